What follows belongs to an exercise in optimizing a design on an open flow for small area; a production flow would make more cautious choices. In this exercise RTL edits were held to simulation tests only and were not proved equivalent to the original. Order is by start time. A run may have started before the one above it ended, and the first run may already hold edits. Not every run is shown, and edits may drop behaviour that the tests do not exercise. Power is estimated from default activity; no workload was simulated.

==> flow/design.v <==
module top_robotic_arm (
    input clk,
    input reset,
    input rst,
    input load_rom_data,
    input select_source,
    input [9:0] x_accel,
    input [9:0] y_accel,
    input [9:0] z_accel,
    output [0:6] HEX_0, HEX_1, HEX_2, HEX_3, HEX_4, HEX_5,
    output [9:0] leds,
    output reg pwm_servo1,
    output reg pwm_servo2,
    output reg pwm_servo3,
    output hsync_out,
    output vsync_out,
    output [3:0] VGA_R,
    output [3:0] VGA_G,
    output [3:0] VGA_B
);
reg [12:0] deb_cnt;
wire deb_match = deb_cnt[12] & deb_cnt[9] & deb_cnt[8] & deb_cnt[7] & deb_cnt[3];  
wire deb_two = (deb_cnt == 13'd2);  
always @(posedge clk)
    if (reset | deb_match)
        deb_cnt <= {12'd0, ~reset};
    else
        deb_cnt <= deb_cnt + 13'd1;
reg rst_lvl, rst_rise, load_lvl, load_rise;
always @(posedge clk)
    if (reset) begin
        rst_lvl <= 1'b0;
        rst_rise <= 1'b0;
        load_lvl <= 1'b0;
        load_rise <= 1'b0;
    end else if (deb_match) begin
        rst_lvl <= ~rst;
        rst_rise <= ~rst & ~rst_lvl;
        load_lvl <= ~load_rom_data;
        load_rise <= ~load_rom_data & ~load_lvl;
    end
wire rst_pulse = rst_rise & deb_two;
wire load_pulse = load_rise & deb_two;
wire rstp = reset | rst_pulse;
reg [29:0] rom [0:15];
initial $readmemb("arm_commands.mem", rom);
reg [3:0] idx;
reg valid, active;
reg [14:0] pos;
wire pos_hi = pos[14] & pos[13] & pos[8] & pos[7] & pos[5] & pos[3];
wire pos_tx = pos_hi & pos[0];    
wire pos_end = pos_hi & ~pos[0];  
always @(posedge clk)
    if (rstp) begin
        idx <= 4'd15;
        valid <= 1'b0;
        active <= 1'b0;
        pos <= 15'd25001;
    end else if (!active) begin
        if (load_pulse & (valid | ~select_source))
            active <= 1'b1;
    end else begin
        if (pos_tx) begin
            pos <= 15'd0;
            idx <= idx + 4'd1;
            valid <= 1'b1;
        end else begin
            pos <= pos + 15'd1;
            if (pos_end & (idx == 4'd15))
                active <= 1'b0;
        end
    end
reg [29:0] rom_word;
integer ri;
always @* begin
    rom_word = 30'd0;
    for (ri = 0; ri < 16; ri = ri + 1)
        if (valid && idx == ri)
            rom_word = rom[ri];
end
wire [9:0] xs = select_source ? x_accel : rom_word[29:20];
wire [9:0] ys = select_source ? y_accel : rom_word[19:10];
wire [9:0] zs = select_source ? z_accel : rom_word[9:0];
assign leds = {{5{zs[9]}}, {5{~zs[9]}}};
reg [13:0] q;
reg [12:0] r;
wire q_wrap = q[13] & q[12] & q[10] & q[8] & q[5] & q[2] & q[1] & q[0];  
wire r_carry = (r >= 13'd4973);
wire [12:0] r_next = r_carry ? r - 13'd4973 : r + 13'd27;
wire p2_start = r_carry & (q == 14'd511);
always @(posedge clk)
    if (rstp | q_wrap) begin
        q <= 14'd107;
        r <= 13'd0;
    end else begin
        q <= q + {13'd0, r_carry};
        r <= p2_start ? 13'd26 : r_next;
    end
wire ph0 = (q < 14'd242);
wire ph1 = ~ph0 & (q[13:9] == 5'd0);
wire ph2 = (q[13:9] == 5'd1) & (q[8:0] < 9'd270);
function pwm_level(input [9:0] v, input [8:0] t, input p0, input p1, input p2);
    reg gt;
    begin
        gt = v[8:0] > t;
        pwm_level = p0 | (p1 & (~v[9] | gt)) | (p2 & ~v[9] & gt);
    end
endfunction
always @(posedge clk)
    if (rstp) begin
        pwm_servo1 <= 1'b0;
        pwm_servo2 <= 1'b0;
        pwm_servo3 <= 1'b0;
    end else begin
        pwm_servo1 <= pwm_level(xs, q[8:0], ph0, ph1, ph2);
        pwm_servo2 <= pwm_level(ys, q[8:0], ph0, ph1, ph2);
        pwm_servo3 <= pwm_level(zs, q[8:0], ph0, ph1, ph2);
    end
function [11:0] bcd(input [9:0] v);
    reg [9:0] a;
    reg [21:0] s;
    integer i;
    begin
        a = v[9] ? -v : v;
        s = {12'd0, a};
        for (i = 0; i < 10; i = i + 1) begin
            if (s[13:10] >= 4'd5) s[13:10] = s[13:10] + 4'd3;
            if (s[17:14] >= 4'd5) s[17:14] = s[17:14] + 4'd3;
            if (s[21:18] >= 4'd5) s[21:18] = s[21:18] + 4'd3;
            s = s << 1;
        end
        bcd = s[21:10];
    end
endfunction
function [6:0] seg7(input [3:0] d);
    case (d)
        4'd0: seg7 = 7'b0000001;
        4'd1: seg7 = 7'b1001111;
        4'd2: seg7 = 7'b0010010;
        4'd3: seg7 = 7'b0000110;
        4'd4: seg7 = 7'b1001100;
        4'd5: seg7 = 7'b0100100;
        4'd6: seg7 = 7'b0100000;
        4'd7: seg7 = 7'b0001111;
        4'd8: seg7 = 7'b0000000;
        4'd9: seg7 = 7'b0000100;
        default: seg7 = 7'b1111111;
    endcase
endfunction
wire [11:0] xd = bcd(xs);
wire x_neg = xs[9];
wire h_nz = (xd[11:8] != 4'd0);
wire t_nz = (xd[7:4] != 4'd0);
assign HEX_0 = seg7(xd[3:0]);
assign HEX_1 = (t_nz | h_nz) ? seg7(xd[7:4]) : (x_neg ? 7'b1111110 : 7'b1111111);
assign HEX_2 = h_nz ? seg7(xd[11:8]) : ((x_neg & t_nz) ? 7'b1111110 : 7'b1111111);
assign HEX_3 = {6'b111111, ~(x_neg & h_nz)};
assign HEX_4 = 7'b1111111;
assign HEX_5 = 7'b1111111;
reg half;
reg [9:0] cx, cy;
wire cx_end = cx[9] & cx[8] & cx[5];           
wire cy_end = cy[9] & cy[3] & cy[2] & cy[0];   
always @(posedge clk)
    if (reset) begin
        half <= 1'b0;
        cx <= 10'd0;
        cy <= 10'd0;
    end else begin
        half <= ~half;
        if (~half) begin
            cx <= cx_end ? 10'd0 : cx + 10'd1;
            if (cx_end)
                cy <= cy_end ? 10'd0 : cy + 10'd1;
        end
    end
assign hsync_out = ~((cx >= 10'd658) & (cx <= 10'd752));
assign vsync_out = ~((cx != 10'd0) ? (cy == 10'd491) : (cy == 10'd492));
function [7:0] digit_row(input [3:0] d, input [3:0] row);
    case ({d, row})
        {4'd0, 4'd0}: digit_row = 8'b00111100;
        {4'd0, 4'd1}: digit_row = 8'b01111110;
        {4'd0, 4'd2}: digit_row = 8'b11000011;
        {4'd0, 4'd3}: digit_row = 8'b11000011;
        {4'd0, 4'd4}: digit_row = 8'b11000011;
        {4'd0, 4'd5}: digit_row = 8'b11000011;
        {4'd0, 4'd6}: digit_row = 8'b11000011;
        {4'd0, 4'd7}: digit_row = 8'b11000011;
        {4'd0, 4'd8}: digit_row = 8'b11000011;
        {4'd0, 4'd9}: digit_row = 8'b11000011;
        {4'd0, 4'd10}: digit_row = 8'b01111110;
        {4'd0, 4'd11}: digit_row = 8'b00111100;
        {4'd1, 4'd0}: digit_row = 8'b00011000;
        {4'd1, 4'd1}: digit_row = 8'b00111000;
        {4'd1, 4'd2}: digit_row = 8'b01111000;
        {4'd1, 4'd3}: digit_row = 8'b11011000;
        {4'd1, 4'd4}: digit_row = 8'b10011000;
        {4'd1, 4'd5}: digit_row = 8'b00011000;
        {4'd1, 4'd6}: digit_row = 8'b00011000;
        {4'd1, 4'd7}: digit_row = 8'b00011000;
        {4'd1, 4'd8}: digit_row = 8'b00011000;
        {4'd1, 4'd9}: digit_row = 8'b00011000;
        {4'd1, 4'd10}: digit_row = 8'b01111110;
        {4'd1, 4'd11}: digit_row = 8'b01111110;
        {4'd2, 4'd0}: digit_row = 8'b00111100;
        {4'd2, 4'd1}: digit_row = 8'b01111110;
        {4'd2, 4'd2}: digit_row = 8'b11000011;
        {4'd2, 4'd3}: digit_row = 8'b10000011;
        {4'd2, 4'd4}: digit_row = 8'b00000110;
        {4'd2, 4'd5}: digit_row = 8'b00001100;
        {4'd2, 4'd6}: digit_row = 8'b00011000;
        {4'd2, 4'd7}: digit_row = 8'b00110000;
        {4'd2, 4'd8}: digit_row = 8'b01100000;
        {4'd2, 4'd9}: digit_row = 8'b11000000;
        {4'd2, 4'd10}: digit_row = 8'b11111111;
        {4'd2, 4'd11}: digit_row = 8'b11111111;
        {4'd3, 4'd0}: digit_row = 8'b00111100;
        {4'd3, 4'd1}: digit_row = 8'b01111110;
        {4'd3, 4'd2}: digit_row = 8'b11000011;
        {4'd3, 4'd3}: digit_row = 8'b00000011;
        {4'd3, 4'd4}: digit_row = 8'b00000011;
        {4'd3, 4'd5}: digit_row = 8'b00111110;
        {4'd3, 4'd6}: digit_row = 8'b00111110;
        {4'd3, 4'd7}: digit_row = 8'b00000011;
        {4'd3, 4'd8}: digit_row = 8'b00000011;
        {4'd3, 4'd9}: digit_row = 8'b11000011;
        {4'd3, 4'd10}: digit_row = 8'b01111110;
        {4'd3, 4'd11}: digit_row = 8'b00111100;
        {4'd4, 4'd0}: digit_row = 8'b00000110;
        {4'd4, 4'd1}: digit_row = 8'b00001110;
        {4'd4, 4'd2}: digit_row = 8'b00011110;
        {4'd4, 4'd3}: digit_row = 8'b00110110;
        {4'd4, 4'd4}: digit_row = 8'b01100110;
        {4'd4, 4'd5}: digit_row = 8'b11000110;
        {4'd4, 4'd6}: digit_row = 8'b11111111;
        {4'd4, 4'd7}: digit_row = 8'b11111111;
        {4'd4, 4'd8}: digit_row = 8'b00000110;
        {4'd4, 4'd9}: digit_row = 8'b00000110;
        {4'd4, 4'd10}: digit_row = 8'b00000110;
        {4'd4, 4'd11}: digit_row = 8'b00000110;
        {4'd5, 4'd0}: digit_row = 8'b11111111;
        {4'd5, 4'd1}: digit_row = 8'b11111111;
        {4'd5, 4'd2}: digit_row = 8'b11000000;
        {4'd5, 4'd3}: digit_row = 8'b11000000;
        {4'd5, 4'd4}: digit_row = 8'b11000000;
        {4'd5, 4'd5}: digit_row = 8'b11111100;
        {4'd5, 4'd6}: digit_row = 8'b11111110;
        {4'd5, 4'd7}: digit_row = 8'b00000011;
        {4'd5, 4'd8}: digit_row = 8'b00000011;
        {4'd5, 4'd9}: digit_row = 8'b11000011;
        {4'd5, 4'd10}: digit_row = 8'b01111110;
        {4'd5, 4'd11}: digit_row = 8'b00111100;
        {4'd6, 4'd0}: digit_row = 8'b00111100;
        {4'd6, 4'd1}: digit_row = 8'b01111110;
        {4'd6, 4'd2}: digit_row = 8'b11000011;
        {4'd6, 4'd3}: digit_row = 8'b11000000;
        {4'd6, 4'd4}: digit_row = 8'b11000000;
        {4'd6, 4'd5}: digit_row = 8'b11111100;
        {4'd6, 4'd6}: digit_row = 8'b11111110;
        {4'd6, 4'd7}: digit_row = 8'b11000011;
        {4'd6, 4'd8}: digit_row = 8'b11000011;
        {4'd6, 4'd9}: digit_row = 8'b11000011;
        {4'd6, 4'd10}: digit_row = 8'b01111110;
        {4'd6, 4'd11}: digit_row = 8'b00111100;
        {4'd7, 4'd0}: digit_row = 8'b11111111;
        {4'd7, 4'd1}: digit_row = 8'b11111111;
        {4'd7, 4'd2}: digit_row = 8'b00000011;
        {4'd7, 4'd3}: digit_row = 8'b00000110;
        {4'd7, 4'd4}: digit_row = 8'b00001100;
        {4'd7, 4'd5}: digit_row = 8'b00011000;
        {4'd7, 4'd6}: digit_row = 8'b00110000;
        {4'd7, 4'd7}: digit_row = 8'b01100000;
        {4'd7, 4'd8}: digit_row = 8'b01100000;
        {4'd7, 4'd9}: digit_row = 8'b01100000;
        {4'd7, 4'd10}: digit_row = 8'b01100000;
        {4'd7, 4'd11}: digit_row = 8'b01100000;
        {4'd8, 4'd0}: digit_row = 8'b00111100;
        {4'd8, 4'd1}: digit_row = 8'b01111110;
        {4'd8, 4'd2}: digit_row = 8'b11000011;
        {4'd8, 4'd3}: digit_row = 8'b11000011;
        {4'd8, 4'd4}: digit_row = 8'b11000011;
        {4'd8, 4'd5}: digit_row = 8'b01111110;
        {4'd8, 4'd6}: digit_row = 8'b01111110;
        {4'd8, 4'd7}: digit_row = 8'b11000011;
        {4'd8, 4'd8}: digit_row = 8'b11000011;
        {4'd8, 4'd9}: digit_row = 8'b11000011;
        {4'd8, 4'd10}: digit_row = 8'b01111110;
        {4'd8, 4'd11}: digit_row = 8'b00111100;
        {4'd9, 4'd0}: digit_row = 8'b00111100;
        {4'd9, 4'd1}: digit_row = 8'b01111110;
        {4'd9, 4'd2}: digit_row = 8'b11000011;
        {4'd9, 4'd3}: digit_row = 8'b11000011;
        {4'd9, 4'd4}: digit_row = 8'b11000011;
        {4'd9, 4'd5}: digit_row = 8'b01111111;
        {4'd9, 4'd6}: digit_row = 8'b00111111;
        {4'd9, 4'd7}: digit_row = 8'b00000011;
        {4'd9, 4'd8}: digit_row = 8'b00000011;
        {4'd9, 4'd9}: digit_row = 8'b11000011;
        {4'd9, 4'd10}: digit_row = 8'b01111110;
        {4'd9, 4'd11}: digit_row = 8'b00111100;
        default: digit_row = 8'b00000000;
    endcase
endfunction
function [7:0] letter_row(input [1:0] l, input [3:0] row);
    case ({l, row})
        {2'd0, 4'd0}: letter_row = 8'b11000011;
        {2'd0, 4'd1}: letter_row = 8'b11000011;
        {2'd0, 4'd2}: letter_row = 8'b11000011;
        {2'd0, 4'd3}: letter_row = 8'b01100110;
        {2'd0, 4'd4}: letter_row = 8'b00111100;
        {2'd0, 4'd5}: letter_row = 8'b00111100;
        {2'd0, 4'd6}: letter_row = 8'b00111100;
        {2'd0, 4'd7}: letter_row = 8'b00111100;
        {2'd0, 4'd8}: letter_row = 8'b01100110;
        {2'd0, 4'd9}: letter_row = 8'b11000011;
        {2'd0, 4'd10}: letter_row = 8'b11000011;
        {2'd0, 4'd11}: letter_row = 8'b11000011;
        {2'd1, 4'd0}: letter_row = 8'b11000011;
        {2'd1, 4'd1}: letter_row = 8'b11000011;
        {2'd1, 4'd2}: letter_row = 8'b11000011;
        {2'd1, 4'd3}: letter_row = 8'b11000011;
        {2'd1, 4'd4}: letter_row = 8'b01100110;
        {2'd1, 4'd5}: letter_row = 8'b00111100;
        {2'd1, 4'd6}: letter_row = 8'b00011000;
        {2'd1, 4'd7}: letter_row = 8'b00011000;
        {2'd1, 4'd8}: letter_row = 8'b00011000;
        {2'd1, 4'd9}: letter_row = 8'b00011000;
        {2'd1, 4'd10}: letter_row = 8'b00011000;
        {2'd1, 4'd11}: letter_row = 8'b00011000;
        {2'd2, 4'd0}: letter_row = 8'b11111111;
        {2'd2, 4'd1}: letter_row = 8'b11111111;
        {2'd2, 4'd2}: letter_row = 8'b00000011;
        {2'd2, 4'd3}: letter_row = 8'b00000110;
        {2'd2, 4'd4}: letter_row = 8'b00001100;
        {2'd2, 4'd5}: letter_row = 8'b00011000;
        {2'd2, 4'd6}: letter_row = 8'b00110000;
        {2'd2, 4'd7}: letter_row = 8'b01100000;
        {2'd2, 4'd8}: letter_row = 8'b11000000;
        {2'd2, 4'd9}: letter_row = 8'b11000000;
        {2'd2, 4'd10}: letter_row = 8'b11111111;
        {2'd2, 4'd11}: letter_row = 8'b11111111;
        default: letter_row = 8'b00000000;
    endcase
endfunction
wire band_x = (cy >= 10'd100) & (cy < 10'd116);
wire band_y = (cy >= 10'd150) & (cy < 10'd166);
wire band_z = (cy >= 10'd200) & (cy < 10'd216);
wire [9:0] row_full = cy - (band_x ? 10'd100 : band_y ? 10'd150 : 10'd200);
wire [3:0] row = row_full[3:0];
wire [1:0] letter = band_x ? 2'd0 : band_y ? 2'd1 : 2'd2;
wire [9:0] vs = band_x ? xs : band_y ? ys : zs;
wire v_neg = vs[9];
wire [11:0] vd = bcd(vs);
wire [9:0] colx = cx - (v_neg ? 10'd5 : 10'd0);
reg text_pixel;
reg [3:0] dsel;
reg [2:0] dcol;
reg dshow;
always @* begin
    dsel = 4'd0;
    dcol = 3'd0;
    dshow = 1'b0;
    if (colx >= 10'd115 && colx < 10'd125) begin
        dsel = vd[11:8];
        dcol = colx - 10'd115;
        dshow = (colx < 10'd123);
    end else if (colx >= 10'd125 && colx < 10'd135) begin
        dsel = vd[7:4];
        dcol = colx - 10'd125;
        dshow = (colx < 10'd133);
    end else if (colx >= 10'd135 && colx < 10'd145) begin
        dsel = vd[3:0];
        dcol = colx - 10'd135;
        dshow = (colx < 10'd143);
    end
end
wire [2:0] lcol = cx - 10'd100;
wire [7:0] lrow = letter_row(letter, row);
wire [7:0] drow = digit_row(dsel, row);
always @* begin
    text_pixel = 1'b0;
    if ((band_x | band_y | band_z) && row < 4'd12) begin
        if (cx >= 10'd100 && cx < 10'd108)
            text_pixel = lrow[3'd7 - lcol];
        else if (v_neg && cx >= 10'd115 && cx < 10'd120)
            text_pixel = (row == 4'd5) | (row == 4'd6);
        else if (dshow && cx >= 10'd115)
            text_pixel = drow[3'd7 - dcol];
    end
end
assign VGA_R = {4{text_pixel}};
assign VGA_G = {4{text_pixel}};
assign VGA_B = {4{text_pixel}};
endmodule
==> flow/arm_commands.mem <==
000000110100100001110101101010
000100000001100010110010010111
010010100001011101100111101110
001011100001010000010100111001
011100100000010000100001110110
011100100100010011000101010000
010011011100000010010011100001
001100111001010100110101111000
011011000001000110010010111101
000100001100010111010001101010
010111101100000110010100101111
001010111000010100000110110010
010000111001011100010001000100
011111001001101111010111101000
001101101001100111100000000100
000000100100110100100110001101
==> flow/run.sh <==
#!/bin/bash
# synth_recipe.tcl (not shown) runs the flow's synth.tcl, then flattens the netlist and writes it again
# the make line also repeats each setting of config.mk as NAME=value (left out here)
make -C /OpenROAD-flow-scripts/flow DESIGN_CONFIG=/design/flow/config.mk WORK_HOME=/design/flow/orfs CLKGATE_MAP_FILE= SYNTH_SCRIPT=/design/flow/synth_recipe.tcl finish
==> flow/config.mk <==
export PLATFORM = sky130hd
export DESIGN_NAME = top_robotic_arm
export DESIGN_NICKNAME = top_robotic_arm
export VERILOG_FILES = /design/flow/design.v
export SDC_FILE = /design/flow/constraint.sdc
export NUM_CORES = 4
export LEC_CHECK = 0
export CAP_MARGIN = 20
export CORE_MARGIN = 2
export CORE_UTILIZATION = 40
export SLEW_MARGIN = 20
==> flow/constraint.sdc <==
create_clock -name core_clock -period 50.0 [get_ports {clk}]
set_input_delay 10.0000 -clock core_clock [delete_from_list [all_inputs] [get_ports {clk}]]
set_output_delay 10.0000 -clock core_clock [all_outputs]
set_load 0.01 [all_outputs]
==> impl_metrics.py, run 1 <==
metrics = {
    "floorplanning": {
        "initial_utilization": 0.408,
        "die_x_um": 187,
        "dieArea_um2": 34800,
        "rows": 66,
        "die_h_um": 187,
        "fp.coreArea_um2": 32700,
        "io_pins": 104,
    },
    "clock_network": {
        "cts_made_buffers": 9,
        "post_cts_buffers": 0,
        "postCtsResizedCells": 0,
        "clk_pin_slew_ns": 0.06,
        "htreeDepth": 3,
        "numClockSinks": 89,
        "cts-root-buf": "clkbuf_16",
        "cts_tree": "built",
        "hold_buffers": 0,
        "clk_latency_ns": 0.37,
        "cts_buffer_depth": 2,
    },
    "timing": {
        "clock.fmax_mhz": 28.2,
        "setup_tns_ns": 0,
        "hold_violations": 0,
        "setup_viol": 0,
        "layout_min_cycle_time_ns": 35.41,
        "finClkSkew_ns": 0.00867,
        "setup_ws_ns": 14.59,
        "worstMarginPinSlew_ns": 1.01,
        "final_max_slew_viol_count": 0,
        "grt_setup_unrepaired": "false",
        "holdWs_ns": 0.480,
        "fin_crit_sh": 0.708,
        "relSlewSlack": 0.329,
    },
    "power": {
        "p_per_area_nw_per_um2": 52.2,
        "p_sw_frac": 0.486,
        "leakage_uw": 0.00592,
        "clkPwrFrac": 0.088,
        "seq_power_share": 0.100,
        "internal-power_uw": 389,
        "power.switching_uw": 368,
        "peakVddDrop_mv": 0.158,
        "power_frac_comb": 0.812,
    },
    "synth": {
        "synthTopCellsByCount": "nor2_1, nand2_1, ha_1",
        "ys_ff_latch": 89,
        "yosysMostFrequentCell": "nor2_1",
        "yosysSeqAreaShare": 0.134,
        "yosysWarningCount": 1,
        "netlist-cell-type-count": 104,
        "synthFlopType": "dfxtp_1",
        "async_flop_share": 0,
        "synth.largest_area_cell": "dfxtp_1",
        "synth.area.top_cells": "dfxtp_1, ha_1, nor2_1, a21oi_1, o21ai_0",
        "avgSynthCellArea_um2": 7.17,
        "syn_inst": 1860,
        "mappedNetlistArea_um2": 13300,
        "synth.top_cell.area_share": 0.134,
        "synth_edf_count": 0,
    },
    "placement": {
        "hpwl_mm": 30.0,
        "place_ws_ns": 14.92,
        "port_buffers": 83,
        "gp_congestion": 0.977,
    },
    "setup_path": {
        "cpMostUsedCell": "ha_1",
        "arrival_ns": 25.41,
        "worstPathMaxFanout": 40,
        "slowest_stage": "clkdlybuf4s50_1",
        "critPathKind": "input pin to primary output",
        "start_kind": "input pin",
        "worstPathRequired_ns": 40.00,
        "cp_slowest_stage_delay_ns": 0.62,
        "crit_path_end_kind": "primary output",
    },
    "detailed_routing": {
        "drtAntennaViolNets": 0,
        "dr.first_iter.drc_count": 1356,
        "drcViolationCount": 0,
        "drtPass1Iterations": 7,
        "drt-wirelength-per-cell_um": 16.9,
        "wl_mm": 39.1,
        "dr_total_vias": 13700,
        "via_per_inst": 5.94,
    },
    "layout": {
        "finalNetCount": 2028,
        "area_growth_pct": 8.73,
        "num_antenna_cells": 0,
        "drive_gt1_frac": 0.0606,
        "finish.utilization": 0.443,
    },
    "global_route": {
        "grt_overflow": 0,
        "grt_pass1_vias": 12500,
        "grt_max_degree": 50,
        "grt_first_pass_wirelength_mm": 63.6,
        "grt.total_usage": 0.216,
        "antenna_found_initial": 0,
    },
    "flow_run": {
        "cap_violations": 0,
    },
    "status": {
        "outcome": "complete, no violations",
    },
    "worst_hold_path": {
        "hold_class": "flip-flop to flip-flop",
    },
}
final cells by class:
cell class | count | area, µm²
clock buffer | 9 | 225
clock inverter | 7 | 61.3
fill | 3400 | 18200
inverter | 123 | 462
multi-input combinational | 1538 | 10500
sequential | 89 | 1780
tap | 442 | 553
timing repair buffer | 100 | 958
power by group through the flow:
stage | clock (µW) | sequential (µW) | combinational (µW)
after floorplan | 0 | 75.8 | 403
after global placement | 0 | 77.3 | 601
after detailed placement | 0 | 77.3 | 607
after CTS | 69.0 | 75.7 | 613
after global routing | 71.8 | 76.1 | 687
final | 66.8 | 75.7 | 614
stage by stage:
stage	power [µW]	cells	cell area, µm²
detailed placement	685	2292	14200
floorplan	479	1879	13400
global placement	678	2292	14200
finish	756	2308	14500
global route	835	2308	14500
CTS	758	2308	14500
path summary, 6_finish.rpt:
kind,from,end,slack (ns),cells past startpoint
setup reg to reg,valid$_SDFFE_PP0P_,pwm_servo1$_SDFF_PP0_,45.05,20
hold / removal,r[0]$_SDFF_PP0_,r[0]$_SDFF_PP0_,0.48,1
setup / recovery,select_source,VGA_G[2],14.59,62
hold reg to reg,r[0]$_SDFF_PP0_,r[0]$_SDFF_PP0_,0.48,1
logic make-up (layout without fill, tap and decap cells):
family                   after synthesis  after routing  synth area share
AND/OR/NAND/NOR                      692            692             0.264
XOR/XNOR                              93             93            0.0611
flip-flops                            89             89             0.134
adder cells (fa/ha/maj)              133            133             0.125
buffers and inverters                252            239            0.0881
other                                  1             20          0.000281
AO/OA/AOI/OAI                        536            536             0.278
multiplexers                          64             64            0.0500
critical path: cells and delay by family:
| kind | cells | cell delay (ns) |
|---|---|---|
| AO/OA/AOI/OAI | 20 | 5.83 |
| buffers and inverters | 9 | 2.45 |
| AND/OR/NAND/NOR | 21 | 4.16 |
| XOR/XNOR | 2 | 0.41 |
| adder cells (fa/ha/maj) | 9 | 2.28 |
| multiplexers | 1 | 0.21 |
cell usage in the layout (no fill, tap or decap), drive strengths merged, types with 16 or more instances in the layout:
cell           count
xor2              38
ha               131
xnor2             55
and2              21
a31oi             26
nand3             57
nor3              47
nor2b             30
or3               21
o21ai            125
nand2            148
o211ai            17
mux2i             49
nand2b            39
nand4             30
dfxtp             89
clkdlybuf4s50     83
buf               17
and3              21
a21oi            129
nor4              24
nor2             192
a211oi            23
o21a              16
conb              20
inv              126
state kept, by name (all words and copies together) (netlist names):
name / flops
pos: 15
q: 14
deb_cnt: 13
r: 13
cx: 10
cy: 10
idx: 4
active: 1
half: 1
load_lvl: 1
load_rise: 1
pwm_servo1: 1
pwm_servo2: 1
pwm_servo3: 1
rst_lvl: 1
rst_rise: 1
valid: 1
routing by layer:
metal,part of all wire,GRT usage,vias to the layer above
met4,0.025,0.0714,0
met2,0.45,0.351,496
met5,0,0,-
li1,-,-,6736
met1,0.47,0.295,6405
met3,0.058,0.0276,71
==> run 2: changes to the inputs <==
==> flow/design.v (replaced) <==
module top_robotic_arm (
    input clk,
    input reset,
    input rst,
    input load_rom_data,
    input select_source,
    input [9:0] x_accel,
    input [9:0] y_accel,
    input [9:0] z_accel,
    output [0:6] HEX_0, HEX_1, HEX_2, HEX_3, HEX_4, HEX_5,
    output [9:0] leds,
    output reg pwm_servo1,
    output reg pwm_servo2,
    output reg pwm_servo3,
    output hsync_out,
    output vsync_out,
    output [3:0] VGA_R,
    output [3:0] VGA_G,
    output [3:0] VGA_B
);
function ge_c(input [15:0] x, input [15:0] c);
    integer i;
    reg g;
    begin
        g = 1'b1;
        for (i = 0; i < 16; i = i + 1)
            g = c[i] ? (x[i] & g) : (x[i] | g);
        ge_c = g;
    end
endfunction
function gt9(input [8:0] a, input [8:0] b);
    integer i;
    reg g;
    begin
        g = 1'b0;
        for (i = 0; i < 9; i = i + 1)
            g = (a[i] & ~b[i]) | (~(a[i] ^ b[i]) & g);
        gt9 = g;
    end
endfunction
reg [12:0] deb_cnt;
wire deb_match = deb_cnt[12] & deb_cnt[9] & deb_cnt[8] & deb_cnt[7] & deb_cnt[3];  
wire deb_two = (deb_cnt == 13'd2);  
always @(posedge clk)
    if (reset | deb_match)
        deb_cnt <= {12'd0, ~reset};
    else
        deb_cnt <= deb_cnt + 13'd1;
reg rst_lvl, rst_rise, load_lvl, load_rise;
always @(posedge clk)
    if (reset) begin
        rst_lvl <= 1'b0;
        rst_rise <= 1'b0;
        load_lvl <= 1'b0;
        load_rise <= 1'b0;
    end else if (deb_match) begin
        rst_lvl <= ~rst;
        rst_rise <= ~rst & ~rst_lvl;
        load_lvl <= ~load_rom_data;
        load_rise <= ~load_rom_data & ~load_lvl;
    end
wire rst_pulse = rst_rise & deb_two;
wire load_pulse = load_rise & deb_two;
wire rstp = reset | rst_pulse;
reg [29:0] rom [0:15];
initial $readmemb("arm_commands.mem", rom);
reg [3:0] idx;
reg valid, active;
reg [14:0] pos;
wire pos_hi = pos[14] & pos[13] & pos[8] & pos[7] & pos[5] & pos[3];
wire pos_tx = pos_hi & pos[0];    
wire pos_end = pos_hi & ~pos[0];  
always @(posedge clk)
    if (rstp) begin
        idx <= 4'd15;
        valid <= 1'b0;
        active <= 1'b0;
        pos <= 15'd25001;
    end else if (!active) begin
        if (load_pulse & (valid | ~select_source))
            active <= 1'b1;
    end else begin
        if (pos_tx) begin
            pos <= 15'd0;
            idx <= idx + 4'd1;
            valid <= 1'b1;
        end else begin
            pos <= pos + 15'd1;
            if (pos_end & (idx == 4'd15))
                active <= 1'b0;
        end
    end
reg [29:0] rom_word;
integer ri;
always @* begin
    rom_word = 30'd0;
    for (ri = 0; ri < 16; ri = ri + 1)
        if (valid && idx == ri)
            rom_word = rom[ri];
end
wire [9:0] xs = select_source ? x_accel : rom_word[29:20];
wire [9:0] ys = select_source ? y_accel : rom_word[19:10];
wire [9:0] zs = select_source ? z_accel : rom_word[9:0];
assign leds = {{5{zs[9]}}, {5{~zs[9]}}};
reg [13:0] q;
reg [7:0] s;
reg [4:0] acc;
wire q_wrap = q[13] & q[12] & q[10] & q[8] & q[5] & q[2] & q[1] & q[0];  
wire late = (q[13:9] != 5'd0);                                         
wire long_step = late ? ge_c(acc, 22) : ((acc == 5'd0) | ge_c(acc, 23));
wire step = long_step ? (s == 8'd185) : (s == 8'd184);
reg [4:0] acc_next;
integer ai;
always @* begin
    acc_next = 5'd0;
    for (ai = 0; ai < 27; ai = ai + 1)
        if (acc == ai)
            acc_next = (ai + 5) % 27;
end
always @(posedge clk)
    if (rstp | q_wrap) begin
        q <= 14'd107;
        s <= 8'd0;
        acc <= 5'd0;
    end else if (step) begin
        q <= q + 14'd1;
        s <= 8'd0;
        acc <= acc_next;
    end else begin
        s <= s + 8'd1;
    end
wire ph0 = ~ge_c(q, 242);
wire ph1 = ~ph0 & ~late;
wire ph2 = (q[13:9] == 5'd1) & ~ge_c(q[8:0], 270);
function pwm_level(input [9:0] v, input [8:0] t, input p0, input p1, input p2);
    reg gt;
    begin
        gt = gt9(v[8:0], t);
        pwm_level = p0 | (p1 & (~v[9] | gt)) | (p2 & ~v[9] & gt);
    end
endfunction
always @(posedge clk)
    if (rstp) begin
        pwm_servo1 <= 1'b0;
        pwm_servo2 <= 1'b0;
        pwm_servo3 <= 1'b0;
    end else begin
        pwm_servo1 <= pwm_level(xs, q[8:0], ph0, ph1, ph2);
        pwm_servo2 <= pwm_level(ys, q[8:0], ph0, ph1, ph2);
        pwm_servo3 <= pwm_level(zs, q[8:0], ph0, ph1, ph2);
    end
function [3:0] add3(input [3:0] d);
    case (d)
        4'd5: add3 = 4'd8;
        4'd6: add3 = 4'd9;
        4'd7: add3 = 4'd10;
        4'd8: add3 = 4'd11;
        4'd9: add3 = 4'd12;
        default: add3 = d;
    endcase
endfunction
function [11:0] bcd(input [9:0] v);
    reg [9:0] a;
    reg [21:0] t;
    reg c;
    integer i;
    begin
        c = v[9];
        for (i = 0; i < 10; i = i + 1) begin
            a[i] = (v[i] ^ v[9]) ^ c;
            c = c & (v[i] ^ v[9]);
        end
        t = {12'd0, a};
        for (i = 0; i < 10; i = i + 1) begin
            t[13:10] = add3(t[13:10]);
            t[17:14] = add3(t[17:14]);
            t[21:18] = add3(t[21:18]);
            t = t << 1;
        end
        bcd = t[21:10];
    end
endfunction
function [6:0] seg7(input [3:0] d);
    case (d)
        4'd0: seg7 = 7'b0000001;
        4'd1: seg7 = 7'b1001111;
        4'd2: seg7 = 7'b0010010;
        4'd3: seg7 = 7'b0000110;
        4'd4: seg7 = 7'b1001100;
        4'd5: seg7 = 7'b0100100;
        4'd6: seg7 = 7'b0100000;
        4'd7: seg7 = 7'b0001111;
        4'd8: seg7 = 7'b0000000;
        4'd9: seg7 = 7'b0000100;
        default: seg7 = 7'b1111111;
    endcase
endfunction
wire [11:0] xd = bcd(xs);
wire x_neg = xs[9];
wire h_nz = (xd[11:8] != 4'd0);
wire t_nz = (xd[7:4] != 4'd0);
assign HEX_0 = seg7(xd[3:0]);
assign HEX_1 = (t_nz | h_nz) ? seg7(xd[7:4]) : (x_neg ? 7'b1111110 : 7'b1111111);
assign HEX_2 = h_nz ? seg7(xd[11:8]) : ((x_neg & t_nz) ? 7'b1111110 : 7'b1111111);
assign HEX_3 = {6'b111111, ~(x_neg & h_nz)};
assign HEX_4 = 7'b1111111;
assign HEX_5 = 7'b1111111;
reg half;
reg [7:0] ca;
reg [2:0] cb;
reg [3:0] la;
reg [5:0] lb;
wire cb_end = cb[2];                                   
wire cx_end = ca[7] & ca[5] & (cb == 3'd0);            
wire lb_end = lb[5] & lb[4] & lb[0];                   
wire cy_end = la[3] & la[1] & lb[4] & lb[3] & lb[0];   
always @(posedge clk)
    if (reset) begin
        half <= 1'b0;
        ca <= 8'd0;
        cb <= 3'd0;
        la <= 4'd0;
        lb <= 6'd0;
    end else begin
        half <= ~half;
        if (~half) begin
            if (cx_end) begin
                ca <= 8'd0;
                cb <= 3'd0;
                if (cy_end) begin
                    la <= 4'd0;
                    lb <= 6'd0;
                end else if (lb_end) begin
                    la <= la + 4'd1;
                    lb <= 6'd0;
                end else begin
                    lb <= lb + 6'd1;
                end
            end else if (cb_end) begin
                ca <= ca + 8'd1;
                cb <= 3'd0;
            end else begin
                cb <= cb + 3'd1;
            end
        end
    end
wire hs = ((ca == 8'd131) & (cb[2] | (cb[1] & cb[0]))) |
          (ge_c(ca, 132) & ~ge_c(ca, 150)) |
          ((ca == 8'd150) & ~ge_c(cb, 3));
assign hsync_out = ~hs;
wire cx_zero = (ca == 8'd0) & (cb == 3'd0);
wire vs = (la == 4'd9) & (cx_zero ? (lb == 6'd42) : (lb == 6'd41));
assign vsync_out = ~vs;
function [7:0] glyph_row(input [3:0] code, input [3:0] row);
    case ({code, row})
        {4'd0, 4'd0}: glyph_row = 8'b00111100;
        {4'd0, 4'd1}: glyph_row = 8'b01111110;
        {4'd0, 4'd2}: glyph_row = 8'b11000011;
        {4'd0, 4'd3}: glyph_row = 8'b11000011;
        {4'd0, 4'd4}: glyph_row = 8'b11000011;
        {4'd0, 4'd5}: glyph_row = 8'b11000011;
        {4'd0, 4'd6}: glyph_row = 8'b11000011;
        {4'd0, 4'd7}: glyph_row = 8'b11000011;
        {4'd0, 4'd8}: glyph_row = 8'b11000011;
        {4'd0, 4'd9}: glyph_row = 8'b11000011;
        {4'd0, 4'd10}: glyph_row = 8'b01111110;
        {4'd0, 4'd11}: glyph_row = 8'b00111100;
        {4'd1, 4'd0}: glyph_row = 8'b00011000;
        {4'd1, 4'd1}: glyph_row = 8'b00111000;
        {4'd1, 4'd2}: glyph_row = 8'b01111000;
        {4'd1, 4'd3}: glyph_row = 8'b11011000;
        {4'd1, 4'd4}: glyph_row = 8'b10011000;
        {4'd1, 4'd5}: glyph_row = 8'b00011000;
        {4'd1, 4'd6}: glyph_row = 8'b00011000;
        {4'd1, 4'd7}: glyph_row = 8'b00011000;
        {4'd1, 4'd8}: glyph_row = 8'b00011000;
        {4'd1, 4'd9}: glyph_row = 8'b00011000;
        {4'd1, 4'd10}: glyph_row = 8'b01111110;
        {4'd1, 4'd11}: glyph_row = 8'b01111110;
        {4'd2, 4'd0}: glyph_row = 8'b00111100;
        {4'd2, 4'd1}: glyph_row = 8'b01111110;
        {4'd2, 4'd2}: glyph_row = 8'b11000011;
        {4'd2, 4'd3}: glyph_row = 8'b10000011;
        {4'd2, 4'd4}: glyph_row = 8'b00000110;
        {4'd2, 4'd5}: glyph_row = 8'b00001100;
        {4'd2, 4'd6}: glyph_row = 8'b00011000;
        {4'd2, 4'd7}: glyph_row = 8'b00110000;
        {4'd2, 4'd8}: glyph_row = 8'b01100000;
        {4'd2, 4'd9}: glyph_row = 8'b11000000;
        {4'd2, 4'd10}: glyph_row = 8'b11111111;
        {4'd2, 4'd11}: glyph_row = 8'b11111111;
        {4'd3, 4'd0}: glyph_row = 8'b00111100;
        {4'd3, 4'd1}: glyph_row = 8'b01111110;
        {4'd3, 4'd2}: glyph_row = 8'b11000011;
        {4'd3, 4'd3}: glyph_row = 8'b00000011;
        {4'd3, 4'd4}: glyph_row = 8'b00000011;
        {4'd3, 4'd5}: glyph_row = 8'b00111110;
        {4'd3, 4'd6}: glyph_row = 8'b00111110;
        {4'd3, 4'd7}: glyph_row = 8'b00000011;
        {4'd3, 4'd8}: glyph_row = 8'b00000011;
        {4'd3, 4'd9}: glyph_row = 8'b11000011;
        {4'd3, 4'd10}: glyph_row = 8'b01111110;
        {4'd3, 4'd11}: glyph_row = 8'b00111100;
        {4'd4, 4'd0}: glyph_row = 8'b00000110;
        {4'd4, 4'd1}: glyph_row = 8'b00001110;
        {4'd4, 4'd2}: glyph_row = 8'b00011110;
        {4'd4, 4'd3}: glyph_row = 8'b00110110;
        {4'd4, 4'd4}: glyph_row = 8'b01100110;
        {4'd4, 4'd5}: glyph_row = 8'b11000110;
        {4'd4, 4'd6}: glyph_row = 8'b11111111;
        {4'd4, 4'd7}: glyph_row = 8'b11111111;
        {4'd4, 4'd8}: glyph_row = 8'b00000110;
        {4'd4, 4'd9}: glyph_row = 8'b00000110;
        {4'd4, 4'd10}: glyph_row = 8'b00000110;
        {4'd4, 4'd11}: glyph_row = 8'b00000110;
        {4'd5, 4'd0}: glyph_row = 8'b11111111;
        {4'd5, 4'd1}: glyph_row = 8'b11111111;
        {4'd5, 4'd2}: glyph_row = 8'b11000000;
        {4'd5, 4'd3}: glyph_row = 8'b11000000;
        {4'd5, 4'd4}: glyph_row = 8'b11000000;
        {4'd5, 4'd5}: glyph_row = 8'b11111100;
        {4'd5, 4'd6}: glyph_row = 8'b11111110;
        {4'd5, 4'd7}: glyph_row = 8'b00000011;
        {4'd5, 4'd8}: glyph_row = 8'b00000011;
        {4'd5, 4'd9}: glyph_row = 8'b11000011;
        {4'd5, 4'd10}: glyph_row = 8'b01111110;
        {4'd5, 4'd11}: glyph_row = 8'b00111100;
        {4'd6, 4'd0}: glyph_row = 8'b00111100;
        {4'd6, 4'd1}: glyph_row = 8'b01111110;
        {4'd6, 4'd2}: glyph_row = 8'b11000011;
        {4'd6, 4'd3}: glyph_row = 8'b11000000;
        {4'd6, 4'd4}: glyph_row = 8'b11000000;
        {4'd6, 4'd5}: glyph_row = 8'b11111100;
        {4'd6, 4'd6}: glyph_row = 8'b11111110;
        {4'd6, 4'd7}: glyph_row = 8'b11000011;
        {4'd6, 4'd8}: glyph_row = 8'b11000011;
        {4'd6, 4'd9}: glyph_row = 8'b11000011;
        {4'd6, 4'd10}: glyph_row = 8'b01111110;
        {4'd6, 4'd11}: glyph_row = 8'b00111100;
        {4'd7, 4'd0}: glyph_row = 8'b11111111;
        {4'd7, 4'd1}: glyph_row = 8'b11111111;
        {4'd7, 4'd2}: glyph_row = 8'b00000011;
        {4'd7, 4'd3}: glyph_row = 8'b00000110;
        {4'd7, 4'd4}: glyph_row = 8'b00001100;
        {4'd7, 4'd5}: glyph_row = 8'b00011000;
        {4'd7, 4'd6}: glyph_row = 8'b00110000;
        {4'd7, 4'd7}: glyph_row = 8'b01100000;
        {4'd7, 4'd8}: glyph_row = 8'b01100000;
        {4'd7, 4'd9}: glyph_row = 8'b01100000;
        {4'd7, 4'd10}: glyph_row = 8'b01100000;
        {4'd7, 4'd11}: glyph_row = 8'b01100000;
        {4'd8, 4'd0}: glyph_row = 8'b00111100;
        {4'd8, 4'd1}: glyph_row = 8'b01111110;
        {4'd8, 4'd2}: glyph_row = 8'b11000011;
        {4'd8, 4'd3}: glyph_row = 8'b11000011;
        {4'd8, 4'd4}: glyph_row = 8'b11000011;
        {4'd8, 4'd5}: glyph_row = 8'b01111110;
        {4'd8, 4'd6}: glyph_row = 8'b01111110;
        {4'd8, 4'd7}: glyph_row = 8'b11000011;
        {4'd8, 4'd8}: glyph_row = 8'b11000011;
        {4'd8, 4'd9}: glyph_row = 8'b11000011;
        {4'd8, 4'd10}: glyph_row = 8'b01111110;
        {4'd8, 4'd11}: glyph_row = 8'b00111100;
        {4'd9, 4'd0}: glyph_row = 8'b00111100;
        {4'd9, 4'd1}: glyph_row = 8'b01111110;
        {4'd9, 4'd2}: glyph_row = 8'b11000011;
        {4'd9, 4'd3}: glyph_row = 8'b11000011;
        {4'd9, 4'd4}: glyph_row = 8'b11000011;
        {4'd9, 4'd5}: glyph_row = 8'b01111111;
        {4'd9, 4'd6}: glyph_row = 8'b00111111;
        {4'd9, 4'd7}: glyph_row = 8'b00000011;
        {4'd9, 4'd8}: glyph_row = 8'b00000011;
        {4'd9, 4'd9}: glyph_row = 8'b11000011;
        {4'd9, 4'd10}: glyph_row = 8'b01111110;
        {4'd9, 4'd11}: glyph_row = 8'b00111100;
        {4'd10, 4'd0}: glyph_row = 8'b11000011;
        {4'd10, 4'd1}: glyph_row = 8'b11000011;
        {4'd10, 4'd2}: glyph_row = 8'b11000011;
        {4'd10, 4'd3}: glyph_row = 8'b01100110;
        {4'd10, 4'd4}: glyph_row = 8'b00111100;
        {4'd10, 4'd5}: glyph_row = 8'b00111100;
        {4'd10, 4'd6}: glyph_row = 8'b00111100;
        {4'd10, 4'd7}: glyph_row = 8'b00111100;
        {4'd10, 4'd8}: glyph_row = 8'b01100110;
        {4'd10, 4'd9}: glyph_row = 8'b11000011;
        {4'd10, 4'd10}: glyph_row = 8'b11000011;
        {4'd10, 4'd11}: glyph_row = 8'b11000011;
        {4'd11, 4'd0}: glyph_row = 8'b11000011;
        {4'd11, 4'd1}: glyph_row = 8'b11000011;
        {4'd11, 4'd2}: glyph_row = 8'b11000011;
        {4'd11, 4'd3}: glyph_row = 8'b11000011;
        {4'd11, 4'd4}: glyph_row = 8'b01100110;
        {4'd11, 4'd5}: glyph_row = 8'b00111100;
        {4'd11, 4'd6}: glyph_row = 8'b00011000;
        {4'd11, 4'd7}: glyph_row = 8'b00011000;
        {4'd11, 4'd8}: glyph_row = 8'b00011000;
        {4'd11, 4'd9}: glyph_row = 8'b00011000;
        {4'd11, 4'd10}: glyph_row = 8'b00011000;
        {4'd11, 4'd11}: glyph_row = 8'b00011000;
        {4'd12, 4'd0}: glyph_row = 8'b11111111;
        {4'd12, 4'd1}: glyph_row = 8'b11111111;
        {4'd12, 4'd2}: glyph_row = 8'b00000011;
        {4'd12, 4'd3}: glyph_row = 8'b00000110;
        {4'd12, 4'd4}: glyph_row = 8'b00001100;
        {4'd12, 4'd5}: glyph_row = 8'b00011000;
        {4'd12, 4'd6}: glyph_row = 8'b00110000;
        {4'd12, 4'd7}: glyph_row = 8'b01100000;
        {4'd12, 4'd8}: glyph_row = 8'b11000000;
        {4'd12, 4'd9}: glyph_row = 8'b11000000;
        {4'd12, 4'd10}: glyph_row = 8'b11111111;
        {4'd12, 4'd11}: glyph_row = 8'b11111111;
        {4'd13, 4'd5}: glyph_row = 8'b11111111;
        {4'd13, 4'd6}: glyph_row = 8'b11111111;
        default: glyph_row = 8'b00000000;
    endcase
endfunction
wire band = ((la == 4'd2) | (la == 4'd3) | (la == 4'd4)) & ~ge_c(lb, 12);
wire [9:0] vsel = (la == 4'd2) ? xs : (la == 4'd3) ? ys : zs;
wire v_neg = vsel[9];
wire [11:0] vd = bcd(vsel);
reg [3:0] code;
reg right;
always @* begin
    code = 4'd15;
    right = ca[0];
    case (ca)
        8'd20, 8'd21: code = (la == 4'd2) ? 4'd10 : (la == 4'd3) ? 4'd11 : 4'd12;
        8'd23: begin
            code = v_neg ? 4'd13 : vd[11:8];
            right = 1'b0;
        end
        8'd24: begin
            code = vd[11:8];
            right = ~v_neg;
        end
        8'd25: begin
            code = v_neg ? vd[11:8] : vd[7:4];
            right = v_neg;
        end
        8'd26: begin
            code = vd[7:4];
            right = ~v_neg;
        end
        8'd27: begin
            code = v_neg ? vd[7:4] : vd[3:0];
            right = v_neg;
        end
        8'd28: begin
            code = vd[3:0];
            right = ~v_neg;
        end
        8'd29: begin
            code = v_neg ? vd[3:0] : 4'd15;
            right = 1'b1;
        end
        default: code = 4'd15;
    endcase
end
wire [7:0] grow = glyph_row(code, lb[3:0]);
wire text_pixel = band & (right ? (~ge_c(cb, 3) & grow[3'd2 - cb]) : grow[3'd7 - cb]);
assign VGA_R = {4{text_pixel}};
assign VGA_G = {4{text_pixel}};
assign VGA_B = {4{text_pixel}};
endmodule
--- a/flow/config.mk
+++ b/flow/config.mk
@@ -6,4 +6,5 @@
 export NUM_CORES = 4
 export LEC_CHECK = 0
+export ABC_AREA = 1
 export CAP_MARGIN = 20
 export CORE_MARGIN = 2
==> run 2 against run 1 <==
  * Synthesized area is 20% lower
  * Routed wire length shrank 22%
  * Worst hold slack worse by 0.033 ns
  * Combinational power fell by 76%
  * Still clean on timing, DRC and antenna
  * Largest power group unchanged
  * Via count is 15% lower
==> impl_metrics.py, run 2 <==
metrics = {
    "layout": {
        "layoutNonFillerInstCount": 2185,
        "top_register": "pos",
        "fillers": 2763,
        "final_common_cell": "nand2_1",
        "num_antenna_cells": 0,
        "drive_gt1_frac": 0.0443,
        "multi_input_area_um2": 7400,
        "reg.largest.list": "pos x15, q x14, deb_cnt x13",
        "seq_area_um2": 1800,
        "final_cell_mix": "nand2_1, inv_1, nor2_1, nand3_1, o21ai_0",
        "area_growth_pct": 10.8,
        "postLayoutCellArea_um2": 11900,
        "largest_reg_flops": 15,
        "finalNetCount": 1973,
    },
    "global_route": {
        "grt_first_pass_wirelength_mm": 50.1,
        "grt_max_degree": 33,
        "grt_pass1_vias": 10400,
        "grt.total_usage": 0.211,
        "antenna_found_initial": 0,
        "grt_overflow": 0,
    },
    "clock_network": {
        "cts_made_buffers": 9,
        "htreeDepth": 3,
        "clk_pin_slew_ns": 0.08,
        "numClockSinks": 90,
        "cts-root-buf": "clkbuf_16",
        "cts_tree": "built",
        "hold_buffers": 0,
        "postCtsResizedCells": 0,
        "post_cts_buffers": 0,
        "clk_latency_ns": 0.34,
        "cts_buffer_depth": 2,
    },
    "placement": {
        "hpwl_mm": 24.2,
        "gp_congestion": 0.975,
        "post_dp_cell_area_um2": 11600,
        "dp.cells": 2169,
        "port_buffers": 83,
    },
    "setup_path": {
        "critPathKind": "input pin to primary output",
        "crit_buf_inv": 8,
        "worst_r2r_path_depth": 22,
        "r2r-start": "idx[0]$_SDFFE_PP1P_",
        "worstPathMaxFanout": 21,
        "worstPathRequired_ns": 40.00,
        "crit_cells": 50,
        "cp_slowest_stage_delay_ns": 0.76,
        "cp_top_family": "simple AND/OR/NAND/NOR gates",
        "cpMostUsedCell": "nand2_1",
        "crit_path_end_kind": "primary output",
        "arrival_ns": 19.25,
        "start_kind": "input pin",
        "startpoint": "select_source",
        "slowest_stage": "clkdlybuf4s50_1",
    },
    "synth": {
        "ys_ff_latch": 90,
        "synth_edf_count": 0,
        "synthFlopType": "dfxtp_1",
        "synthTopCellsByCount": "nand2_1, inv_1, nor2_1",
        "synth.largest_area_cell": "dfxtp_1",
        "netlist-cell-type-count": 64,
        "avgSynthCellArea_um2": 5.95,
        "yosysMostFrequentCell": "nand2_1",
        "async_flop_share": 0,
        "mappedNetlistArea_um2": 10700,
        "yosysSeqAreaShare": 0.168,
        "syn_inst": 1803,
        "synth.area.top_cells": "dfxtp_1, nand2_1, ha_1, inv_1, nor2_1",
        "yosysWarningCount": 1,
        "synth.top_cell.area_share": 0.168,
    },
    "timing": {
        "worstMarginPinSlew_ns": 0.874,
        "finClkSkew_ns": 0.0191,
        "layout_min_cycle_time_ns": 29.25,
        "fin_crit_sh": 0.585,
        "holdWs_ns": 0.447,
        "hold_violations": 0,
        "setup_tns_ns": 0,
        "grt_setup_unrepaired": "false",
        "relSlewSlack": 0.416,
        "setup_viol": 0,
        "clock.fmax_mhz": 34.2,
        "final_max_slew_viol_count": 0,
    },
    "flow_run": {
        "cap_violations": 0,
    },
    "detailed_routing": {
        "dr_total_vias": 11700,
        "dr.first_iter.drc_count": 877,
        "drt-wirelength-per-cell_um": 13.9,
        "wl_mm": 30.4,
        "drtPass1Iterations": 7,
        "via_per_inst": 5.33,
        "drtAntennaViolNets": 0,
        "drcViolationCount": 0,
    },
    "status": {
        "outcome": "complete, no violations",
    },
    "power": {
        "peakVddDrop_mv": 0.0165,
        "p_per_area_nw_per_um2": 24.4,
        "leakage_uw": 0.00586,
    },
    "floorplanning": {
        "fp.coreArea_um2": 26200,
        "rows": 59,
        "dieArea_um2": 28100,
        "initial_utilization": 0.409,
        "die_h_um": 168,
        "io_pins": 104,
        "die_x_um": 168,
    },
    "worst_hold_path": {
        "worstHoldPathCells": 1,
        "hp-start": "load_lvl$_SDFFE_PP0P_",
        "hold_class": "flip-flop to flip-flop",
    },
}
## run 2: metrics by stage
step / utilization / worst slack [ns] / power, µW
2_1_floorplan: - / 23.54 / 170
3_3_place_gp: 0.442 / 21.14 / 222
3_5_place_dp: 0.442 / 20.81 / 224
4_1_cts: 0.453 / 20.79 / 292
5_1_grt: 0.453 / 19.59 / 312
6_report: 0.453 / 20.75 / 289
## run 2: worst paths after layout
path              slack [ns]                      to
hold reg to reg         0.45  load_rise$_SDFFE_PP0P_
hold / removal          0.45  load_rise$_SDFFE_PP0P_
setup / recovery       20.75                VGA_R[3]
setup reg to reg       45.81   pwm_servo2$_SDFF_PP0_
## run 2: kinds of logic (layout without fill, tap and decap cells)
group	after synthesis	count (layout)	share of synthesized area
AND/OR/NAND/NOR	886	886	0.362
buffers and inverters	371	399	0.148
flip-flops	90	90	0.168
adder cells (fa/ha/maj)	93	93	0.109
AO/OA/AOI/OAI	333	333	0.189
XOR/XNOR	29	29	0.0237
other	1	20	0.000350
## run 2: layout make-up
cell class | count | area share
clock buffers | 9 | 0.0190
repair buffers | 84 | 0.0706
well taps | 335 | 0.0353
flip-flops and latches | 90 | 0.152
multi-input cells | 1361 | 0.623
inverters | 299 | 0.0945
clock inverters | 7 | 0.00590
## run 2: power breakdown
part / internal [µW] / leakage (µW) / switching, µW
sequential: 72.5 / 0.000729 / 1.14
combinational: 63.1 / 0.00499 / 85.9
clock: 35.0 / 0.000141 / 31.7
## run 2: routing by layer
metal,vias to the layer above,GRT usage,wire (µm)
met5,-,0,0
met4,0,0.0650,920
met3,58,0.0279,1540
met2,367,0.346,13300
met1,5252,0.289,14600
li1,5975,-,-
==> run 3: changes to the inputs <==
--- a/flow/design.v
+++ b/flow/design.v
@@ -68,7 +68,6 @@
 reg valid, active;
 reg [14:0] pos;
-wire pos_hi = pos[14] & pos[13] & pos[8] & pos[7] & pos[5] & pos[3];
-wire pos_tx = pos_hi & pos[0];    
-wire pos_end = pos_hi & ~pos[0];  
+wire pos_tx = (pos == 15'd1);
+wire pos_end = (pos == 15'd703);
 always @(posedge clk)
     if (rstp) begin
@@ -76,17 +75,19 @@
         valid <= 1'b0;
         active <= 1'b0;
-        pos <= 15'd25001;
+        pos <= 15'd1;
     end else if (!active) begin
         if (load_pulse & (valid | ~select_source))
             active <= 1'b1;
     end else begin
+        if (pos_end) begin
+            pos <= 15'd1;
+            if (idx == 4'd15)
+                active <= 1'b0;
+        end else begin
+            pos <= {pos[13:0], pos[14] ^ pos[0]};
+        end
         if (pos_tx) begin
-            pos <= 15'd0;
             idx <= idx + 4'd1;
             valid <= 1'b1;
-        end else begin
-            pos <= pos + 15'd1;
-            if (pos_end & (idx == 4'd15))
-                active <= 1'b0;
         end
     end
@@ -109,5 +110,5 @@
 wire late = (q[13:9] != 5'd0);                                         
 wire long_step = late ? ge_c(acc, 22) : ((acc == 5'd0) | ge_c(acc, 23));
-wire step = long_step ? (s == 8'd185) : (s == 8'd184);
+wire step = long_step ? (s == 8'd83) : (s == 8'd169);
 reg [4:0] acc_next;
 integer ai;
@@ -121,12 +122,12 @@
     if (rstp | q_wrap) begin
         q <= 14'd107;
-        s <= 8'd0;
+        s <= 8'd1;
         acc <= 5'd0;
     end else if (step) begin
         q <= q + 14'd1;
-        s <= 8'd0;
+        s <= 8'd1;
         acc <= acc_next;
     end else begin
-        s <= s + 8'd1;
+        s <= {s[6:0], s[7] ^ s[2]};
     end
 wire ph0 = ~ge_c(q, 242);
@@ -206,5 +207,5 @@
 assign HEX_4 = 7'b1111111;
 assign HEX_5 = 7'b1111111;
-reg half;
+wire half = deb_cnt[0];
 reg [7:0] ca;
 reg [2:0] cb;
@@ -217,5 +218,4 @@
 always @(posedge clk)
     if (reset) begin
-        half <= 1'b0;
         ca <= 8'd0;
         cb <= 3'd0;
@@ -223,5 +223,4 @@
         lb <= 6'd0;
     end else begin
-        half <= ~half;
         if (~half) begin
             if (cx_end) begin
@@ -415,4 +414,634 @@
     endcase
 endfunction
+function glyph_px(input [3:0] code, input [3:0] row, input [2:0] col);
+    case ({code, row, col})
+        {4'd0, 4'd0, 3'd2}: glyph_px = 1'b1;
+        {4'd0, 4'd0, 3'd3}: glyph_px = 1'b1;
+        {4'd0, 4'd0, 3'd4}: glyph_px = 1'b1;
+        {4'd0, 4'd0, 3'd5}: glyph_px = 1'b1;
+        {4'd0, 4'd1, 3'd1}: glyph_px = 1'b1;
+        {4'd0, 4'd1, 3'd2}: glyph_px = 1'b1;
+        {4'd0, 4'd1, 3'd3}: glyph_px = 1'b1;
+        {4'd0, 4'd1, 3'd4}: glyph_px = 1'b1;
+        {4'd0, 4'd1, 3'd5}: glyph_px = 1'b1;
+        {4'd0, 4'd1, 3'd6}: glyph_px = 1'b1;
+        {4'd0, 4'd2, 3'd0}: glyph_px = 1'b1;
+        {4'd0, 4'd2, 3'd1}: glyph_px = 1'b1;
+        {4'd0, 4'd2, 3'd6}: glyph_px = 1'b1;
+        {4'd0, 4'd2, 3'd7}: glyph_px = 1'b1;
+        {4'd0, 4'd3, 3'd0}: glyph_px = 1'b1;
+        {4'd0, 4'd3, 3'd1}: glyph_px = 1'b1;
+        {4'd0, 4'd3, 3'd6}: glyph_px = 1'b1;
+        {4'd0, 4'd3, 3'd7}: glyph_px = 1'b1;
+        {4'd0, 4'd4, 3'd0}: glyph_px = 1'b1;
+        {4'd0, 4'd4, 3'd1}: glyph_px = 1'b1;
+        {4'd0, 4'd4, 3'd6}: glyph_px = 1'b1;
+        {4'd0, 4'd4, 3'd7}: glyph_px = 1'b1;
+        {4'd0, 4'd5, 3'd0}: glyph_px = 1'b1;
+        {4'd0, 4'd5, 3'd1}: glyph_px = 1'b1;
+        {4'd0, 4'd5, 3'd6}: glyph_px = 1'b1;
+        {4'd0, 4'd5, 3'd7}: glyph_px = 1'b1;
+        {4'd0, 4'd6, 3'd0}: glyph_px = 1'b1;
+        {4'd0, 4'd6, 3'd1}: glyph_px = 1'b1;
+        {4'd0, 4'd6, 3'd6}: glyph_px = 1'b1;
+        {4'd0, 4'd6, 3'd7}: glyph_px = 1'b1;
+        {4'd0, 4'd7, 3'd0}: glyph_px = 1'b1;
+        {4'd0, 4'd7, 3'd1}: glyph_px = 1'b1;
+        {4'd0, 4'd7, 3'd6}: glyph_px = 1'b1;
+        {4'd0, 4'd7, 3'd7}: glyph_px = 1'b1;
+        {4'd0, 4'd8, 3'd0}: glyph_px = 1'b1;
+        {4'd0, 4'd8, 3'd1}: glyph_px = 1'b1;
+        {4'd0, 4'd8, 3'd6}: glyph_px = 1'b1;
+        {4'd0, 4'd8, 3'd7}: glyph_px = 1'b1;
+        {4'd0, 4'd9, 3'd0}: glyph_px = 1'b1;
+        {4'd0, 4'd9, 3'd1}: glyph_px = 1'b1;
+        {4'd0, 4'd9, 3'd6}: glyph_px = 1'b1;
+        {4'd0, 4'd9, 3'd7}: glyph_px = 1'b1;
+        {4'd0, 4'd10, 3'd1}: glyph_px = 1'b1;
+        {4'd0, 4'd10, 3'd2}: glyph_px = 1'b1;
+        {4'd0, 4'd10, 3'd3}: glyph_px = 1'b1;
+        {4'd0, 4'd10, 3'd4}: glyph_px = 1'b1;
+        {4'd0, 4'd10, 3'd5}: glyph_px = 1'b1;
+        {4'd0, 4'd10, 3'd6}: glyph_px = 1'b1;
+        {4'd0, 4'd11, 3'd2}: glyph_px = 1'b1;
+        {4'd0, 4'd11, 3'd3}: glyph_px = 1'b1;
+        {4'd0, 4'd11, 3'd4}: glyph_px = 1'b1;
+        {4'd0, 4'd11, 3'd5}: glyph_px = 1'b1;
+        {4'd1, 4'd0, 3'd3}: glyph_px = 1'b1;
+        {4'd1, 4'd0, 3'd4}: glyph_px = 1'b1;
+        {4'd1, 4'd1, 3'd2}: glyph_px = 1'b1;
+        {4'd1, 4'd1, 3'd3}: glyph_px = 1'b1;
+        {4'd1, 4'd1, 3'd4}: glyph_px = 1'b1;
+        {4'd1, 4'd2, 3'd1}: glyph_px = 1'b1;
+        {4'd1, 4'd2, 3'd2}: glyph_px = 1'b1;
+        {4'd1, 4'd2, 3'd3}: glyph_px = 1'b1;
+        {4'd1, 4'd2, 3'd4}: glyph_px = 1'b1;
+        {4'd1, 4'd3, 3'd0}: glyph_px = 1'b1;
+        {4'd1, 4'd3, 3'd1}: glyph_px = 1'b1;
+        {4'd1, 4'd3, 3'd3}: glyph_px = 1'b1;
+        {4'd1, 4'd3, 3'd4}: glyph_px = 1'b1;
+        {4'd1, 4'd4, 3'd0}: glyph_px = 1'b1;
+        {4'd1, 4'd4, 3'd3}: glyph_px = 1'b1;
+        {4'd1, 4'd4, 3'd4}: glyph_px = 1'b1;
+        {4'd1, 4'd5, 3'd3}: glyph_px = 1'b1;
+        {4'd1, 4'd5, 3'd4}: glyph_px = 1'b1;
+        {4'd1, 4'd6, 3'd3}: glyph_px = 1'b1;
+        {4'd1, 4'd6, 3'd4}: glyph_px = 1'b1;
+        {4'd1, 4'd7, 3'd3}: glyph_px = 1'b1;
+        {4'd1, 4'd7, 3'd4}: glyph_px = 1'b1;
+        {4'd1, 4'd8, 3'd3}: glyph_px = 1'b1;
+        {4'd1, 4'd8, 3'd4}: glyph_px = 1'b1;
+        {4'd1, 4'd9, 3'd3}: glyph_px = 1'b1;
+        {4'd1, 4'd9, 3'd4}: glyph_px = 1'b1;
+        {4'd1, 4'd10, 3'd1}: glyph_px = 1'b1;
+        {4'd1, 4'd10, 3'd2}: glyph_px = 1'b1;
+        {4'd1, 4'd10, 3'd3}: glyph_px = 1'b1;
+        {4'd1, 4'd10, 3'd4}: glyph_px = 1'b1;
+        {4'd1, 4'd10, 3'd5}: glyph_px = 1'b1;
+        {4'd1, 4'd10, 3'd6}: glyph_px = 1'b1;
+        {4'd1, 4'd11, 3'd1}: glyph_px = 1'b1;
+        {4'd1, 4'd11, 3'd2}: glyph_px = 1'b1;
+        {4'd1, 4'd11, 3'd3}: glyph_px = 1'b1;
+        {4'd1, 4'd11, 3'd4}: glyph_px = 1'b1;
+        {4'd1, 4'd11, 3'd5}: glyph_px = 1'b1;
+        {4'd1, 4'd11, 3'd6}: glyph_px = 1'b1;
+        {4'd2, 4'd0, 3'd2}: glyph_px = 1'b1;
+        {4'd2, 4'd0, 3'd3}: glyph_px = 1'b1;
+        {4'd2, 4'd0, 3'd4}: glyph_px = 1'b1;
+        {4'd2, 4'd0, 3'd5}: glyph_px = 1'b1;
+        {4'd2, 4'd1, 3'd1}: glyph_px = 1'b1;
+        {4'd2, 4'd1, 3'd2}: glyph_px = 1'b1;
+        {4'd2, 4'd1, 3'd3}: glyph_px = 1'b1;
+        {4'd2, 4'd1, 3'd4}: glyph_px = 1'b1;
+        {4'd2, 4'd1, 3'd5}: glyph_px = 1'b1;
+        {4'd2, 4'd1, 3'd6}: glyph_px = 1'b1;
+        {4'd2, 4'd2, 3'd0}: glyph_px = 1'b1;
+        {4'd2, 4'd2, 3'd1}: glyph_px = 1'b1;
+        {4'd2, 4'd2, 3'd6}: glyph_px = 1'b1;
+        {4'd2, 4'd2, 3'd7}: glyph_px = 1'b1;
+        {4'd2, 4'd3, 3'd0}: glyph_px = 1'b1;
+        {4'd2, 4'd3, 3'd6}: glyph_px = 1'b1;
+        {4'd2, 4'd3, 3'd7}: glyph_px = 1'b1;
+        {4'd2, 4'd4, 3'd5}: glyph_px = 1'b1;
+        {4'd2, 4'd4, 3'd6}: glyph_px = 1'b1;
+        {4'd2, 4'd5, 3'd4}: glyph_px = 1'b1;
+        {4'd2, 4'd5, 3'd5}: glyph_px = 1'b1;
+        {4'd2, 4'd6, 3'd3}: glyph_px = 1'b1;
+        {4'd2, 4'd6, 3'd4}: glyph_px = 1'b1;
+        {4'd2, 4'd7, 3'd2}: glyph_px = 1'b1;
+        {4'd2, 4'd7, 3'd3}: glyph_px = 1'b1;
+        {4'd2, 4'd8, 3'd1}: glyph_px = 1'b1;
+        {4'd2, 4'd8, 3'd2}: glyph_px = 1'b1;
+        {4'd2, 4'd9, 3'd0}: glyph_px = 1'b1;
+        {4'd2, 4'd9, 3'd1}: glyph_px = 1'b1;
+        {4'd2, 4'd10, 3'd0}: glyph_px = 1'b1;
+        {4'd2, 4'd10, 3'd1}: glyph_px = 1'b1;
+        {4'd2, 4'd10, 3'd2}: glyph_px = 1'b1;
+        {4'd2, 4'd10, 3'd3}: glyph_px = 1'b1;
+        {4'd2, 4'd10, 3'd4}: glyph_px = 1'b1;
+        {4'd2, 4'd10, 3'd5}: glyph_px = 1'b1;
+        {4'd2, 4'd10, 3'd6}: glyph_px = 1'b1;
+        {4'd2, 4'd10, 3'd7}: glyph_px = 1'b1;
+        {4'd2, 4'd11, 3'd0}: glyph_px = 1'b1;
+        {4'd2, 4'd11, 3'd1}: glyph_px = 1'b1;
+        {4'd2, 4'd11, 3'd2}: glyph_px = 1'b1;
+        {4'd2, 4'd11, 3'd3}: glyph_px = 1'b1;
+        {4'd2, 4'd11, 3'd4}: glyph_px = 1'b1;
+        {4'd2, 4'd11, 3'd5}: glyph_px = 1'b1;
+        {4'd2, 4'd11, 3'd6}: glyph_px = 1'b1;
+        {4'd2, 4'd11, 3'd7}: glyph_px = 1'b1;
+        {4'd3, 4'd0, 3'd2}: glyph_px = 1'b1;
+        {4'd3, 4'd0, 3'd3}: glyph_px = 1'b1;
+        {4'd3, 4'd0, 3'd4}: glyph_px = 1'b1;
+        {4'd3, 4'd0, 3'd5}: glyph_px = 1'b1;
+        {4'd3, 4'd1, 3'd1}: glyph_px = 1'b1;
+        {4'd3, 4'd1, 3'd2}: glyph_px = 1'b1;
+        {4'd3, 4'd1, 3'd3}: glyph_px = 1'b1;
+        {4'd3, 4'd1, 3'd4}: glyph_px = 1'b1;
+        {4'd3, 4'd1, 3'd5}: glyph_px = 1'b1;
+        {4'd3, 4'd1, 3'd6}: glyph_px = 1'b1;
+        {4'd3, 4'd2, 3'd0}: glyph_px = 1'b1;
+        {4'd3, 4'd2, 3'd1}: glyph_px = 1'b1;
+        {4'd3, 4'd2, 3'd6}: glyph_px = 1'b1;
+        {4'd3, 4'd2, 3'd7}: glyph_px = 1'b1;
+        {4'd3, 4'd3, 3'd6}: glyph_px = 1'b1;
+        {4'd3, 4'd3, 3'd7}: glyph_px = 1'b1;
+        {4'd3, 4'd4, 3'd6}: glyph_px = 1'b1;
+        {4'd3, 4'd4, 3'd7}: glyph_px = 1'b1;
+        {4'd3, 4'd5, 3'd2}: glyph_px = 1'b1;
+        {4'd3, 4'd5, 3'd3}: glyph_px = 1'b1;
+        {4'd3, 4'd5, 3'd4}: glyph_px = 1'b1;
+        {4'd3, 4'd5, 3'd5}: glyph_px = 1'b1;
+        {4'd3, 4'd5, 3'd6}: glyph_px = 1'b1;
+        {4'd3, 4'd6, 3'd2}: glyph_px = 1'b1;
+        {4'd3, 4'd6, 3'd3}: glyph_px = 1'b1;
+        {4'd3, 4'd6, 3'd4}: glyph_px = 1'b1;
+        {4'd3, 4'd6, 3'd5}: glyph_px = 1'b1;
+        {4'd3, 4'd6, 3'd6}: glyph_px = 1'b1;
+        {4'd3, 4'd7, 3'd6}: glyph_px = 1'b1;
+        {4'd3, 4'd7, 3'd7}: glyph_px = 1'b1;
+        {4'd3, 4'd8, 3'd6}: glyph_px = 1'b1;
+        {4'd3, 4'd8, 3'd7}: glyph_px = 1'b1;
+        {4'd3, 4'd9, 3'd0}: glyph_px = 1'b1;
+        {4'd3, 4'd9, 3'd1}: glyph_px = 1'b1;
+        {4'd3, 4'd9, 3'd6}: glyph_px = 1'b1;
+        {4'd3, 4'd9, 3'd7}: glyph_px = 1'b1;
+        {4'd3, 4'd10, 3'd1}: glyph_px = 1'b1;
+        {4'd3, 4'd10, 3'd2}: glyph_px = 1'b1;
+        {4'd3, 4'd10, 3'd3}: glyph_px = 1'b1;
+        {4'd3, 4'd10, 3'd4}: glyph_px = 1'b1;
+        {4'd3, 4'd10, 3'd5}: glyph_px = 1'b1;
+        {4'd3, 4'd10, 3'd6}: glyph_px = 1'b1;
+        {4'd3, 4'd11, 3'd2}: glyph_px = 1'b1;
+        {4'd3, 4'd11, 3'd3}: glyph_px = 1'b1;
+        {4'd3, 4'd11, 3'd4}: glyph_px = 1'b1;
+        {4'd3, 4'd11, 3'd5}: glyph_px = 1'b1;
+        {4'd4, 4'd0, 3'd5}: glyph_px = 1'b1;
+        {4'd4, 4'd0, 3'd6}: glyph_px = 1'b1;
+        {4'd4, 4'd1, 3'd4}: glyph_px = 1'b1;
+        {4'd4, 4'd1, 3'd5}: glyph_px = 1'b1;
+        {4'd4, 4'd1, 3'd6}: glyph_px = 1'b1;
+        {4'd4, 4'd2, 3'd3}: glyph_px = 1'b1;
+        {4'd4, 4'd2, 3'd4}: glyph_px = 1'b1;
+        {4'd4, 4'd2, 3'd5}: glyph_px = 1'b1;
+        {4'd4, 4'd2, 3'd6}: glyph_px = 1'b1;
+        {4'd4, 4'd3, 3'd2}: glyph_px = 1'b1;
+        {4'd4, 4'd3, 3'd3}: glyph_px = 1'b1;
+        {4'd4, 4'd3, 3'd5}: glyph_px = 1'b1;
+        {4'd4, 4'd3, 3'd6}: glyph_px = 1'b1;
+        {4'd4, 4'd4, 3'd1}: glyph_px = 1'b1;
+        {4'd4, 4'd4, 3'd2}: glyph_px = 1'b1;
+        {4'd4, 4'd4, 3'd5}: glyph_px = 1'b1;
+        {4'd4, 4'd4, 3'd6}: glyph_px = 1'b1;
+        {4'd4, 4'd5, 3'd0}: glyph_px = 1'b1;
+        {4'd4, 4'd5, 3'd1}: glyph_px = 1'b1;
+        {4'd4, 4'd5, 3'd5}: glyph_px = 1'b1;
+        {4'd4, 4'd5, 3'd6}: glyph_px = 1'b1;
+        {4'd4, 4'd6, 3'd0}: glyph_px = 1'b1;
+        {4'd4, 4'd6, 3'd1}: glyph_px = 1'b1;
+        {4'd4, 4'd6, 3'd2}: glyph_px = 1'b1;
+        {4'd4, 4'd6, 3'd3}: glyph_px = 1'b1;
+        {4'd4, 4'd6, 3'd4}: glyph_px = 1'b1;
+        {4'd4, 4'd6, 3'd5}: glyph_px = 1'b1;
+        {4'd4, 4'd6, 3'd6}: glyph_px = 1'b1;
+        {4'd4, 4'd6, 3'd7}: glyph_px = 1'b1;
+        {4'd4, 4'd7, 3'd0}: glyph_px = 1'b1;
+        {4'd4, 4'd7, 3'd1}: glyph_px = 1'b1;
+        {4'd4, 4'd7, 3'd2}: glyph_px = 1'b1;
+        {4'd4, 4'd7, 3'd3}: glyph_px = 1'b1;
+        {4'd4, 4'd7, 3'd4}: glyph_px = 1'b1;
+        {4'd4, 4'd7, 3'd5}: glyph_px = 1'b1;
+        {4'd4, 4'd7, 3'd6}: glyph_px = 1'b1;
+        {4'd4, 4'd7, 3'd7}: glyph_px = 1'b1;
+        {4'd4, 4'd8, 3'd5}: glyph_px = 1'b1;
+        {4'd4, 4'd8, 3'd6}: glyph_px = 1'b1;
+        {4'd4, 4'd9, 3'd5}: glyph_px = 1'b1;
+        {4'd4, 4'd9, 3'd6}: glyph_px = 1'b1;
+        {4'd4, 4'd10, 3'd5}: glyph_px = 1'b1;
+        {4'd4, 4'd10, 3'd6}: glyph_px = 1'b1;
+        {4'd4, 4'd11, 3'd5}: glyph_px = 1'b1;
+        {4'd4, 4'd11, 3'd6}: glyph_px = 1'b1;
+        {4'd5, 4'd0, 3'd0}: glyph_px = 1'b1;
+        {4'd5, 4'd0, 3'd1}: glyph_px = 1'b1;
+        {4'd5, 4'd0, 3'd2}: glyph_px = 1'b1;
+        {4'd5, 4'd0, 3'd3}: glyph_px = 1'b1;
+        {4'd5, 4'd0, 3'd4}: glyph_px = 1'b1;
+        {4'd5, 4'd0, 3'd5}: glyph_px = 1'b1;
+        {4'd5, 4'd0, 3'd6}: glyph_px = 1'b1;
+        {4'd5, 4'd0, 3'd7}: glyph_px = 1'b1;
+        {4'd5, 4'd1, 3'd0}: glyph_px = 1'b1;
+        {4'd5, 4'd1, 3'd1}: glyph_px = 1'b1;
+        {4'd5, 4'd1, 3'd2}: glyph_px = 1'b1;
+        {4'd5, 4'd1, 3'd3}: glyph_px = 1'b1;
+        {4'd5, 4'd1, 3'd4}: glyph_px = 1'b1;
+        {4'd5, 4'd1, 3'd5}: glyph_px = 1'b1;
+        {4'd5, 4'd1, 3'd6}: glyph_px = 1'b1;
+        {4'd5, 4'd1, 3'd7}: glyph_px = 1'b1;
+        {4'd5, 4'd2, 3'd0}: glyph_px = 1'b1;
+        {4'd5, 4'd2, 3'd1}: glyph_px = 1'b1;
+        {4'd5, 4'd3, 3'd0}: glyph_px = 1'b1;
+        {4'd5, 4'd3, 3'd1}: glyph_px = 1'b1;
+        {4'd5, 4'd4, 3'd0}: glyph_px = 1'b1;
+        {4'd5, 4'd4, 3'd1}: glyph_px = 1'b1;
+        {4'd5, 4'd5, 3'd0}: glyph_px = 1'b1;
+        {4'd5, 4'd5, 3'd1}: glyph_px = 1'b1;
+        {4'd5, 4'd5, 3'd2}: glyph_px = 1'b1;
+        {4'd5, 4'd5, 3'd3}: glyph_px = 1'b1;
+        {4'd5, 4'd5, 3'd4}: glyph_px = 1'b1;
+        {4'd5, 4'd5, 3'd5}: glyph_px = 1'b1;
+        {4'd5, 4'd6, 3'd0}: glyph_px = 1'b1;
+        {4'd5, 4'd6, 3'd1}: glyph_px = 1'b1;
+        {4'd5, 4'd6, 3'd2}: glyph_px = 1'b1;
+        {4'd5, 4'd6, 3'd3}: glyph_px = 1'b1;
+        {4'd5, 4'd6, 3'd4}: glyph_px = 1'b1;
+        {4'd5, 4'd6, 3'd5}: glyph_px = 1'b1;
+        {4'd5, 4'd6, 3'd6}: glyph_px = 1'b1;
+        {4'd5, 4'd7, 3'd6}: glyph_px = 1'b1;
+        {4'd5, 4'd7, 3'd7}: glyph_px = 1'b1;
+        {4'd5, 4'd8, 3'd6}: glyph_px = 1'b1;
+        {4'd5, 4'd8, 3'd7}: glyph_px = 1'b1;
+        {4'd5, 4'd9, 3'd0}: glyph_px = 1'b1;
+        {4'd5, 4'd9, 3'd1}: glyph_px = 1'b1;
+        {4'd5, 4'd9, 3'd6}: glyph_px = 1'b1;
+        {4'd5, 4'd9, 3'd7}: glyph_px = 1'b1;
+        {4'd5, 4'd10, 3'd1}: glyph_px = 1'b1;
+        {4'd5, 4'd10, 3'd2}: glyph_px = 1'b1;
+        {4'd5, 4'd10, 3'd3}: glyph_px = 1'b1;
+        {4'd5, 4'd10, 3'd4}: glyph_px = 1'b1;
+        {4'd5, 4'd10, 3'd5}: glyph_px = 1'b1;
+        {4'd5, 4'd10, 3'd6}: glyph_px = 1'b1;
+        {4'd5, 4'd11, 3'd2}: glyph_px = 1'b1;
+        {4'd5, 4'd11, 3'd3}: glyph_px = 1'b1;
+        {4'd5, 4'd11, 3'd4}: glyph_px = 1'b1;
+        {4'd5, 4'd11, 3'd5}: glyph_px = 1'b1;
+        {4'd6, 4'd0, 3'd2}: glyph_px = 1'b1;
+        {4'd6, 4'd0, 3'd3}: glyph_px = 1'b1;
+        {4'd6, 4'd0, 3'd4}: glyph_px = 1'b1;
+        {4'd6, 4'd0, 3'd5}: glyph_px = 1'b1;
+        {4'd6, 4'd1, 3'd1}: glyph_px = 1'b1;
+        {4'd6, 4'd1, 3'd2}: glyph_px = 1'b1;
+        {4'd6, 4'd1, 3'd3}: glyph_px = 1'b1;
+        {4'd6, 4'd1, 3'd4}: glyph_px = 1'b1;
+        {4'd6, 4'd1, 3'd5}: glyph_px = 1'b1;
+        {4'd6, 4'd1, 3'd6}: glyph_px = 1'b1;
+        {4'd6, 4'd2, 3'd0}: glyph_px = 1'b1;
+        {4'd6, 4'd2, 3'd1}: glyph_px = 1'b1;
+        {4'd6, 4'd2, 3'd6}: glyph_px = 1'b1;
+        {4'd6, 4'd2, 3'd7}: glyph_px = 1'b1;
+        {4'd6, 4'd3, 3'd0}: glyph_px = 1'b1;
+        {4'd6, 4'd3, 3'd1}: glyph_px = 1'b1;
+        {4'd6, 4'd4, 3'd0}: glyph_px = 1'b1;
+        {4'd6, 4'd4, 3'd1}: glyph_px = 1'b1;
+        {4'd6, 4'd5, 3'd0}: glyph_px = 1'b1;
+        {4'd6, 4'd5, 3'd1}: glyph_px = 1'b1;
+        {4'd6, 4'd5, 3'd2}: glyph_px = 1'b1;
+        {4'd6, 4'd5, 3'd3}: glyph_px = 1'b1;
+        {4'd6, 4'd5, 3'd4}: glyph_px = 1'b1;
+        {4'd6, 4'd5, 3'd5}: glyph_px = 1'b1;
+        {4'd6, 4'd6, 3'd0}: glyph_px = 1'b1;
+        {4'd6, 4'd6, 3'd1}: glyph_px = 1'b1;
+        {4'd6, 4'd6, 3'd2}: glyph_px = 1'b1;
+        {4'd6, 4'd6, 3'd3}: glyph_px = 1'b1;
+        {4'd6, 4'd6, 3'd4}: glyph_px = 1'b1;
+        {4'd6, 4'd6, 3'd5}: glyph_px = 1'b1;
+        {4'd6, 4'd6, 3'd6}: glyph_px = 1'b1;
+        {4'd6, 4'd7, 3'd0}: glyph_px = 1'b1;
+        {4'd6, 4'd7, 3'd1}: glyph_px = 1'b1;
+        {4'd6, 4'd7, 3'd6}: glyph_px = 1'b1;
+        {4'd6, 4'd7, 3'd7}: glyph_px = 1'b1;
+        {4'd6, 4'd8, 3'd0}: glyph_px = 1'b1;
+        {4'd6, 4'd8, 3'd1}: glyph_px = 1'b1;
+        {4'd6, 4'd8, 3'd6}: glyph_px = 1'b1;
+        {4'd6, 4'd8, 3'd7}: glyph_px = 1'b1;
+        {4'd6, 4'd9, 3'd0}: glyph_px = 1'b1;
+        {4'd6, 4'd9, 3'd1}: glyph_px = 1'b1;
+        {4'd6, 4'd9, 3'd6}: glyph_px = 1'b1;
+        {4'd6, 4'd9, 3'd7}: glyph_px = 1'b1;
+        {4'd6, 4'd10, 3'd1}: glyph_px = 1'b1;
+        {4'd6, 4'd10, 3'd2}: glyph_px = 1'b1;
+        {4'd6, 4'd10, 3'd3}: glyph_px = 1'b1;
+        {4'd6, 4'd10, 3'd4}: glyph_px = 1'b1;
+        {4'd6, 4'd10, 3'd5}: glyph_px = 1'b1;
+        {4'd6, 4'd10, 3'd6}: glyph_px = 1'b1;
+        {4'd6, 4'd11, 3'd2}: glyph_px = 1'b1;
+        {4'd6, 4'd11, 3'd3}: glyph_px = 1'b1;
+        {4'd6, 4'd11, 3'd4}: glyph_px = 1'b1;
+        {4'd6, 4'd11, 3'd5}: glyph_px = 1'b1;
+        {4'd7, 4'd0, 3'd0}: glyph_px = 1'b1;
+        {4'd7, 4'd0, 3'd1}: glyph_px = 1'b1;
+        {4'd7, 4'd0, 3'd2}: glyph_px = 1'b1;
+        {4'd7, 4'd0, 3'd3}: glyph_px = 1'b1;
+        {4'd7, 4'd0, 3'd4}: glyph_px = 1'b1;
+        {4'd7, 4'd0, 3'd5}: glyph_px = 1'b1;
+        {4'd7, 4'd0, 3'd6}: glyph_px = 1'b1;
+        {4'd7, 4'd0, 3'd7}: glyph_px = 1'b1;
+        {4'd7, 4'd1, 3'd0}: glyph_px = 1'b1;
+        {4'd7, 4'd1, 3'd1}: glyph_px = 1'b1;
+        {4'd7, 4'd1, 3'd2}: glyph_px = 1'b1;
+        {4'd7, 4'd1, 3'd3}: glyph_px = 1'b1;
+        {4'd7, 4'd1, 3'd4}: glyph_px = 1'b1;
+        {4'd7, 4'd1, 3'd5}: glyph_px = 1'b1;
+        {4'd7, 4'd1, 3'd6}: glyph_px = 1'b1;
+        {4'd7, 4'd1, 3'd7}: glyph_px = 1'b1;
+        {4'd7, 4'd2, 3'd6}: glyph_px = 1'b1;
+        {4'd7, 4'd2, 3'd7}: glyph_px = 1'b1;
+        {4'd7, 4'd3, 3'd5}: glyph_px = 1'b1;
+        {4'd7, 4'd3, 3'd6}: glyph_px = 1'b1;
+        {4'd7, 4'd4, 3'd4}: glyph_px = 1'b1;
+        {4'd7, 4'd4, 3'd5}: glyph_px = 1'b1;
+        {4'd7, 4'd5, 3'd3}: glyph_px = 1'b1;
+        {4'd7, 4'd5, 3'd4}: glyph_px = 1'b1;
+        {4'd7, 4'd6, 3'd2}: glyph_px = 1'b1;
+        {4'd7, 4'd6, 3'd3}: glyph_px = 1'b1;
+        {4'd7, 4'd7, 3'd1}: glyph_px = 1'b1;
+        {4'd7, 4'd7, 3'd2}: glyph_px = 1'b1;
+        {4'd7, 4'd8, 3'd1}: glyph_px = 1'b1;
+        {4'd7, 4'd8, 3'd2}: glyph_px = 1'b1;
+        {4'd7, 4'd9, 3'd1}: glyph_px = 1'b1;
+        {4'd7, 4'd9, 3'd2}: glyph_px = 1'b1;
+        {4'd7, 4'd10, 3'd1}: glyph_px = 1'b1;
+        {4'd7, 4'd10, 3'd2}: glyph_px = 1'b1;
+        {4'd7, 4'd11, 3'd1}: glyph_px = 1'b1;
+        {4'd7, 4'd11, 3'd2}: glyph_px = 1'b1;
+        {4'd8, 4'd0, 3'd2}: glyph_px = 1'b1;
+        {4'd8, 4'd0, 3'd3}: glyph_px = 1'b1;
+        {4'd8, 4'd0, 3'd4}: glyph_px = 1'b1;
+        {4'd8, 4'd0, 3'd5}: glyph_px = 1'b1;
+        {4'd8, 4'd1, 3'd1}: glyph_px = 1'b1;
+        {4'd8, 4'd1, 3'd2}: glyph_px = 1'b1;
+        {4'd8, 4'd1, 3'd3}: glyph_px = 1'b1;
+        {4'd8, 4'd1, 3'd4}: glyph_px = 1'b1;
+        {4'd8, 4'd1, 3'd5}: glyph_px = 1'b1;
+        {4'd8, 4'd1, 3'd6}: glyph_px = 1'b1;
+        {4'd8, 4'd2, 3'd0}: glyph_px = 1'b1;
+        {4'd8, 4'd2, 3'd1}: glyph_px = 1'b1;
+        {4'd8, 4'd2, 3'd6}: glyph_px = 1'b1;
+        {4'd8, 4'd2, 3'd7}: glyph_px = 1'b1;
+        {4'd8, 4'd3, 3'd0}: glyph_px = 1'b1;
+        {4'd8, 4'd3, 3'd1}: glyph_px = 1'b1;
+        {4'd8, 4'd3, 3'd6}: glyph_px = 1'b1;
+        {4'd8, 4'd3, 3'd7}: glyph_px = 1'b1;
+        {4'd8, 4'd4, 3'd0}: glyph_px = 1'b1;
+        {4'd8, 4'd4, 3'd1}: glyph_px = 1'b1;
+        {4'd8, 4'd4, 3'd6}: glyph_px = 1'b1;
+        {4'd8, 4'd4, 3'd7}: glyph_px = 1'b1;
+        {4'd8, 4'd5, 3'd1}: glyph_px = 1'b1;
+        {4'd8, 4'd5, 3'd2}: glyph_px = 1'b1;
+        {4'd8, 4'd5, 3'd3}: glyph_px = 1'b1;
+        {4'd8, 4'd5, 3'd4}: glyph_px = 1'b1;
+        {4'd8, 4'd5, 3'd5}: glyph_px = 1'b1;
+        {4'd8, 4'd5, 3'd6}: glyph_px = 1'b1;
+        {4'd8, 4'd6, 3'd1}: glyph_px = 1'b1;
+        {4'd8, 4'd6, 3'd2}: glyph_px = 1'b1;
+        {4'd8, 4'd6, 3'd3}: glyph_px = 1'b1;
+        {4'd8, 4'd6, 3'd4}: glyph_px = 1'b1;
+        {4'd8, 4'd6, 3'd5}: glyph_px = 1'b1;
+        {4'd8, 4'd6, 3'd6}: glyph_px = 1'b1;
+        {4'd8, 4'd7, 3'd0}: glyph_px = 1'b1;
+        {4'd8, 4'd7, 3'd1}: glyph_px = 1'b1;
+        {4'd8, 4'd7, 3'd6}: glyph_px = 1'b1;
+        {4'd8, 4'd7, 3'd7}: glyph_px = 1'b1;
+        {4'd8, 4'd8, 3'd0}: glyph_px = 1'b1;
+        {4'd8, 4'd8, 3'd1}: glyph_px = 1'b1;
+        {4'd8, 4'd8, 3'd6}: glyph_px = 1'b1;
+        {4'd8, 4'd8, 3'd7}: glyph_px = 1'b1;
+        {4'd8, 4'd9, 3'd0}: glyph_px = 1'b1;
+        {4'd8, 4'd9, 3'd1}: glyph_px = 1'b1;
+        {4'd8, 4'd9, 3'd6}: glyph_px = 1'b1;
+        {4'd8, 4'd9, 3'd7}: glyph_px = 1'b1;
+        {4'd8, 4'd10, 3'd1}: glyph_px = 1'b1;
+        {4'd8, 4'd10, 3'd2}: glyph_px = 1'b1;
+        {4'd8, 4'd10, 3'd3}: glyph_px = 1'b1;
+        {4'd8, 4'd10, 3'd4}: glyph_px = 1'b1;
+        {4'd8, 4'd10, 3'd5}: glyph_px = 1'b1;
+        {4'd8, 4'd10, 3'd6}: glyph_px = 1'b1;
+        {4'd8, 4'd11, 3'd2}: glyph_px = 1'b1;
+        {4'd8, 4'd11, 3'd3}: glyph_px = 1'b1;
+        {4'd8, 4'd11, 3'd4}: glyph_px = 1'b1;
+        {4'd8, 4'd11, 3'd5}: glyph_px = 1'b1;
+        {4'd9, 4'd0, 3'd2}: glyph_px = 1'b1;
+        {4'd9, 4'd0, 3'd3}: glyph_px = 1'b1;
+        {4'd9, 4'd0, 3'd4}: glyph_px = 1'b1;
+        {4'd9, 4'd0, 3'd5}: glyph_px = 1'b1;
+        {4'd9, 4'd1, 3'd1}: glyph_px = 1'b1;
+        {4'd9, 4'd1, 3'd2}: glyph_px = 1'b1;
+        {4'd9, 4'd1, 3'd3}: glyph_px = 1'b1;
+        {4'd9, 4'd1, 3'd4}: glyph_px = 1'b1;
+        {4'd9, 4'd1, 3'd5}: glyph_px = 1'b1;
+        {4'd9, 4'd1, 3'd6}: glyph_px = 1'b1;
+        {4'd9, 4'd2, 3'd0}: glyph_px = 1'b1;
+        {4'd9, 4'd2, 3'd1}: glyph_px = 1'b1;
+        {4'd9, 4'd2, 3'd6}: glyph_px = 1'b1;
+        {4'd9, 4'd2, 3'd7}: glyph_px = 1'b1;
+        {4'd9, 4'd3, 3'd0}: glyph_px = 1'b1;
+        {4'd9, 4'd3, 3'd1}: glyph_px = 1'b1;
+        {4'd9, 4'd3, 3'd6}: glyph_px = 1'b1;
+        {4'd9, 4'd3, 3'd7}: glyph_px = 1'b1;
+        {4'd9, 4'd4, 3'd0}: glyph_px = 1'b1;
+        {4'd9, 4'd4, 3'd1}: glyph_px = 1'b1;
+        {4'd9, 4'd4, 3'd6}: glyph_px = 1'b1;
+        {4'd9, 4'd4, 3'd7}: glyph_px = 1'b1;
+        {4'd9, 4'd5, 3'd1}: glyph_px = 1'b1;
+        {4'd9, 4'd5, 3'd2}: glyph_px = 1'b1;
+        {4'd9, 4'd5, 3'd3}: glyph_px = 1'b1;
+        {4'd9, 4'd5, 3'd4}: glyph_px = 1'b1;
+        {4'd9, 4'd5, 3'd5}: glyph_px = 1'b1;
+        {4'd9, 4'd5, 3'd6}: glyph_px = 1'b1;
+        {4'd9, 4'd5, 3'd7}: glyph_px = 1'b1;
+        {4'd9, 4'd6, 3'd2}: glyph_px = 1'b1;
+        {4'd9, 4'd6, 3'd3}: glyph_px = 1'b1;
+        {4'd9, 4'd6, 3'd4}: glyph_px = 1'b1;
+        {4'd9, 4'd6, 3'd5}: glyph_px = 1'b1;
+        {4'd9, 4'd6, 3'd6}: glyph_px = 1'b1;
+        {4'd9, 4'd6, 3'd7}: glyph_px = 1'b1;
+        {4'd9, 4'd7, 3'd6}: glyph_px = 1'b1;
+        {4'd9, 4'd7, 3'd7}: glyph_px = 1'b1;
+        {4'd9, 4'd8, 3'd6}: glyph_px = 1'b1;
+        {4'd9, 4'd8, 3'd7}: glyph_px = 1'b1;
+        {4'd9, 4'd9, 3'd0}: glyph_px = 1'b1;
+        {4'd9, 4'd9, 3'd1}: glyph_px = 1'b1;
+        {4'd9, 4'd9, 3'd6}: glyph_px = 1'b1;
+        {4'd9, 4'd9, 3'd7}: glyph_px = 1'b1;
+        {4'd9, 4'd10, 3'd1}: glyph_px = 1'b1;
+        {4'd9, 4'd10, 3'd2}: glyph_px = 1'b1;
+        {4'd9, 4'd10, 3'd3}: glyph_px = 1'b1;
+        {4'd9, 4'd10, 3'd4}: glyph_px = 1'b1;
+        {4'd9, 4'd10, 3'd5}: glyph_px = 1'b1;
+        {4'd9, 4'd10, 3'd6}: glyph_px = 1'b1;
+        {4'd9, 4'd11, 3'd2}: glyph_px = 1'b1;
+        {4'd9, 4'd11, 3'd3}: glyph_px = 1'b1;
+        {4'd9, 4'd11, 3'd4}: glyph_px = 1'b1;
+        {4'd9, 4'd11, 3'd5}: glyph_px = 1'b1;
+        {4'd10, 4'd0, 3'd0}: glyph_px = 1'b1;
+        {4'd10, 4'd0, 3'd1}: glyph_px = 1'b1;
+        {4'd10, 4'd0, 3'd6}: glyph_px = 1'b1;
+        {4'd10, 4'd0, 3'd7}: glyph_px = 1'b1;
+        {4'd10, 4'd1, 3'd0}: glyph_px = 1'b1;
+        {4'd10, 4'd1, 3'd1}: glyph_px = 1'b1;
+        {4'd10, 4'd1, 3'd6}: glyph_px = 1'b1;
+        {4'd10, 4'd1, 3'd7}: glyph_px = 1'b1;
+        {4'd10, 4'd2, 3'd0}: glyph_px = 1'b1;
+        {4'd10, 4'd2, 3'd1}: glyph_px = 1'b1;
+        {4'd10, 4'd2, 3'd6}: glyph_px = 1'b1;
+        {4'd10, 4'd2, 3'd7}: glyph_px = 1'b1;
+        {4'd10, 4'd3, 3'd1}: glyph_px = 1'b1;
+        {4'd10, 4'd3, 3'd2}: glyph_px = 1'b1;
+        {4'd10, 4'd3, 3'd5}: glyph_px = 1'b1;
+        {4'd10, 4'd3, 3'd6}: glyph_px = 1'b1;
+        {4'd10, 4'd4, 3'd2}: glyph_px = 1'b1;
+        {4'd10, 4'd4, 3'd3}: glyph_px = 1'b1;
+        {4'd10, 4'd4, 3'd4}: glyph_px = 1'b1;
+        {4'd10, 4'd4, 3'd5}: glyph_px = 1'b1;
+        {4'd10, 4'd5, 3'd2}: glyph_px = 1'b1;
+        {4'd10, 4'd5, 3'd3}: glyph_px = 1'b1;
+        {4'd10, 4'd5, 3'd4}: glyph_px = 1'b1;
+        {4'd10, 4'd5, 3'd5}: glyph_px = 1'b1;
+        {4'd10, 4'd6, 3'd2}: glyph_px = 1'b1;
+        {4'd10, 4'd6, 3'd3}: glyph_px = 1'b1;
+        {4'd10, 4'd6, 3'd4}: glyph_px = 1'b1;
+        {4'd10, 4'd6, 3'd5}: glyph_px = 1'b1;
+        {4'd10, 4'd7, 3'd2}: glyph_px = 1'b1;
+        {4'd10, 4'd7, 3'd3}: glyph_px = 1'b1;
+        {4'd10, 4'd7, 3'd4}: glyph_px = 1'b1;
+        {4'd10, 4'd7, 3'd5}: glyph_px = 1'b1;
+        {4'd10, 4'd8, 3'd1}: glyph_px = 1'b1;
+        {4'd10, 4'd8, 3'd2}: glyph_px = 1'b1;
+        {4'd10, 4'd8, 3'd5}: glyph_px = 1'b1;
+        {4'd10, 4'd8, 3'd6}: glyph_px = 1'b1;
+        {4'd10, 4'd9, 3'd0}: glyph_px = 1'b1;
+        {4'd10, 4'd9, 3'd1}: glyph_px = 1'b1;
+        {4'd10, 4'd9, 3'd6}: glyph_px = 1'b1;
+        {4'd10, 4'd9, 3'd7}: glyph_px = 1'b1;
+        {4'd10, 4'd10, 3'd0}: glyph_px = 1'b1;
+        {4'd10, 4'd10, 3'd1}: glyph_px = 1'b1;
+        {4'd10, 4'd10, 3'd6}: glyph_px = 1'b1;
+        {4'd10, 4'd10, 3'd7}: glyph_px = 1'b1;
+        {4'd10, 4'd11, 3'd0}: glyph_px = 1'b1;
+        {4'd10, 4'd11, 3'd1}: glyph_px = 1'b1;
+        {4'd10, 4'd11, 3'd6}: glyph_px = 1'b1;
+        {4'd10, 4'd11, 3'd7}: glyph_px = 1'b1;
+        {4'd11, 4'd0, 3'd0}: glyph_px = 1'b1;
+        {4'd11, 4'd0, 3'd1}: glyph_px = 1'b1;
+        {4'd11, 4'd0, 3'd6}: glyph_px = 1'b1;
+        {4'd11, 4'd0, 3'd7}: glyph_px = 1'b1;
+        {4'd11, 4'd1, 3'd0}: glyph_px = 1'b1;
+        {4'd11, 4'd1, 3'd1}: glyph_px = 1'b1;
+        {4'd11, 4'd1, 3'd6}: glyph_px = 1'b1;
+        {4'd11, 4'd1, 3'd7}: glyph_px = 1'b1;
+        {4'd11, 4'd2, 3'd0}: glyph_px = 1'b1;
+        {4'd11, 4'd2, 3'd1}: glyph_px = 1'b1;
+        {4'd11, 4'd2, 3'd6}: glyph_px = 1'b1;
+        {4'd11, 4'd2, 3'd7}: glyph_px = 1'b1;
+        {4'd11, 4'd3, 3'd0}: glyph_px = 1'b1;
+        {4'd11, 4'd3, 3'd1}: glyph_px = 1'b1;
+        {4'd11, 4'd3, 3'd6}: glyph_px = 1'b1;
+        {4'd11, 4'd3, 3'd7}: glyph_px = 1'b1;
+        {4'd11, 4'd4, 3'd1}: glyph_px = 1'b1;
+        {4'd11, 4'd4, 3'd2}: glyph_px = 1'b1;
+        {4'd11, 4'd4, 3'd5}: glyph_px = 1'b1;
+        {4'd11, 4'd4, 3'd6}: glyph_px = 1'b1;
+        {4'd11, 4'd5, 3'd2}: glyph_px = 1'b1;
+        {4'd11, 4'd5, 3'd3}: glyph_px = 1'b1;
+        {4'd11, 4'd5, 3'd4}: glyph_px = 1'b1;
+        {4'd11, 4'd5, 3'd5}: glyph_px = 1'b1;
+        {4'd11, 4'd6, 3'd3}: glyph_px = 1'b1;
+        {4'd11, 4'd6, 3'd4}: glyph_px = 1'b1;
+        {4'd11, 4'd7, 3'd3}: glyph_px = 1'b1;
+        {4'd11, 4'd7, 3'd4}: glyph_px = 1'b1;
+        {4'd11, 4'd8, 3'd3}: glyph_px = 1'b1;
+        {4'd11, 4'd8, 3'd4}: glyph_px = 1'b1;
+        {4'd11, 4'd9, 3'd3}: glyph_px = 1'b1;
+        {4'd11, 4'd9, 3'd4}: glyph_px = 1'b1;
+        {4'd11, 4'd10, 3'd3}: glyph_px = 1'b1;
+        {4'd11, 4'd10, 3'd4}: glyph_px = 1'b1;
+        {4'd11, 4'd11, 3'd3}: glyph_px = 1'b1;
+        {4'd11, 4'd11, 3'd4}: glyph_px = 1'b1;
+        {4'd12, 4'd0, 3'd0}: glyph_px = 1'b1;
+        {4'd12, 4'd0, 3'd1}: glyph_px = 1'b1;
+        {4'd12, 4'd0, 3'd2}: glyph_px = 1'b1;
+        {4'd12, 4'd0, 3'd3}: glyph_px = 1'b1;
+        {4'd12, 4'd0, 3'd4}: glyph_px = 1'b1;
+        {4'd12, 4'd0, 3'd5}: glyph_px = 1'b1;
+        {4'd12, 4'd0, 3'd6}: glyph_px = 1'b1;
+        {4'd12, 4'd0, 3'd7}: glyph_px = 1'b1;
+        {4'd12, 4'd1, 3'd0}: glyph_px = 1'b1;
+        {4'd12, 4'd1, 3'd1}: glyph_px = 1'b1;
+        {4'd12, 4'd1, 3'd2}: glyph_px = 1'b1;
+        {4'd12, 4'd1, 3'd3}: glyph_px = 1'b1;
+        {4'd12, 4'd1, 3'd4}: glyph_px = 1'b1;
+        {4'd12, 4'd1, 3'd5}: glyph_px = 1'b1;
+        {4'd12, 4'd1, 3'd6}: glyph_px = 1'b1;
+        {4'd12, 4'd1, 3'd7}: glyph_px = 1'b1;
+        {4'd12, 4'd2, 3'd6}: glyph_px = 1'b1;
+        {4'd12, 4'd2, 3'd7}: glyph_px = 1'b1;
+        {4'd12, 4'd3, 3'd5}: glyph_px = 1'b1;
+        {4'd12, 4'd3, 3'd6}: glyph_px = 1'b1;
+        {4'd12, 4'd4, 3'd4}: glyph_px = 1'b1;
+        {4'd12, 4'd4, 3'd5}: glyph_px = 1'b1;
+        {4'd12, 4'd5, 3'd3}: glyph_px = 1'b1;
+        {4'd12, 4'd5, 3'd4}: glyph_px = 1'b1;
+        {4'd12, 4'd6, 3'd2}: glyph_px = 1'b1;
+        {4'd12, 4'd6, 3'd3}: glyph_px = 1'b1;
+        {4'd12, 4'd7, 3'd1}: glyph_px = 1'b1;
+        {4'd12, 4'd7, 3'd2}: glyph_px = 1'b1;
+        {4'd12, 4'd8, 3'd0}: glyph_px = 1'b1;
+        {4'd12, 4'd8, 3'd1}: glyph_px = 1'b1;
+        {4'd12, 4'd9, 3'd0}: glyph_px = 1'b1;
+        {4'd12, 4'd9, 3'd1}: glyph_px = 1'b1;
+        {4'd12, 4'd10, 3'd0}: glyph_px = 1'b1;
+        {4'd12, 4'd10, 3'd1}: glyph_px = 1'b1;
+        {4'd12, 4'd10, 3'd2}: glyph_px = 1'b1;
+        {4'd12, 4'd10, 3'd3}: glyph_px = 1'b1;
+        {4'd12, 4'd10, 3'd4}: glyph_px = 1'b1;
+        {4'd12, 4'd10, 3'd5}: glyph_px = 1'b1;
+        {4'd12, 4'd10, 3'd6}: glyph_px = 1'b1;
+        {4'd12, 4'd10, 3'd7}: glyph_px = 1'b1;
+        {4'd12, 4'd11, 3'd0}: glyph_px = 1'b1;
+        {4'd12, 4'd11, 3'd1}: glyph_px = 1'b1;
+        {4'd12, 4'd11, 3'd2}: glyph_px = 1'b1;
+        {4'd12, 4'd11, 3'd3}: glyph_px = 1'b1;
+        {4'd12, 4'd11, 3'd4}: glyph_px = 1'b1;
+        {4'd12, 4'd11, 3'd5}: glyph_px = 1'b1;
+        {4'd12, 4'd11, 3'd6}: glyph_px = 1'b1;
+        {4'd12, 4'd11, 3'd7}: glyph_px = 1'b1;
+        {4'd13, 4'd5, 3'd0}: glyph_px = 1'b1;
+        {4'd13, 4'd5, 3'd1}: glyph_px = 1'b1;
+        {4'd13, 4'd5, 3'd2}: glyph_px = 1'b1;
+        {4'd13, 4'd5, 3'd3}: glyph_px = 1'b1;
+        {4'd13, 4'd5, 3'd4}: glyph_px = 1'b1;
+        {4'd13, 4'd5, 3'd5}: glyph_px = 1'b1;
+        {4'd13, 4'd5, 3'd6}: glyph_px = 1'b1;
+        {4'd13, 4'd5, 3'd7}: glyph_px = 1'b1;
+        {4'd13, 4'd6, 3'd0}: glyph_px = 1'b1;
+        {4'd13, 4'd6, 3'd1}: glyph_px = 1'b1;
+        {4'd13, 4'd6, 3'd2}: glyph_px = 1'b1;
+        {4'd13, 4'd6, 3'd3}: glyph_px = 1'b1;
+        {4'd13, 4'd6, 3'd4}: glyph_px = 1'b1;
+        {4'd13, 4'd6, 3'd5}: glyph_px = 1'b1;
+        {4'd13, 4'd6, 3'd6}: glyph_px = 1'b1;
+        {4'd13, 4'd6, 3'd7}: glyph_px = 1'b1;
+        default: glyph_px = 1'b0;
+    endcase
+endfunction
 wire band = ((la == 4'd2) | (la == 4'd3) | (la == 4'd4)) & ~ge_c(lb, 12);
 wire [9:0] vsel = (la == 4'd2) ? xs : (la == 4'd3) ? ys : zs;
@@ -458,5 +1087,6 @@
 end
 wire [7:0] grow = glyph_row(code, lb[3:0]);
-wire text_pixel = band & (right ? (~ge_c(cb, 3) & grow[3'd2 - cb]) : grow[3'd7 - cb]);
+wire [2:0] gcol = right ? cb + 3'd5 : cb;
+wire text_pixel = band & (~right | ~ge_c(cb, 3)) & glyph_px(code, lb[3:0], gcol);
 assign VGA_R = {4{text_pixel}};
 assign VGA_G = {4{text_pixel}};
==> flow/flow/run.sh (new file) <==
#!/bin/bash
# Layout flow: the standard synthesis, then its combinational logic mapped
# again by ABC for area (flip-flops, their names and cells kept as they are),
# checked equivalent to the standard netlist, then the standard layout
# from that netlist. Each tool's output goes to a log file here.
set -u
W=$PWD
F=$W/flow
LIB=$FLOW_HOME/platforms/$FLOW_PLATFORM/lib/sky130_fd_sc_hd__tt_025C_1v80.lib
R=orfs/results/$FLOW_PLATFORM/top_robotic_arm/base

# 1. standard synthesis
bash standard.sh synth > synth_std.log 2>&1 || exit 1
cp $R/1_2_yosys.v std.v

# 2. remap the combinational logic
DU=""
for c in $(sed -n '/^export DONT_USE_CELLS/,/^$/p' $FLOW_HOME/platforms/$FLOW_PLATFORM/config.mk | tr -d '\\' | grep -o 'sky130_fd_sc_hd__[a-z0-9_]*'); do
  DU="$DU -dont_use $c"
done
sed -e "s#@LIB@#$LIB#g" -e "s#@DU@#$DU#g" $F/resyn.ys.in > resyn.ys
yosys -s resyn.ys > resyn.log 2>&1
ok=$?

# 3. prove the remapped netlist equal to the standard one
if [ $ok -eq 0 ]; then
  sed -e "s#@LIB@#$LIB#g" $F/equiv.ys.in > equiv.ys
  timeout 1200 yosys -s equiv.ys > equiv.log 2>&1
  ok=$?
fi

# 4. standard layout from the chosen netlist
mv orfs orfs_synth
if [ $ok -eq 0 ]; then
  cp opt.v netlist.v
else
  cp std.v netlist.v
fi
bash standard.sh SYNTH_NETLIST_FILES=$W/netlist.v REMOVE_ABC_BUFFERS=1 \
  BUFFER_PORTS_ARGS="-buffer_cell sky130_fd_sc_hd__buf_1" \
  CTS_ARGS="-sink_clustering_enable -repair_clock_nets -dont_use_dummy_load -buf_list {sky130_fd_sc_hd__clkbuf_4 sky130_fd_sc_hd__clkbuf_8}" \
  finish > layout.log 2>&1
==> flow/flow/area.abc (new file) <==
strash
dc2
resub -K 6 -N 2
&get -n
&deepsyn -T 120
&put
dch -f
amap
topo
==> flow/flow/equiv.ys.in (new file) <==
read_liberty -ignore_miss_func @LIB@
read_verilog std.v
rename top_robotic_arm gold
read_verilog opt.v
rename top_robotic_arm gate
hierarchy -check
flatten gold gate
equiv_make gold gate equiv
equiv_simple -seq 2
equiv_induct -seq 2
equiv_status -assert
==> flow/flow/resyn.ys.in (new file) <==
read_liberty -ignore_miss_func @LIB@
read_verilog std.v
hierarchy -top top_robotic_arm
setattr -mod -set keep_hierarchy 1 sky130_fd_sc_hd__dfxtp_1 sky130_fd_sc_hd__dfxtp_2 sky130_fd_sc_hd__dfxtp_4 sky130_fd_sc_hd__conb_1
flatten
opt -purge
abc -liberty @LIB@ -script flow/area.abc @DU@
opt_clean -purge
splitnets
opt_clean -purge
hilomap -singleton -hicell sky130_fd_sc_hd__conb_1 HI -locell sky130_fd_sc_hd__conb_1 LO
insbuf -buf sky130_fd_sc_hd__buf_4 A X
opt_clean -purge
stat -liberty @LIB@
select top_robotic_arm
write_verilog -noattr -nohex -nodec -selected opt.v
==> flow/standard.sh (new file) <==
#!/bin/bash
# synth_recipe.tcl (not shown) runs the flow's synth.tcl, then flattens the netlist and writes it again
# the make line also repeats each setting of config.mk as NAME=value (left out here)
make -C /OpenROAD-flow-scripts/flow DESIGN_CONFIG=/design/flow/config.mk WORK_HOME=/design/flow/orfs CLKGATE_MAP_FILE= SYNTH_SCRIPT=/design/flow/synth_recipe.tcl "${@:-finish}"
removed: flow/run.sh
==> run 3 against run 2 <==
  * Power is 32% lower
  * Non-clock buffer count is 6 higher
  * Via count is 31% lower
  * Fmax is 4.3% lower
  * Synthesized area is 35% lower
  * Critical path type unchanged
  * Global-route usage is 1.1 points higher
  * Combinational power is 45% lower
  * Flip-flop and latch count is 1 lower
  * Clock skew is 0.0055 ns higher
==> impl_metrics.py, run 3 <==
metrics = {
    "setup_path": {
        "crit_buf_inv": 15,
        "reg2reg_slack_ns": 44.00,
        "crit_cells": 63,
        "start_kind": "input pin",
        "worst_r2r_path_depth": 32,
        "r2r-start": "idx[1]$_SDFFE_PP1P_",
        "cp_top_family": "simple AND/OR/NAND/NOR gates",
        "cp_slowest_stage_delay_ns": 0.51,
        "slowest_stage": "o221ai_1",
        "startpoint": "select_source",
        "worstPathMaxFanout": 30,
        "crit_path_end_kind": "primary output",
        "arrival_ns": 20.57,
        "worstPathRequired_ns": 40.00,
        "r2r_end": "pwm_servo1$_SDFF_PP0_",
        "cpMostUsedCell": "nor2_1",
        "endpoint": "VGA_R[1]",
        "critPathKind": "input pin to primary output",
    },
    "floorplanning": {
        "rows": 48,
        "fp.coreArea_um2": 17100,
        "initial_utilization": 0.406,
        "io_pins": 104,
        "dieArea_um2": 18400,
        "die_h_um": 136,
        "die_x_um": 136,
    },
    "timing": {
        "final_max_slew_viol_count": 0,
        "clock.fmax_mhz": 32.7,
        "setup_tns_ns": 0,
        "fin_crit_sh": 0.611,
        "grt_setup_unrepaired": "false",
        "worstMarginPinSlew_ns": 1.04,
        "finClkSkew_ns": 0.0246,
        "hold_violations": 0,
        "relSlewSlack": 0.285,
        "layout_min_cycle_time_ns": 30.57,
        "setup_viol": 0,
    },
    "placement": {
        "hpwl_mm": 16.5,
        "post_dp_cell_area_um2": 7370,
        "gp_congestion": 1.01,
        "port_buffers": 83,
    },
    "global_route": {
        "grt_max_degree": 31,
        "antenna_found_initial": 0,
        "grt_pass1_vias": 7027,
        "grt_first_pass_wirelength_mm": 33.6,
        "grt_overflow": 0,
        "grt.total_usage": 0.223,
    },
    "clock_network": {
        "postCtsResizedCells": 0,
        "htreeDepth": 3,
        "cts_buffer_depth": 2,
        "clk_pin_slew_ns": 0.07,
        "cts-root-buf": "clkbuf_8",
        "post_cts_buffers": 0,
        "numClockSinks": 89,
        "hold_buffers": 0,
        "clk_latency_ns": 0.36,
        "cts_tree": "built",
        "cts_made_buffers": 9,
    },
    "layout": {
        "reg.largest.list": "pos x15, q x14, deb_cnt x13",
        "postLayoutCellArea_um2": 7500,
        "finalNetCount": 1239,
        "seq_area_um2": 1780,
        "largest_reg_flops": 15,
        "fillers": 1887,
        "final_common_cell": "nor2_1",
        "multi_input_area_um2": 4330,
        "drive_gt1_frac": 0.0141,
        "final_cell_mix": "nor2_1, clkinv_1, nand2_1, dfxtp_1, o21ai_0",
        "finish.utilization": 0.438,
        "top_register": "pos",
        "num_antenna_cells": 0,
        "area_growth_pct": 7.96,
    },
    "worst_hold_path": {
        "hp-start": "s[0]$_SDFF_PP1_",
        "hold_class": "flip-flop to flip-flop",
    },
    "synth": {
        "mappedNetlistArea_um2": 6950,
        "yosysWarningCount": 0,
        "syn_inst": 1124,
        "avgSynthCellArea_um2": 6.18,
    },
    "detailed_routing": {
        "dr.first_iter.drc_count": 772,
        "drtPass1Iterations": 5,
        "drcViolationCount": 0,
        "wl_mm": 20.5,
        "drtAntennaViolNets": 0,
        "dr_total_vias": 8043,
        "via_per_inst": 5.64,
        "drt-wirelength-per-cell_um": 14.3,
    },
    "status": {
        "outcome": "complete, no violations",
    },
    "power": {
        "peakVddDrop_mv": 0.0174,
        "p_per_area_nw_per_um2": 26.3,
        "leakage_uw": 0.00257,
    },
    "flow_run": {
        "cap_violations": 0,
    },
}
-- run 3: how the worst min path moves through the flow --
| stage | end | cells past startpoint | slack, ns |
|---|---|---|---|
| final | s[1]$_SDFF_PP0_ | 2 | 0.42 |
| after global routing | s[1]$_SDFF_PP0_ | 2 | 0.44 |
| after CTS | s[6]$_SDFF_PP0_ | 2 | 0.43 |
| after detailed placement | s[7]$_SDFF_PP0_ | 2 | 0.43 |
| after global placement | s[1]$_SDFF_PP0_ | 2 | 0.43 |
| after floorplan | s[1]$_SDFF_PP0_ | 2 | 0.40 |
-- run 3: metrics by stage --
step                setup WS, ns  power, µW  instances  hold slack, ns
global placement           20.16        161       1418           0.430
floorplan                  20.57        140       1103           0.401
finish                     19.43        197       1427           0.423
detailed placement         19.73        161       1418           0.431
CTS                        19.66        198       1427           0.426
global route               17.78        214       1427           0.438
-- run 3: worst reg2reg max path: cells and delay by family (launching register included) --
family	cells	cell delay [ns]
and+or+nand+nor	12	2.11
AOI/OAI and AO/OA	17	2.67
DFF	1	0.44
buffers and inverters	3	0.73
-- run 3: layout make-up --
cell class	count	area share
multi-input combinational	850	0.578
timing repair buffer	90	0.0486
clock buffer	9	0.0165
sequential	89	0.238
tap	225	0.0375
inverter	164	0.0821
-- run 3: routing by layer --
metal | GRT usage | part of all wire | vias to the layer above
li1 | - | - | 4081
met1 | 0.298 | 0.46 | 3577
met5 | 0 | 0 | -
met4 | 0.0938 | 0.036 | 0
met3 | 0.0273 | 0.060 | 73
met2 | 0.362 | 0.45 | 312
-- run 3: where the power goes --
group          total (µW)  internal [µW]  switching, µW
clock                37.0           16.1           20.9
combinational        81.6           26.9           54.7
sequential           78.6           74.8           3.81

static timing again, ports no longer ideal:
The results above use ideal ports. As a check the final layouts listed here were re-extracted and re-timed, cells and wires unchanged.
Step 1 (the two cells are an assumption about what drives the block):
set clk [get_ports {clk}]
set_driving_cell -lib_cell sky130_fd_sc_hd__clkbuf_16 $clk
set_driving_cell -lib_cell sky130_fd_sc_hd__buf_2 [delete_from_list [all_inputs] $clk]
Step 2 adds t to the input delays and takes it off the output delays; t is the mean of the earliest and latest rising clock arrival at the registers after step 1. Input paths then give back, and output paths get back, about the clock's delay inside the block.
Three values: no drivers, after step 1, after step 2; two values: the first two.
| run | t (ns) | setup slack, ns | worst hold slack (ns) | worst setup path after step 2 | latest minus earliest clock arrival (ns) |
|---|---|---|---|---|---|
| run 1 | 0.410 | 14.593 / 14.570 / 14.570 | 0.480 / 0.480 / 0.480 | input to output | 0.008 / 0.008 |
| run 2 | 0.384 | 20.750 / 20.726 / 20.726 | 0.447 / 0.447 / 0.447 | input to output | 0.021 / 0.022 |
| run 3 | 0.377 | 19.435 / 19.413 / 19.413 | 0.423 / 0.423 / 0.423 | input to output | 0.025 / 0.024 |
After both steps setup and hold are still met in every run listed. The setup slack of run 2, which loses most, moves by -0.024 ns with the drivers and by -0.024 ns with both steps.
